From an optimization exercise on the open Yosys and OpenROAD flow, aimed at small area, a short achievable clock period and few clock cycles; shortcuts taken in it are not production practice.
Only simulation tests tie the RTL to the original design; equivalence was not proved.
The runs stand in the order in which they began. Some may have run side by side, so a run need not build on the results above it, and the first need not be the original design.
Not every run is shown, and edits may drop behaviour that the tests do not exercise.

File: flow/design.v
`timescale 1ns / 1ps
module Viterbi(
		input wire clock,
		input wire reset,
		input wire enable,
		input wire [1:0] Vinput,
		output reg outputValid,
		output reg Voutput
    );
	parameter N = 96;
	reg [64*N-1:0] preState;      
	reg [8*64-1:0] stateMetric;   
	reg [7:0] inputCounter;
	reg [4*64-1:0] encOut;        
	reg [N - 1:0] decoded;
	reg [5:0] min;
	integer i, k;
	reg [7:0] bm0 [0:63];
	reg [7:0] bm1 [0:63];
	reg [7:0] pathA [0:63];   
	reg [7:0] pathB [0:63];   
	reg [63:0] sel;
	reg [7:0] best [0:63];
	reg [5:0] minNext;
	reg [7:0] minMetric;
	always @*
	begin
		for(i = 0; i < 64; i = i + 1)
		begin
			bm0[i] = (encOut[i*4+1] ^ Vinput[1]) + (encOut[i*4+0] ^ Vinput[0]);
			bm1[i] = (encOut[i*4+3] ^ Vinput[1]) + (encOut[i*4+2] ^ Vinput[0]);
			pathA[i] = bm1[i] + stateMetric[((i + 64)/2)*8 +: 8];
			pathB[i] = bm0[i] + stateMetric[(i/2)*8 +: 8];
			sel[i] = (pathA[i] <= pathB[i]);
			best[i] = sel[i] ? pathA[i] : pathB[i];
		end
		minNext = min;
		minMetric = stateMetric[min*8 +: 8];
		for(i = 0; i < 64; i = i + 1)
			if(best[i] < minMetric)
			begin
				minNext = i;
				minMetric = stateMetric[i*8 +: 8];
			end
	end
	reg [5:0] tbState [0:N];
	reg [N - 1:0] tbBits;
	always @*
	begin
		tbState[N] = min;
		for(k = N - 1; k >= 0; k = k - 1)
		begin
			tbBits[k] = tbState[k+1][0];
			tbState[k] = {preState[k*64 + tbState[k+1]], tbState[k+1][5:1]};
		end
	end
	always@(posedge clock)
	begin
		if(reset)
		begin
			inputCounter <= 'd0;
			outputValid <= 'd0;
			min <= 0;
			encOut <= {4'b1100, 4'b0011, 4'b1001, 4'b0110, 4'b0011, 4'b1100, 4'b0110, 4'b1001,
			           4'b0011, 4'b1100, 4'b0110, 4'b1001, 4'b1100, 4'b0011, 4'b1001, 4'b0110,
			           4'b1100, 4'b0011, 4'b1001, 4'b0110, 4'b0011, 4'b1100, 4'b0110, 4'b1001,
			           4'b0011, 4'b1100, 4'b0110, 4'b1001, 4'b1100, 4'b0011, 4'b1001, 4'b0110,
			           4'b0110, 4'b1001, 4'b0011, 4'b1100, 4'b1001, 4'b0110, 4'b1100, 4'b0011,
			           4'b1001, 4'b0110, 4'b1100, 4'b0011, 4'b0110, 4'b1001, 4'b0011, 4'b1100,
			           4'b0110, 4'b1001, 4'b0011, 4'b1100, 4'b1001, 4'b0110, 4'b1100, 4'b0011,
			           4'b1001, 4'b0110, 4'b1100, 4'b0011, 4'b0110, 4'b1001, 4'b0011, 4'b1100};   
		end
		else if(enable)
		begin
			if(inputCounter < 2 * N + 2)
				inputCounter <= inputCounter + 1;
			if(inputCounter < 6)
			begin
				for(k = 0; k < 6; k = k + 1)
					if(inputCounter == k)
						preState[k*64 +: 64] <= preState[k*64 +: 64] & ~((64'd2 << k) - 64'd1);
				for(i = 0; i < 64; i = i + 1)
				begin
					if(i < (2 << inputCounter))
					begin
						if(inputCounter == 0)
							stateMetric[i*8 +: 8] <= bm0[i];
						else
							stateMetric[i*8 +: 8] <= pathB[i];
					end
				end
			end
			else if(inputCounter < N)
			begin
				for(k = 6; k < N; k = k + 1)
					if(inputCounter == k)
						preState[k*64 +: 64] <= sel;
				for(i = 0; i < 64; i = i + 1)
					stateMetric[i*8 +: 8] <= best[i];
				min <= minNext;
			end
			else if(inputCounter == N)  
			begin
				decoded <= tbBits;
			end
			else if(inputCounter < 2 * N + 1)
			begin
				outputValid <= 1;
				Voutput <= decoded[inputCounter - N - 1];
			end
			else
				outputValid <= 0;
		end
	end
endmodule
File: flow/run.sh
#!/bin/bash
# synth_recipe.tcl (not shown) runs the flow's synth.tcl, then flattens the netlist and writes it again
# the make line also repeats each setting of config.mk as NAME=value (left out here)
make -C /OpenROAD-flow-scripts/flow DESIGN_CONFIG=/design/flow/config.mk WORK_HOME=/design/flow/orfs CLKGATE_MAP_FILE= SYNTH_SCRIPT=/design/flow/synth_recipe.tcl finish
File: flow/config.mk
export PLATFORM = sky130hd
export DESIGN_NAME = Viterbi
export DESIGN_NICKNAME = Viterbi
export VERILOG_FILES = /design/flow/design.v
export SDC_FILE = /design/flow/constraint.sdc
export NUM_CORES = 4
export LEC_CHECK = 0
export CAP_MARGIN = 20
export CORE_MARGIN = 2
export CORE_UTILIZATION = 30
export PLACE_DENSITY = 0.5
export SLEW_MARGIN = 20
File: flow/constraint.sdc
create_clock -name core_clock -period 500.0 [get_ports {clock}]
set_input_delay 100.0000 -clock core_clock [delete_from_list [all_inputs] [get_ports {clock}]]
set_output_delay 100.0000 -clock core_clock [all_outputs]
set_load 0.01 [all_outputs]
==> flow_summary_export.csv, run 1 <==
group,metric,value,unit
outcome,run_status,"complete, no violations",
clock_tree,cts_buffers,720,
floorplanning,row_count,379,
clock_tree,max-clock-path-buffers,5,
floorplanning,die_area,1080000,um2
clock_tree,cts_hold_repair.buffers,0,
clock_tree,clk_transition_reported_paths,0.05,ns
setup_path,longest_individual_stage_delay_on_the_worst_path,0.92,ns
hold_path,holdPathStages,1,
layout,ff_latch_area,192000,um2
floorplanning,initial_core_util,30.1,%
grt,grt_start_max_net_pins,129,
grt,grt_pass1_vias,202810,
yosys,mappedNetlistArea,320000,um2
yosys,synth_fp_nets,25166,
hold_path,hp-class,"reg2reg",
drt,drcViolationCount,0,
layout,most-common-layout-cells,"6369 x edfxtp_1, 2054 x mux2i_1, 2014 x nand2_1",
layout,layout.cells.most_common,"edfxtp_1",
layout,area_delta_synth_final,13.0,%
placement,placement.io_buffers,6,
layout,post_layout_net_count,25138,
placement,detailedPlacementHpwl,789000,um
sta,grt_setup_unrepaired,"no",
yosys,seq_area_frac_synth,59.8,%
drt,postRouteWirelength,1260000,um
setup_path,critical_path.n_buffers_inverters,45,
setup_path,r2r_setup_slack,360.56,ns
setup_path,rr_endpoint,"min[1]",
setup_path,timing.rr.start,"min[0]",
drt,first_pass_iters,6,
sta,relSlewSlack,12.9,%
floorplanning,boundaryPins,7,
clock_tree,worstSkewPairLatency,1.14,ns
yosys,number_of_cells_produced_by_synthesis,24120,
floorplanning,core,1060000,um2
sta,tightestPinTransition,1.30,ns
drt,drtAntennaViolNets,0,
layout,drive_gt1_share,15.3,%
sta,clock-skew-final,0.104,ns
drt,vias_per_instance,5.49,
sta,slew_violations,0,
grt,grt-ovfl-total,0,
run,maxCapViolCount,0,
floorplanning,die_x,1040,um
placement,placer_s_final_routability_congestion_estimate,0.941,
drt,detail_route.iter0.violations,27909,
yosys,async_flop_share,0,%
setup_path,critical_path.endpoint,"min[1]",
setup_path,crit_type,"in2reg",
grt,grt.total_usage,22.6,%
setup_path,cp_top_family,"compound AO/OA/AOI/OAI gates",
sta,finalSetupTns,0,ns
yosys,synth_area_per_cell,13.3,um2
clock_tree,clock_sinks,6384,
setup_path,crit_path_max_fanout,63,
yosys,synth_enable_flop_cells,6369,
floorplanning,die-height,1040,um
sta,final-setup-viol-count,0,
hold_path,min_delay_worst_endpoint,"outputValid",
hold_path,hold_path.startpoint,"outputValid",
sta,timing.final.crit_share,47.8,%
sta,maxClockFrequency,4.18,MHz
yosys,ys_types,124,
clock_tree,clockRootBuffer,"clkbuf_16",
setup_path,critical_path.startpoint,"Vinput[0]",
drt,post_drt_wl_per_cell,32.4,um
setup_path,r2r.worst_path.cells,568,
clock_tree,post_cts_resized,0,
yosys,postSynthRegisterBits,6384,
layout,multiInputGateArea,121000,um2
grt,first_pass_grt_wire_length,1710000,um
setup_path,worstPathRequired,501.00,ns
sta,final_period_minus_worst_setup_slack,238.98,ns
clock_tree,htreeDepth,6,
drt,total_number_of_vias,213152,
sta,hold_violations,0,
setup_path,worst_path_max_delay_cell,"o41ai_1",
setup_path,critPathMostFrequentCell,"ha_1",
setup_path,crit_arrival,239.98,ns
setup_path,worst-path-stages,577,
clock_tree,post_cts_setup_driven_buffer_insertion_count,0,
grt,antenna_violations_before_repair,234,
setup_path,worst_setup_path_end_kind,"register",
setup_path,timing.critical_path.from_type,"input pin",
yosys,yosysWarnings,7,
clock_tree,cts_tree,"yes",
yosys,yosys_most_used_dff,"edfxtp_1",
layout,fillCellCount,103706,
==> cells by family (layout without fill, tap and decap cells) <==
group / Yosys count / after routing / share of synthesized area, %
DFF: 6384 / 6384 / 59.8
AOI/OAI and AO/OA: 5046 / 5046 / 9.71
and+or+nand+nor: 4697 / 4697 / 6.50
muxes: 3898 / 3898 / 14.3
buffers and inverters: 2140 / 2683 / 2.90
adders and majority gates: 1069 / 1069 / 4.31
xor gates and xnor gates: 886 / 886 / 2.42
other: 0 / 79 / 0
==> sequential cells by signal (all words and copies together) (netlist names) <==
signal        cells
Voutput           1
decoded          96
inputCounter      8
min               6
outputValid       1
preState       5760
stateMetric     512
==> metrics by stage <==
| stage | std cells | area [um2] | hold WS (ns) | worst slack (ns) | utilization [%] |
|---|---|---|---|---|---|
| 2_1_floorplan | 24120 | 320000 | 0.403 | 279.19 | - |
| 6_report | 38839 | 362000 | 0.585 | 261.02 | 34.0 |
| 5_1_grt | 38770 | 361000 | 0.598 | 248.26 | 34.0 |
| 3_5_place_dp | 37464 | 339000 | 0.565 | 260.92 | 31.8 |
| 3_3_place_gp | 37462 | 339000 | 0.550 | 261.26 | 31.8 |
| 4_1_cts | 38757 | 361000 | 0.569 | 261.63 | 34.0 |
==> cell usage after synthesis, drive strengths merged, types with 467 or more instances <==
cell type  count  area (um2)
edfxtp      6369      191000
mux2i       2080       21000
nand2       2058        7720
o21ai       1691        8470
mux2        1446       16300
nor2        1327        4980
a21oi       1259        6310
ha           977       12200
clkbuf       892        3370
inv          663        2510
buf          581        3380
xnor2        467        4090
==> final cells by class <==
| cell class | count | area share, % |
|---|---|---|
| multi-input cells | 15596 | 33.5 |
| inverters | 665 | 0.712 |
| clock buffers | 890 | 5.19 |
| diodes | 79 | 0.0547 |
| repair buffers | 725 | 1.60 |
| flip-flops and latches | 6384 | 53.0 |
| well taps | 14097 | 4.88 |
| clock inverters | 403 | 1.08 |
==> layer usage <==
layer / vias up / track usage, % / share of wire (%)
met5: - / 0 / 0.012
met4: 18 / 6.81 / 3.2
met3: 1604 / 3.04 / 7.6
met2: 9613 / 36.7 / 46
met1: 109876 / 31.4 / 43
li1: 92041 / - / -
Testbench counts, summed over its fixed seeds: cycles 24,704.
Power of run 1 is not shown: the default activity estimate is doubtful for this run.
==> inputs of run 2 (changes only) <==
==> flow/design.v (replaced) <==
`timescale 1ns / 1ps
module Viterbi(
		input wire clock,
		input wire reset,
		input wire enable,
		input wire [1:0] Vinput,
		output reg outputValid,
		output reg Voutput
    );
	parameter N = 96;
	localparam NC = N - 6;        
	localparam [63:0] LAB = {2'd3,2'd2,2'd0,2'd1,2'd0,2'd1,2'd3,2'd2,
	                         2'd3,2'd2,2'd0,2'd1,2'd0,2'd1,2'd3,2'd2,
	                         2'd1,2'd0,2'd2,2'd3,2'd2,2'd3,2'd1,2'd0,
	                         2'd1,2'd0,2'd2,2'd3,2'd2,2'd3,2'd1,2'd0};  
	reg rst_q, en_q;
	reg [1:0] vin_q;
	always @(posedge clock)
	begin
		rst_q <= reset;
		en_q <= enable;
		vin_q <= Vinput;
	end
	reg [7:0] cnt;                
	reg [5*64-1:0] sm;            
	reg [5:0] min;
	reg [64*NC-1:0] surv;         
	wire step = en_q & (cnt < N);
	wire full = (cnt >= 6);       
	integer i, j, k;
	reg [1:0] bmL [0:3];
	reg [4:0] D, Do;
	reg [1:0] x, y;
	reg s0, s1;
	reg [63:0] sel;
	reg [4:0] best [0:63];
	reg [4:0] base0, base1;
	always @*
	begin
		for(i = 0; i < 4; i = i + 1)
			bmL[i] = (i[1] ^ vin_q[1]) + (i[0] ^ vin_q[0]);
		for(j = 0; j < 32; j = j + 1)
		begin
			x = bmL[LAB[2*j +: 2]];
			y = 2'd2 - x;
			D = sm[(j+32)*5 +: 5] - sm[j*5 +: 5];
			Do = D ^ 5'b10000;
			case(x)
				2'd0: begin s0 = (Do <= 5'd14); s1 = (Do <= 5'd18); end
				2'd1: begin s0 = (Do <= 5'd16); s1 = s0; end
				default: begin s0 = (Do <= 5'd18); s1 = (Do <= 5'd14); end
			endcase
			s0 = s0 & full;
			s1 = s1 & full;
			sel[2*j] = s0;
			sel[2*j+1] = s1;
			base0 = s0 ? sm[(j+32)*5 +: 5] : sm[j*5 +: 5];
			base1 = s1 ? sm[(j+32)*5 +: 5] : sm[j*5 +: 5];
			best[2*j] = base0 + (s0 ? y : x);
			best[2*j+1] = base1 + (s1 ? x : y);
		end
	end
	reg [4:0] M;
	reg [4:0] dM;
	reg [63:0] lt;
	reg [5:0] minNext;
	always @*
	begin
		M = sm[min*5 +: 5];
		for(i = 0; i < 64; i = i + 1)
		begin
			dM = best[i] - M;
			lt[i] = dM[4];
			if(lt[i])
				M = sm[i*5 +: 5];
		end
	end
	reg [63:0] any1;
	reg [5:0] idx1 [0:63];
	always @*
	begin
		for(i = 0; i < 64; i = i + 1)
		begin
			any1[i] = lt[i];
			idx1[i] = 6'd0;
		end
		for(k = 1; k < 64; k = k * 2)
			for(i = 0; i < 64; i = i + 2*k)
			begin
				idx1[i] = any1[i+k] ? (idx1[i+k] | k) : idx1[i];
				any1[i] = any1[i] | any1[i+k];
			end
		minNext = any1[0] ? idx1[0] : min;
	end
	reg [5:0] S;
	reg [N-1:0] tb;
	reg [63:0] col;
	reg [31:0] h5;
	reg [15:0] h4;
	reg [7:0] h3;
	reg [3:0] h2;
	reg [1:0] h1;
	always @*
	begin
		S = min;
		for(i = 0; i < 6; i = i + 1)
			tb[N-1-i] = min[i];
		for(k = N - 1; k >= 6; k = k - 1)
		begin
			col = surv[(k-6)*64 +: 64];
			for(i = 0; i < 32; i = i + 1) h5[i] = S[0] ? col[2*i+1] : col[2*i];
			for(i = 0; i < 16; i = i + 1) h4[i] = S[1] ? h5[2*i+1] : h5[2*i];
			for(i = 0; i < 8; i = i + 1) h3[i] = S[2] ? h4[2*i+1] : h4[2*i];
			for(i = 0; i < 4; i = i + 1) h2[i] = S[3] ? h3[2*i+1] : h3[2*i];
			for(i = 0; i < 2; i = i + 1) h1[i] = S[4] ? h2[2*i+1] : h2[2*i];
			tb[k-6] = S[5] ? h1[1] : h1[0];
			S = {tb[k-6], S[5:1]};
		end
	end
	always @(posedge clock)
	begin
		if(step)
		begin
			for(i = 0; i < 64; i = i + 1)
				sm[i*5 +: 5] <= best[i];
			if(full)
			begin
				surv <= {sel, surv[64*NC-1:64]};
				min <= minNext;
			end
		end
		if(rst_q)
		begin
			cnt <= 8'd0;
			min <= 6'd0;
			sm[4:0] <= 5'd0;      
		end
		else if(step || (cnt >= N && cnt < 2 * N + 1))
			cnt <= cnt + 8'd1;
	end
	wire [7:0] oidx = cnt - 8'd96;
	always @(posedge clock)
	begin
		if(reset || rst_q)
			outputValid <= 1'b0;
		else
			outputValid <= (cnt >= N) && (cnt < 2 * N);
		Voutput <= tb[oidx[6:0]];
	end
endmodule
==> flow_summary_export.csv, run 2 <==
group,metric,value,unit
grt,grt.total_usage,14.6,%
drt,drtAntennaViolNets,0,
outcome,run_status,"complete, no violations",
sta,clock-skew-final,0.104,ns
layout,post_layout_net_count,16146,
yosys,yosys_most_used_dff,"edfxtp_1",
sta,tightestPinTransition,1.19,ns
yosys,seq_area_frac_synth,66.0,%
clock_tree,clk_transition_reported_paths,0.06,ns
layout,largest_reg_flops,5760,
setup_path,longest_individual_stage_delay_on_the_worst_path,0.84,ns
clock_tree,htreeDepth,6,
sta,timing.final.crit_share,23.6,%
clock_tree,max-clock-path-buffers,5,
yosys,yosysTopAreaCell,"edfxtp_1",
yosys,mappedNetlistArea,277000,um2
clock_tree,cts_tree,"yes",
grt,antenna_violations_before_repair,36,
drt,drcViolationCount,0,
yosys,number_of_cells_produced_by_synthesis,15329,
setup_path,worstPathRequired,500.94,ns
drt,detail_route.iter0.violations,12945,
floorplanning,row_count,352,
setup_path,r2r.worst_path.cells,474,
floorplanning,die-height,965,um
sta,finalSetupTns,0,ns
yosys,postSynthRegisterBits,6100,
yosys,synth_fp_nets,15768,
clock_tree,clock_sinks,6100,
setup_path,worst_setup_path_end_kind,"register",
setup_path,timing.critical_path.from_type,"register",
setup_path,r2r_setup_slack,381.78,ns
floorplanning,initial_core_util,30.1,%
yosys,share_of_yosys_cell_area_claimed_by_the_top_area_cell_type,65.9,%
setup_path,crit_arrival,119.15,ns
sta,final-setup-viol-count,0,
run,maxCapViolCount,0,
yosys,synth_area_per_cell,18.1,um2
drt,postRouteWirelength,698000,um
layout,multiInputGateArea,86500,um2
sta,grt_setup_unrepaired,"no",
drt,vias_per_instance,5.00,
setup_path,crit_path_max_fanout,17,
drt,first_pass_iters,6,
layout,drive_gt1_share,23.2,%
layout,biggestRegsByFlops,"surv (5760), sm (320), cnt (8)",
yosys,synth.most_common_cell,"edfxtp_1",
clock_tree,worstSkewPairLatency,1.09,ns
setup_path,cp_top_family,"compound AO/OA/AOI/OAI gates",
drt,total_number_of_vias,142252,
yosys,synth_top_cells_by_area,"edfxtp_1 66%, mux4_2 12%, mux2i_1 2.7%",
yosys,yosysWarnings,4,
placement,placement.io_buffers,6,
sta,slew_violations,0,
setup_path,rr_endpoint,"min[2]",
clock_tree,post_cts_resized,0,
layout,final_core_util,33.8,%
setup_path,timing.rr.start,"sm[2]",
sta,final_period_minus_worst_setup_slack,118.22,ns
setup_path,critical_path.n_buffers_inverters,28,
clock_tree,cts_hold_repair.buffers,0,
hold_path,hp-class,"reg2reg",
layout,most-common-layout-cells,"6075 x edfxtp_1, 1519 x mux4_2, 930 x nand2_1",
floorplanning,boundaryPins,7,
layout,layout.cells.most_common,"edfxtp_1",
setup_path,critPathMostFrequentCell,"ha_1",
yosys,ys_types,196,
clock_tree,post_cts_setup_driven_buffer_insertion_count,0,
grt,first_pass_grt_wire_length,1020000,um
clock_tree,clockRootBuffer,"clkbuf_16",
floorplanning,core,920000,um2
clock_tree,cts_buffers,696,
setup_path,worst_path_max_delay_cell,"xnor2_1",
layout,largest-register,"surv",
hold_path,min_delay_worst_endpoint,"surv[2638]",
sta,hold_violations,0,
placement,placer_s_final_routability_congestion_estimate,0.892,
yosys,yosys-top-cells-count,"6075 x edfxtp_1, 1518 x mux4_2, 930 x nand2_1",
hold_path,holdPathStages,0,
layout,fillCellCount,87176,
layout,area_delta_synth_final,12.1,%
sta,relSlewSlack,20.6,%
floorplanning,die_x,965,um
placement,detailedPlacementHpwl,478000,um
grt,grt-ovfl-total,0,
sta,maxClockFrequency,8.46,MHz
grt,grt_start_max_net_pins,204,
floorplanning,die_area,931000,um2
layout,ff_latch_area,183000,um2
yosys,synth_enable_flop_cells,6075,
hold_path,hold_path.startpoint,"surv[2702]",
drt,post_drt_wl_per_cell,24.5,um
setup_path,crit_type,"reg2reg",
yosys,async_flop_share,0,%
grt,grt_pass1_vias,146672,
[run 2: area by class of cell]
class	instances	area share, %
Antenna cell	29	0.0234
Clock buffer	837	5.85
Clock inverter	366	0.948
Inverter	505	0.613
Multi-Input combinational cell	8083	27.9
Sequential cell	6100	58.9
Tap cell	12213	4.92
Timing Repair Buffer	321	0.847
[run 2: cell families (layout without fill, tap and decap cells)]
| family | Yosys count | in the layout | share of synthesized area [%] |
|---|---|---|---|
| buf+inv | 1146 | 2029 | 2.88 |
| xor+xnor | 444 | 444 | 1.53 |
| compound gates | 2103 | 2103 | 5.14 |
| mux | 2833 | 2833 | 17.9 |
| simple gates | 2161 | 2161 | 3.88 |
| fa+ha+maj | 542 | 542 | 2.62 |
| other cells | 0 | 29 | 0 |
| flops | 6100 | 6100 | 66.0 |
[run 2: how the worst max path moves through the flow]
stage | endpoint | slack (ns) | start | depth (start not counted)
floorplan | min[0] | 230.59 | cnt[0] | 15
global placement | min[0] | 384.00 | sm[2] | 478
global route | min[3] | 372.78 | cnt[0] | 481
finish | min[2] | 381.78 | sm[2] | 474
CTS | min[2] | 383.05 | sm[2] | 475
detailed placement | min[2] | 383.58 | sm[2] | 475
[run 2: layer usage]
metal,GRT usage (%),vias to the layer above,share of wire (%)
met5,0,-,0.0064
met2,23.1,3421,46
met4,4.74,6,3.3
li1,-,62981,-
met1,20.4,74805,45
met3,2.68,1039,5.2
[run 2: metrics by stage]
| stage | std cells | hold slack, ns | setup WS [ns] | cell area [um2] |
|---|---|---|---|---|
| floorplan | 15329 | 0.417 | 230.59 | 277000 |
| global placement | 27220 | 0.422 | 384.00 | 289000 |
| detailed placement | 27221 | 0.426 | 383.58 | 289000 |
| CTS | 28424 | 0.373 | 383.05 | 310000 |
| global route | 28439 | 0.381 | 372.78 | 310000 |
| finish | 28454 | 0.359 | 381.78 | 310000 |
[run 2: worst register-to-register path: cells and delay by family (launching register included)]
kind / cells / cell delay [ns]
flip-flops: 1 / 0.58
AO/OA/AOI/OAI: 182 / 42.61
adder cells (fa/ha/maj): 65 / 21.40
XOR/XNOR: 30 / 13.14
multiplexers: 33 / 9.19
AND/OR/NAND/NOR: 136 / 28.56
buffers and inverters: 28 / 2.78
Testbench counts for the RTL of run 2, summed over its fixed seeds: cycles 24,704.
Power of run 2 is not shown: default switching activity piles up to over one toggle a cycle in this logic, so the estimate is an artifact.
==> inputs of run 3 (changes only) <==
--- a/flow/design.v
+++ b/flow/design.v
@@ -24,8 +24,10 @@
 	reg [7:0] cnt;                
 	reg [5*64-1:0] sm;            
 	reg [5:0] min;
-	reg [64*NC-1:0] surv;         
+	localparam CW = 49;
+	reg [CW*NC-1:0] surv;
 	wire step = en_q & (cnt < N);
+	wire pv = vin_q[1] ^ vin_q[0];
 	wire full = (cnt >= 6);       
 	integer i, j, k;
 	reg [1:0] bmL [0:3];
@@ -60,19 +62,42 @@
 			best[2*j+1] = base1 + (s1 ? x : y);
 		end
 	end
+	reg [CW-1:0] newcol;
+	reg dmq;
+	always @*
+	begin
+		for(i = 0; i < 16; i = i + 1)
+		begin
+			dmq = i[0] ^ pv;        
+			newcol[3*i+0] = dmq ? sel[2*(i+16)] : sel[2*i];
+			newcol[3*i+1] = dmq ? sel[2*(i+16)+1] : sel[2*i+1];
+			newcol[3*i+2] = dmq ? sel[2*i] : sel[2*(i+16)];
+		end
+		newcol[48] = pv;
+	end
 	reg [4:0] M;
-	reg [4:0] dM;
 	reg [63:0] lt;
 	reg [5:0] minNext;
+	reg c0, c1, cc, l0;
+	integer n;
 	always @*
 	begin
 		M = sm[min*5 +: 5];
-		for(i = 0; i < 64; i = i + 1)
+		for(i = 0; i < 64; i = i + 2)
 		begin
-			dM = best[i] - M;
-			lt[i] = dM[4];
-			if(lt[i])
-				M = sm[i*5 +: 5];
+			c0 = 1'b0;
+			c1 = 1'b0;
+			cc = 1'b0;
+			for(n = 0; n < 4; n = n + 1)
+			begin
+				c0 = (~best[i][n] & M[n]) | ((~best[i][n] | M[n]) & c0);
+				c1 = (~best[i+1][n] & M[n]) | ((~best[i+1][n] | M[n]) & c1);
+				cc = (~best[i+1][n] & sm[i*5+n]) | ((~best[i+1][n] | sm[i*5+n]) & cc);
+			end
+			l0 = best[i][4] ^ M[4] ^ c0;
+			lt[i] = l0;
+			lt[i+1] = l0 ? (best[i+1][4] ^ sm[i*5+4] ^ cc) : (best[i+1][4] ^ M[4] ^ c1);
+			M = lt[i+1] ? sm[(i+1)*5 +: 5] : (lt[i] ? sm[i*5 +: 5] : M);
 		end
 	end
 	reg [63:0] any1;
@@ -92,31 +117,42 @@
 			end
 		minNext = any1[0] ? idx1[0] : min;
 	end
-	reg [5:0] S;
+	localparam KS = 51;
+	reg [5:0] S, Smid;
 	reg [N-1:0] tb;
-	reg [63:0] col;
-	reg [31:0] h5;
-	reg [15:0] h4;
-	reg [7:0] h3;
-	reg [3:0] h2;
-	reg [1:0] h1;
+	reg [CW-1:0] col;
+	reg [2:0] h4 [0:7];
+	reg [2:0] h3 [0:3];
+	reg [2:0] h2 [0:1];
+	reg [2:0] w;
+	reg x0, x1;
+	reg [5:0] Sup;
 	always @*
 	begin
 		S = min;
+		Sup = 6'd0;
 		for(i = 0; i < 6; i = i + 1)
 			tb[N-1-i] = min[i];
 		for(k = N - 1; k >= 6; k = k - 1)
 		begin
-			col = surv[(k-6)*64 +: 64];
-			for(i = 0; i < 32; i = i + 1) h5[i] = S[0] ? col[2*i+1] : col[2*i];
-			for(i = 0; i < 16; i = i + 1) h4[i] = S[1] ? h5[2*i+1] : h5[2*i];
-			for(i = 0; i < 8; i = i + 1) h3[i] = S[2] ? h4[2*i+1] : h4[2*i];
-			for(i = 0; i < 4; i = i + 1) h2[i] = S[3] ? h3[2*i+1] : h3[2*i];
-			for(i = 0; i < 2; i = i + 1) h1[i] = S[4] ? h2[2*i+1] : h2[2*i];
-			tb[k-6] = S[5] ? h1[1] : h1[0];
+			if(k == KS - 1)
+			begin
+				Sup = S;
+				S = Smid;
+			end
+			col = surv[(k-6)*CW +: CW];
+			for(i = 0; i < 8; i = i + 1) h4[i] = S[1] ? col[3*(2*i+1) +: 3] : col[3*(2*i) +: 3];
+			for(i = 0; i < 4; i = i + 1) h3[i] = S[2] ? h4[2*i+1] : h4[2*i];
+			for(i = 0; i < 2; i = i + 1) h2[i] = S[3] ? h3[2*i+1] : h3[2*i];
+			w = S[4] ? h2[1] : h2[0];
+			x0 = (S[1] ^ col[48]) ? w[2] : (S[0] ? w[1] : w[0]);
+			x1 = (S[1] ^ col[48]) ? (S[0] ? w[1] : w[0]) : w[2];
+			tb[k-6] = S[5] ? x1 : x0;
 			S = {tb[k-6], S[5:1]};
 		end
 	end
+	always @(posedge clock)
+		Smid <= Sup;
 	always @(posedge clock)
 	begin
 		if(step)
@@ -125,7 +161,7 @@
 				sm[i*5 +: 5] <= best[i];
 			if(full)
 			begin
-				surv <= {sel, surv[64*NC-1:64]};
+				surv <= {newcol, surv[CW*NC-1:CW]};
 				min <= minNext;
 			end
 		end
@@ -135,16 +171,16 @@
 			min <= 6'd0;
 			sm[4:0] <= 5'd0;      
 		end
-		else if(step || (cnt >= N && cnt < 2 * N + 1))
+		else if(step || (cnt >= N && cnt < 2 * N + 2))
 			cnt <= cnt + 8'd1;
 	end
-	wire [7:0] oidx = cnt - 8'd96;
+	wire [7:0] oidx = cnt - 8'd97;
 	always @(posedge clock)
 	begin
 		if(reset || rst_q)
 			outputValid <= 1'b0;
 		else
-			outputValid <= (cnt >= N) && (cnt < 2 * N);
+			outputValid <= (cnt >= N + 1) && (cnt < 2 * N + 1);
 		Voutput <= tb[oidx[6:0]];
 	end
 endmodule
--- a/flow/config.mk
+++ b/flow/config.mk
@@ -7,6 +7,9 @@
 export LEC_CHECK = 0
 export CAP_MARGIN = 20
 export CORE_MARGIN = 2
-export CORE_UTILIZATION = 30
-export PLACE_DENSITY = 0.5
+export CORE_UTILIZATION = 50
+export CTS_BUF_LIST = sky130_fd_sc_hd__clkbuf_8
+export CTS_CLUSTER_DIAMETER = 45
+export CTS_CLUSTER_SIZE = 18
+export PLACE_DENSITY = 0.6
 export SLEW_MARGIN = 20
==> flow_summary_export.csv, run 3 <==
group,metric,value,unit
floorplanning,die_x,671,um
floorplanning,boundaryPins,7,
clock_tree,max-clock-path-buffers,4,
setup_path,critical_path.endpoint,"outputValid",
drt,drcViolationCount,0,
sta,timing.final.crit_share,20.4,%
setup_path,timing.critical_path.from_type,"register",
yosys,mappedNetlistArea,222000,um2
grt,grt_pass1_vias,123728,
yosys,seq_area_frac_synth,64.1,%
setup_path,crit_arrival,2.05,ns
clock_tree,clockRootBuffer,"clkbuf_8",
yosys,synth.most_common_cell,"edfxtp_1",
setup_path,crit_type,"reg2out",
layout,most-common-layout-cells,"4725 x edfxtp_1, 1161 x mux4_2, 730 x nand2_1",
sta,maxClockFrequency,9.80,MHz
floorplanning,initial_core_util,50.3,%
sta,clock-skew-final,0.119,ns
yosys,synth_top_family_by_area,"multiplexers",
floorplanning,row_count,244,
yosys,yosysTopAreaCell,"edfxtp_1",
grt,grt-ovfl-total,0,
layout,post_layout_net_count,13739,
yosys,synth.mux.area_fraction,16.5,%
clock_tree,htreeDepth,6,
sta,relSlewSlack,17.9,%
drt,drtAntennaViolNets,0,
sta,final-setup-viol-count,0,
yosys,number_of_cells_produced_by_synthesis,13127,
setup_path,crit_path_max_fanout,1,
grt,first_pass_grt_wire_length,832000,um
clock_tree,cts_buffers,556,
sta,hold_violations,0,
clock_tree,post_cts_setup_driven_buffer_insertion_count,0,
yosys,yosys-top-cells-count,"4725 x edfxtp_1, 1161 x mux4_2, 730 x nand2_1",
setup_path,worst_setup_path_end_kind,"primary output",
yosys,synth_enable_flop_cells,4725,
clock_tree,cts_tree,"yes",
sta,slew_violations,0,
grt,antenna_violations_before_repair,45,
clock_tree,post_cts_resized,0,
run,maxCapViolCount,0,
grt,grt_start_max_net_pins,221,
setup_path,worst-path-stages,1,
sta,grt_setup_unrepaired,"no",
yosys,post_synthesis_share_of_cell_area_spent_on_full_adders_half_adders_and_majority_gates,2.94,%
placement,placer_s_final_routability_congestion_estimate,0.986,
yosys,yosys_most_used_dff,"edfxtp_1",
setup_path,path_cells,"clkdlybuf4s50_1",
drt,vias_per_instance,6.24,
hold_path,hold_path.startpoint,"surv[4305]",
outcome,run_status,"complete, no violations",
setup_path,timing.rr.start,"sm[2]",
layout,layout.cells.most_common,"edfxtp_1",
drt,met1Wirelength,238000,um
clock_tree,cts_hold_repair.buffers,0,
yosys,simple_gate_share_of_the_synthesized_area,4.29,%
setup_path,critical_path.startpoint,"outputValid",
setup_path,longest_individual_stage_delay_on_the_worst_path,0.53,ns
hold_path,hp-class,"reg2reg",
floorplanning,die-height,671,um
drt,detail_route.iter0.violations,13116,
drt,met2_wirelength,263000,um
yosys,ys_types,203,
yosys,yosysWarnings,7,
layout,area_delta_synth_final,9.07,%
placement,detailedPlacementHpwl,389000,um
layout,drive_gt1_share,23.4,%
sta,final_period_minus_worst_setup_slack,102.05,ns
clock_tree,clock_sinks,4756,
placement,placement.io_buffers,6,
yosys,synth_compound_area_share,7.20,%
yosys,share_of_yosys_cell_area_claimed_by_the_top_area_cell_type,63.8,%
yosys,synthXorXnorAreaFrac,2.87,%
drt,first_pass_iters,7,
yosys,async_flop_share,0,%
setup_path,cp_top_family,"buffers and inverters",
clock_tree,worstSkewPairLatency,1.26,ns
layout,largest_reg_flops,4410,
floorplanning,die_area,450000,um2
yosys,postSynthRegisterBits,4756,
sta,tightestPinTransition,1.23,ns
floorplanning,core,442000,um2
drt,postRouteWirelength,562000,um
drt,post_drt_wl_per_cell,28.4,um
grt,grt.total_usage,24.6,%
yosys,synth_top_cells_by_area,"edfxtp_1 64%, mux4_2 12%, mux2i_1 2.7%",
setup_path,worst_path_max_delay_cell,"clkdlybuf4s50_1",
setup_path,rr_endpoint,"min[0]",
yosys,synth_area_per_cell,16.9,um2
yosys,synth_fp_nets,13496,
setup_path,critical_path.n_buffers_inverters,1,
setup_path,r2r_setup_slack,430.90,ns
hold_path,holdPathStages,0,
drt,total_number_of_vias,123288,
setup_path,r2r.worst_path.cells,190,
drt,highest_layer,"met5",
layout,biggestRegsByFlops,"surv (4410), sm (320), cnt (8)",
sta,finalSetupTns,0,ns
clock_tree,clk_transition_reported_paths,0.09,ns
layout,largest-register,"surv",
drt,met3WireLength,40100,um
setup_path,worstPathRequired,400.00,ns
[run 3: changes by cell type in the layout (fill, tap and decap cells not counted), moves of 149 or more]
| cell | change |
|---|---|
| mux2i_1 | -153 |
| nand2_1 | -200 |
| clkbuf_16 | -706 |
| mux2_2 | -149 |
| o21ai_0 | -218 |
| edfxtp_1 | -1350 |
| xor2_1 | +150 |
| clkbuf_8 | +576 |
| mux4_2 | -358 |
[run 3: per-stage QoR]
stage	setup WS [ns]	instances	cell area, um2	hold slack (ns)	util, %
after global placement	398.70	18714	230000	0.422	52.0
after global routing	397.79	19744	242000	0.416	54.8
after floorplan	359.80	13127	222000	0.421	-
final	397.95	19758	242000	0.386	54.8
after CTS	397.79	19736	242000	0.387	54.8
after detailed placement	398.74	18714	230000	0.427	52.0
[run 3: worst min-delay path by stage]
stage,endpoint,slack [ns]
after global placement,surv[2563],0.42
after floorplan,surv[1007],0.42
after global routing,surv[4273],0.42
final,surv[4256],0.39
after detailed placement,surv[76],0.43
after CTS,surv[4273],0.39
[run 3: layer usage]
metal  vias to the layer above  global-route usage, %
met3                      1010                   4.45
met2                      4526                   38.8
met5                         -                      0
met4                        26                   8.32
met1                     64108                   34.7
li1                      53618                      -
[run 3: logic make-up (layout without fill, tap and decap cells)]
| logic type | count (synthesis) | after routing |
|---|---|---|
| xor gates and xnor gates | 690 | 690 |
| adders and majority gates | 485 | 485 |
| DFF | 4756 | 4756 |
| muxes | 2083 | 2083 |
| and+or+nand+nor | 1948 | 1948 |
| buffers and inverters | 983 | 1690 |
| AOI/OAI and AO/OA | 2182 | 2182 |
| other | 0 | 20 |
[run 3: final cells by class]
type                       instances  area [um2]
antenna                           20        50.0
clock buffer                     576        7930
clock inverter                   446        4680
fill                           34626      200000
inverter                         433        1640
multi-input combinational       7388       76300
sequential                      4756      143000
tap                             5904        7390
timing repair buffer             235        1950
Testbench counts for the RTL of run 3, summed over its fixed seeds: cycles 24,832.
Power of run 3 is left out for the same reason.
==> inputs of run 4 (changes only) <==
--- a/flow/design.v
+++ b/flow/design.v
@@ -117,42 +117,51 @@
 			end
 		minNext = any1[0] ? idx1[0] : min;
 	end
-	localparam KS = 51;
+	localparam K = 10;
 	reg [5:0] S, Smid;
-	reg [N-1:0] tb;
+	reg [N-7-K:0] tb;
+	reg [K+5:0] ub, ubits;
 	reg [CW-1:0] col;
 	reg [2:0] h4 [0:7];
 	reg [2:0] h3 [0:3];
 	reg [2:0] h2 [0:1];
 	reg [2:0] w;
-	reg x0, x1;
+	reg x0, x1, p;
 	reg [5:0] Sup;
 	always @*
 	begin
-		S = min;
+		S = minNext;
 		Sup = 6'd0;
 		for(i = 0; i < 6; i = i + 1)
-			tb[N-1-i] = min[i];
+			ub[K+5-i] = minNext[i];
 		for(k = N - 1; k >= 6; k = k - 1)
 		begin
-			if(k == KS - 1)
+			if(k == N - K - 1)
 			begin
 				Sup = S;
 				S = Smid;
 			end
-			col = surv[(k-6)*CW +: CW];
+			col = (k == N - 1) ? newcol : (k >= N - K) ? surv[(k-5)*CW +: CW] : surv[(k-6)*CW +: CW];
 			for(i = 0; i < 8; i = i + 1) h4[i] = S[1] ? col[3*(2*i+1) +: 3] : col[3*(2*i) +: 3];
 			for(i = 0; i < 4; i = i + 1) h3[i] = S[2] ? h4[2*i+1] : h4[2*i];
 			for(i = 0; i < 2; i = i + 1) h2[i] = S[3] ? h3[2*i+1] : h3[2*i];
 			w = S[4] ? h2[1] : h2[0];
 			x0 = (S[1] ^ col[48]) ? w[2] : (S[0] ? w[1] : w[0]);
 			x1 = (S[1] ^ col[48]) ? (S[0] ? w[1] : w[0]) : w[2];
-			tb[k-6] = S[5] ? x1 : x0;
-			S = {tb[k-6], S[5:1]};
+			p = S[5] ? x1 : x0;
+			if(k >= N - K)
+				ub[k-(N-K)] = p;
+			else
+				tb[k-6] = p;
+			S = {p, S[5:1]};
 		end
 	end
 	always @(posedge clock)
-		Smid <= Sup;
+		if(step && cnt == N - 1)
+		begin
+			Smid <= Sup;
+			ubits <= ub;
+		end
 	always @(posedge clock)
 	begin
 		if(step)
@@ -171,16 +180,17 @@
 			min <= 6'd0;
 			sm[4:0] <= 5'd0;      
 		end
-		else if(step || (cnt >= N && cnt < 2 * N + 2))
+		else if(step || (cnt >= N && cnt < 2 * N + 1))
 			cnt <= cnt + 8'd1;
 	end
-	wire [7:0] oidx = cnt - 8'd97;
+	wire [7:0] oidx = cnt - 8'd96;
+	wire [N-1:0] bits = {ubits, tb};
 	always @(posedge clock)
 	begin
 		if(reset || rst_q)
 			outputValid <= 1'b0;
 		else
-			outputValid <= (cnt >= N + 1) && (cnt < 2 * N + 1);
-		Voutput <= tb[oidx[6:0]];
+			outputValid <= (cnt >= N) && (cnt < 2 * N);
+		Voutput <= bits[oidx[6:0]];
 	end
 endmodule
==> flow_summary_export.csv, run 4 <==
group,metric,value,unit
outcome,run_status,"complete, no violations",
sta,clock-skew-final,0.0840,ns
setup_path,r2r_setup_slack,413.21,ns
drt,drtAntennaViolNets,0,
sta,hold_violations,0,
layout,drive_gt1_share,22.0,%
layout,post_layout_net_count,14037,
clock_tree,clockRootBuffer,"clkbuf_8",
drt,drcViolationCount,0,
clock_tree,post_cts_setup_driven_buffer_insertion_count,0,
placement,detailedPlacementHpwl,396000,um
drt,detail_route.iter0.violations,12353,
grt,grt_start_max_net_pins,209,
yosys,ys_types,203,
clock_tree,cts_buffers,543,
setup_path,crit_path_max_fanout,1,
placement,placement.io_buffers,6,
setup_path,timing.critical_path.from_type,"register",
clock_tree,cts_tree,"yes",
run,maxCapViolCount,0,
setup_path,crit_arrival,2.06,ns
grt,grt-ovfl-total,0,
yosys,yosys-top-cells-count,"4741 x edfxtp_1, 1068 x mux4_2, 848 x mux2i_1",
clock_tree,cts_hold_repair.buffers,0,
floorplanning,die-height,672,um
setup_path,worstPathRequired,400.00,ns
hold_path,hp-class,"reg2reg",
yosys,synth_enable_flop_cells,4741,
clock_tree,clk_transition_reported_paths,0.10,ns
hold_path,holdPathStages,0,
hold_path,min_delay_worst_endpoint,"surv[3885]",
yosys,synth_area_per_cell,16.6,um2
floorplanning,die_x,672,um
sta,final_period_minus_worst_setup_slack,102.06,ns
grt,grt.total_usage,24.8,%
layout,most-common-layout-cells,"4741 x edfxtp_1, 1068 x mux4_2, 815 x mux2i_1",
sta,tightestPinTransition,1.19,ns
drt,first_pass_iters,6,
yosys,mappedNetlistArea,223000,um2
setup_path,timing.rr.start,"ubits[3]",
yosys,synth.most_common_cell,"edfxtp_1",
grt,first_pass_grt_wire_length,843000,um
clock_tree,clock_sinks,4766,
sta,grt_setup_unrepaired,"no",
sta,timing.final.crit_share,20.4,%
yosys,share_of_yosys_cell_area_claimed_by_the_top_area_cell_type,63.8,%
layout,biggestRegsByFlops,"surv (4410), sm (320), ubits (16)",
layout,final_core_util,54.5,%
placement,placedInstanceArea,230000,um2
drt,vias_per_instance,6.21,
yosys,yosysWarnings,7,
drt,postRouteWirelength,569000,um
grt,antenna_violations_before_repair,24,
layout,layout.cells.most_common,"edfxtp_1",
sta,final-setup-viol-count,0,
hold_path,hold_path.startpoint,"surv[3934]",
setup_path,worst_setup_path_end_kind,"primary output",
yosys,yosysTopAreaCell,"edfxtp_1",
placement,placer_s_final_routability_congestion_estimate,0.977,
yosys,seq_area_frac_synth,64.0,%
drt,total_number_of_vias,124457,
setup_path,path_cells,"clkdlybuf4s50_1",
floorplanning,row_count,245,
floorplanning,initial_core_util,50.2,%
setup_path,longest_individual_stage_delay_on_the_worst_path,0.54,ns
yosys,async_flop_share,0,%
clock_tree,post_cts_resized,0,
floorplanning,core,445000,um2
layout,largest_reg_flops,4410,
sta,slew_violations,0,
yosys,synth_fp_nets,13826,
setup_path,critical_path.n_buffers_inverters,1,
setup_path,rr_endpoint,"Voutput",
placement,placedCellCount,19050,
clock_tree,max-clock-path-buffers,4,
layout,post_layout_nonfiller_instances,20054,
floorplanning,boundaryPins,7,
yosys,synth_top_cells_by_area,"edfxtp_1 64%, mux4_2 11%, mux2i_1 3.8%",
setup_path,r2r.worst_path.cells,264,
setup_path,cp_top_family,"buffers and inverters",
sta,finalSetupTns,0,ns
clock_tree,worstSkewPairLatency,1.20,ns
layout,largest-register,"surv",
sta,relSlewSlack,19.5,%
setup_path,worst_path_max_delay_cell,"clkdlybuf4s50_1",
yosys,postSynthRegisterBits,4766,
yosys,number_of_cells_produced_by_synthesis,13457,
drt,post_drt_wl_per_cell,28.4,um
clock_tree,htreeDepth,6,
floorplanning,die_area,452000,um2
grt,grt_pass1_vias,125978,
setup_path,crit_type,"reg2out",
yosys,yosys_most_used_dff,"edfxtp_1",
layout,design_area,242000,um2
layout,area_delta_synth_final,8.57,%
sta,maxClockFrequency,9.80,MHz
[run 4: how the worst max path moves through the flow]
stage                     start     endpoint  slack, ns  depth (start not counted)
floorplan                cnt[0]       min[1]     372.07                         12
global placement          reset  outputValid     399.12                          2
detailed placement        reset  outputValid     399.09                          2
CTS                 outputValid  outputValid     397.78                          1
global route        outputValid  outputValid     397.83                          1
finish              outputValid  outputValid     397.95                          1
[run 4: metrics by stage]
step	setup WS (ns)	hold slack, ns
after global routing	397.83	0.386
after global placement	399.12	0.403
final	397.95	0.423
after floorplan	372.07	0.400
after detailed placement	399.09	0.405
after CTS	397.78	0.386
[run 4: cell type report]
cell class	instances	area [um2]
Antenna cell	8	20.0
Clock buffer	563	7750
Clock inverter	432	4390
Fill cell	35096	203000
Inverter	486	1850
Multi-Input combinational cell	7635	76200
Sequential cell	4766	143000
Tap cell	5928	7420
Timing Repair Buffer	236	1940
[run 4: cell families after synthesis]
family	count (synthesis)	share of synthesized area [%]
AO/OA/AOI/OAI	2162	7.14
XOR/XNOR	656	2.67
adder cells (fa/ha/maj)	480	2.89
buffers and inverters	1056	2.24
flip-flops	4766	64.0
multiplexers	2206	16.3
AND/OR/NAND/NOR	2131	4.81
[run 4: per-layer routing]
metal,global-route usage [%],vias to the layer above,share of wire (%)
met4,9.59,22,4.2
met3,3.83,1098,6.0
met2,41.1,4209,49
met5,0,-,0.026
li1,-,54527,-
met1,33.2,64601,41
Testbench counts for the RTL of run 4, summed over its fixed seeds: cycles 24,704.
Power of run 4 is left out for the same reason.
==> inputs of run 5 (changes only) <==
--- a/flow/design.v
+++ b/flow/design.v
@@ -78,26 +78,43 @@
 	reg [4:0] M;
 	reg [63:0] lt;
 	reg [5:0] minNext;
-	reg c0, c1, cc, l0;
-	integer n;
+	reg [3:0] ca;           
+	reg [3:0] cm [0:2];     
+	reg c, t;
+	reg [4:0] ua, ub;
+	integer n, l, g;
 	always @*
 	begin
 		M = sm[min*5 +: 5];
-		for(i = 0; i < 64; i = i + 2)
-		begin
-			c0 = 1'b0;
-			c1 = 1'b0;
-			cc = 1'b0;
-			for(n = 0; n < 4; n = n + 1)
-			begin
-				c0 = (~best[i][n] & M[n]) | ((~best[i][n] | M[n]) & c0);
-				c1 = (~best[i+1][n] & M[n]) | ((~best[i+1][n] | M[n]) & c1);
-				cc = (~best[i+1][n] & sm[i*5+n]) | ((~best[i+1][n] | sm[i*5+n]) & cc);
-			end
-			l0 = best[i][4] ^ M[4] ^ c0;
-			lt[i] = l0;
-			lt[i+1] = l0 ? (best[i+1][4] ^ sm[i*5+4] ^ cc) : (best[i+1][4] ^ M[4] ^ c1);
-			M = lt[i+1] ? sm[(i+1)*5 +: 5] : (lt[i] ? sm[i*5 +: 5] : M);
+		for(g = 0; g < 64; g = g + 4)
+		begin
+			for(l = 0; l < 4; l = l + 1)
+			begin
+				ua = best[g+l];
+				c = 1'b0;
+				for(n = 0; n < 4; n = n + 1)
+					c = (~ua[n] & M[n]) | ((~ua[n] | M[n]) & c);
+				ca[l] = ua[4] ^ M[4] ^ c;
+			end
+			for(k = 0; k < 3; k = k + 1)
+			begin
+				cm[k] = 4'd0;
+				for(l = k + 1; l < 4; l = l + 1)
+				begin
+					ua = best[g+l];
+					ub = sm[(g+k)*5 +: 5];
+					c = 1'b0;
+					for(n = 0; n < 4; n = n + 1)
+						c = (~ua[n] & ub[n]) | ((~ua[n] | ub[n]) & c);
+					cm[k][l] = ua[4] ^ ub[4] ^ c;
+				end
+			end
+			lt[g] = ca[0];
+			lt[g+1] = lt[g] ? cm[0][1] : ca[1];
+			lt[g+2] = lt[g+1] ? cm[1][2] : (lt[g] ? cm[0][2] : ca[2]);
+			lt[g+3] = lt[g+2] ? cm[2][3] : (lt[g+1] ? cm[1][3] : (lt[g] ? cm[0][3] : ca[3]));
+			M = lt[g+3] ? sm[(g+3)*5 +: 5] : lt[g+2] ? sm[(g+2)*5 +: 5] :
+			    lt[g+1] ? sm[(g+1)*5 +: 5] : lt[g] ? sm[g*5 +: 5] : M;
 		end
 	end
 	reg [63:0] any1;
@@ -117,51 +134,42 @@
 			end
 		minNext = any1[0] ? idx1[0] : min;
 	end
-	localparam K = 10;
+	localparam KS = 51;
 	reg [5:0] S, Smid;
-	reg [N-7-K:0] tb;
-	reg [K+5:0] ub, ubits;
+	reg [N-1:0] tb;
 	reg [CW-1:0] col;
 	reg [2:0] h4 [0:7];
 	reg [2:0] h3 [0:3];
 	reg [2:0] h2 [0:1];
 	reg [2:0] w;
-	reg x0, x1, p;
+	reg x0, x1;
 	reg [5:0] Sup;
 	always @*
 	begin
-		S = minNext;
+		S = min;
 		Sup = 6'd0;
 		for(i = 0; i < 6; i = i + 1)
-			ub[K+5-i] = minNext[i];
+			tb[N-1-i] = min[i];
 		for(k = N - 1; k >= 6; k = k - 1)
 		begin
-			if(k == N - K - 1)
+			if(k == KS - 1)
 			begin
 				Sup = S;
 				S = Smid;
 			end
-			col = (k == N - 1) ? newcol : (k >= N - K) ? surv[(k-5)*CW +: CW] : surv[(k-6)*CW +: CW];
+			col = surv[(k-6)*CW +: CW];
 			for(i = 0; i < 8; i = i + 1) h4[i] = S[1] ? col[3*(2*i+1) +: 3] : col[3*(2*i) +: 3];
 			for(i = 0; i < 4; i = i + 1) h3[i] = S[2] ? h4[2*i+1] : h4[2*i];
 			for(i = 0; i < 2; i = i + 1) h2[i] = S[3] ? h3[2*i+1] : h3[2*i];
 			w = S[4] ? h2[1] : h2[0];
 			x0 = (S[1] ^ col[48]) ? w[2] : (S[0] ? w[1] : w[0]);
 			x1 = (S[1] ^ col[48]) ? (S[0] ? w[1] : w[0]) : w[2];
-			p = S[5] ? x1 : x0;
-			if(k >= N - K)
-				ub[k-(N-K)] = p;
-			else
-				tb[k-6] = p;
-			S = {p, S[5:1]};
-		end
-	end
-	always @(posedge clock)
-		if(step && cnt == N - 1)
-		begin
-			Smid <= Sup;
-			ubits <= ub;
-		end
+			tb[k-6] = S[5] ? x1 : x0;
+			S = {tb[k-6], S[5:1]};
+		end
+	end
+	always @(posedge clock)
+		Smid <= Sup;
 	always @(posedge clock)
 	begin
 		if(step)
@@ -180,17 +188,16 @@
 			min <= 6'd0;
 			sm[4:0] <= 5'd0;      
 		end
-		else if(step || (cnt >= N && cnt < 2 * N + 1))
+		else if(step || (cnt >= N && cnt < 2 * N + 2))
 			cnt <= cnt + 8'd1;
 	end
-	wire [7:0] oidx = cnt - 8'd96;
-	wire [N-1:0] bits = {ubits, tb};
+	wire [7:0] oidx = cnt - 8'd97;
 	always @(posedge clock)
 	begin
 		if(reset || rst_q)
 			outputValid <= 1'b0;
 		else
-			outputValid <= (cnt >= N) && (cnt < 2 * N);
-		Voutput <= bits[oidx[6:0]];
+			outputValid <= (cnt >= N + 1) && (cnt < 2 * N + 1);
+		Voutput <= tb[oidx[6:0]];
 	end
 endmodule
==> flow/flow/run.sh (new file) <==
#!/bin/bash
# Own layout flow: the standard ORFS flow (standard.sh), with one change:
# the ABC script that maps the combinational logic in synthesis is replaced by
# an area-oriented one (flow/abc_area_map.script: structural choices + amap).
# Registers, their names and cell types come out of synthesis unchanged.
set -euo pipefail
work=$(pwd)
rm -rf "$work/orfs_scripts"
cp -r "$FLOW_HOME/scripts" "$work/orfs_scripts"
cp "$work/flow/abc_area_map.script" "$work/orfs_scripts/abc_speed.script"
bash "$work/standard.sh" SCRIPTS_DIR="$work/orfs_scripts" finish > "$work/flow_make.log" 2>&1
==> flow/flow/abc_area_map.script (new file) <==
strash
dch -f
amap
strash
dch -f
amap
topo
stime -c
buffer -c
dnsize -c
==> flow/standard.sh (new file) <==
#!/bin/bash
# synth_recipe.tcl (not shown) runs the flow's synth.tcl, then flattens the netlist and writes it again
# the make line also repeats each setting of config.mk as NAME=value (left out here)
make -C /OpenROAD-flow-scripts/flow DESIGN_CONFIG=/design/flow/config.mk WORK_HOME=/design/flow/orfs CLKGATE_MAP_FILE= SYNTH_SCRIPT=/design/flow/synth_recipe.tcl "${@:-finish}"
removed: flow/run.sh
==> flow_summary_export.csv, run 5 <==
group,metric,value,unit
drt,first_pass_iters,9,
drt,post_drt_wl_per_cell,28.4,um
yosys,synth_area_per_cell,13.2,um2
yosys,synth_enable_flop_cells,4725,
yosys,synth_fp_nets,16236,
sta,relSlewSlack,14.8,%
placement,detailedPlacementHpwl,401000,um
layout,post_layout_net_count,16090,
clock_tree,cts_hold_repair.buffers,0,
placement,placer_s_final_routability_congestion_estimate,0.984,
drt,total_number_of_vias,146460,
yosys,async_flop_share,0,%
sta,grt_setup_unrepaired,"no",
yosys,yosysTopAreaCell,"edfxtp_1",
floorplanning,die_area,424000,um2
clock_tree,clk_transition_reported_paths,0.10,ns
clock_tree,clockRootBuffer,"clkbuf_8",
layout,layout.cells.most_common,"edfxtp_1",
clock_tree,max-clock-path-buffers,4,
grt,first_pass_grt_wire_length,906000,um
yosys,synth.most_common_cell,"edfxtp_1",
yosys,postSynthRegisterBits,4756,
clock_tree,worstSkewPairLatency,1.28,ns
drt,drcViolationCount,0,
layout,area_delta_synth_final,9.11,%
grt,grt_pass1_vias,138082,
yosys,yosys_most_used_dff,"edfxtp_1",
layout,drive_gt1_share,8.86,%
layout,largest_reg_flops,4410,
layout,biggestRegsByFlops,"surv (4410), sm (320), cnt (8)",
sta,finalSetupTns,0,ns
yosys,yosysWarnings,8,
setup_path,path_cells,"clkdlybuf4s50_1",
drt,postRouteWirelength,616000,um
setup_path,cp_top_family,"buffers and inverters",
layout,most-common-layout-cells,"4725 x edfxtp_1, 2841 x o22ai_1, 1344 x a21oi_1",
clock_tree,post_cts_setup_driven_buffer_insertion_count,0,
setup_path,longest_individual_stage_delay_on_the_worst_path,0.52,ns
grt,grt-ovfl-total,0,
setup_path,worstPathRequired,400.00,ns
clock_tree,cts_buffers,536,
clock_tree,cts_tree,"yes",
setup_path,critical_path.n_buffers_inverters,1,
sta,slew_violations,0,
sta,clock-skew-final,0.120,ns
setup_path,worst_setup_path_end_kind,"primary output",
sta,timing.final.crit_share,20.4,%
layout,largest-register,"surv",
run,maxCapViolCount,0,
layout,fillCellCount,34114,
sta,final_period_minus_worst_setup_slack,102.05,ns
sta,tightestPinTransition,1.27,ns
yosys,share_of_yosys_cell_area_claimed_by_the_top_area_cell_type,67.7,%
layout,final_core_util,54.8,%
setup_path,crit_arrival,2.05,ns
floorplanning,core,417000,um2
drt,vias_per_instance,6.76,
floorplanning,die-height,651,um
floorplanning,row_count,237,
grt,grt_start_max_net_pins,191,
hold_path,hp-class,"reg2reg",
setup_path,crit_type,"reg2out",
floorplanning,initial_core_util,50.3,%
outcome,run_status,"complete, no violations",
setup_path,timing.critical_path.from_type,"register",
yosys,seq_area_frac_synth,68.0,%
floorplanning,die_x,651,um
clock_tree,post_cts_resized,0,
sta,maxClockFrequency,9.80,MHz
clock_tree,clock_sinks,4756,
floorplanning,boundaryPins,7,
placement,placement.io_buffers,6,
grt,antenna_violations_before_repair,13,
grt,grt.total_usage,27.9,%
clock_tree,htreeDepth,6,
setup_path,worst_path_max_delay_cell,"clkdlybuf4s50_1",
yosys,mappedNetlistArea,210000,um2
yosys,synth_top_cells_by_area,"edfxtp_1 68%, o22ai_1 8.6%, a221oi_1 3.4%",
drt,detail_route.iter0.violations,18790,
sta,final-setup-viol-count,0,
drt,drtAntennaViolNets,0,
yosys,yosys-top-cells-count,"4725 x edfxtp_1, 2884 x o22ai_1, 1354 x a21oi_1",
setup_path,crit_path_max_fanout,1,
yosys,number_of_cells_produced_by_synthesis,15867,
yosys,ys_types,56,
sta,hold_violations,0,
## run 5: worst register-to-register path, delay by kind of cell (launching register included)
kind	cells	cell delay, ns
DFF	1	0.52
buffers and inverters	79	21.41
and+or+nand+nor	26	5.02
AOI/OAI and AO/OA	136	55.49
## run 5: logic make-up (layout without fill, tap and decap cells)
kind of cell,count (synthesis),after routing,synth area share (%)
flops,4756,4756,68.0
fa+ha+maj,364,364,2.52
other cells,0,8,0
simple gates,1708,1708,3.32
xor+xnor,2,2,0.00836
buf+inv,2073,2368,3.72
compound gates,6964,6964,22.4
## run 5: final cells by class
class	count	area, um2	area share (%)
Clock buffer	543	7470	3.27
Multi-Input combinational cell	9038	60400	26.4
Timing Repair Buffer	352	2820	1.23
Inverter	1037	3910	1.71
Sequential cell	4756	143000	62.3
Tap cell	5497	6880	3.01
Antenna cell	8	20.0	0.00876
Clock inverter	436	4580	2.00
## run 5: layer usage
layer  vias to the layer above  GRT usage, %  share of wire, %
met5                         -             0             0.013
met4                        10          9.80               3.7
met3                      1202          5.15               8.5
met2                      6664          43.0                46
met1                     73480          39.8                42
li1                      65104             -                 -
## run 5: path summary, 6_finish.rpt
kind                    start           to  slack (ns)  cells after the start
hold reg to reg    surv[2349]   surv[2300]        0.37                      0
hold / removal     surv[2349]   surv[2300]        0.37                      0
setup / recovery  outputValid  outputValid      397.95                      1
setup reg to reg       min[0]       min[4]      417.38                    241
## run 5: per-stage QoR
stage	setup slack, ns	cell area (um2)	cells	hold slack, ns
3_3_place_gp	399.05	216000	20678	0.427
2_1_floorplan	269.18	210000	15867	0.417
5_1_grt	397.85	229000	21661	0.410
6_report	397.95	229000	21667	0.375
3_5_place_dp	399.04	216000	20678	0.432
4_1_cts	397.80	229000	21657	0.402
Testbench counts for the RTL of run 5, summed over its fixed seeds: cycles 24,832.
Power of run 5 is left out for the same reason.
==> inputs of run 6 (changes only) <==
--- a/flow/design.v
+++ b/flow/design.v
@@ -81,7 +81,7 @@
 	reg [3:0] ca;           
 	reg [3:0] cm [0:2];     
 	reg c, t;
-	reg [4:0] ua, ub;
+	reg [4:0] ca_a, ca_b;
 	integer n, l, g;
 	always @*
 	begin
@@ -90,23 +90,23 @@
 		begin
 			for(l = 0; l < 4; l = l + 1)
 			begin
-				ua = best[g+l];
+				ca_a = best[g+l];
 				c = 1'b0;
 				for(n = 0; n < 4; n = n + 1)
-					c = (~ua[n] & M[n]) | ((~ua[n] | M[n]) & c);
-				ca[l] = ua[4] ^ M[4] ^ c;
+					c = (~ca_a[n] & M[n]) | ((~ca_a[n] | M[n]) & c);
+				ca[l] = ca_a[4] ^ M[4] ^ c;
 			end
 			for(k = 0; k < 3; k = k + 1)
 			begin
 				cm[k] = 4'd0;
 				for(l = k + 1; l < 4; l = l + 1)
 				begin
-					ua = best[g+l];
-					ub = sm[(g+k)*5 +: 5];
+					ca_a = best[g+l];
+					ca_b = sm[(g+k)*5 +: 5];
 					c = 1'b0;
 					for(n = 0; n < 4; n = n + 1)
-						c = (~ua[n] & ub[n]) | ((~ua[n] | ub[n]) & c);
-					cm[k][l] = ua[4] ^ ub[4] ^ c;
+						c = (~ca_a[n] & ca_b[n]) | ((~ca_a[n] | ca_b[n]) & c);
+					cm[k][l] = ca_a[4] ^ ca_b[4] ^ c;
 				end
 			end
 			lt[g] = ca[0];
@@ -134,42 +134,51 @@
 			end
 		minNext = any1[0] ? idx1[0] : min;
 	end
-	localparam KS = 51;
+	localparam K = 20;
 	reg [5:0] S, Smid;
-	reg [N-1:0] tb;
+	reg [N-7-K:0] tb;
+	reg [K+5:0] ub, ubits;
 	reg [CW-1:0] col;
 	reg [2:0] h4 [0:7];
 	reg [2:0] h3 [0:3];
 	reg [2:0] h2 [0:1];
 	reg [2:0] w;
-	reg x0, x1;
+	reg x0, x1, p;
 	reg [5:0] Sup;
 	always @*
 	begin
-		S = min;
+		S = minNext;
 		Sup = 6'd0;
 		for(i = 0; i < 6; i = i + 1)
-			tb[N-1-i] = min[i];
+			ub[K+5-i] = minNext[i];
 		for(k = N - 1; k >= 6; k = k - 1)
 		begin
-			if(k == KS - 1)
+			if(k == N - K - 1)
 			begin
 				Sup = S;
 				S = Smid;
 			end
-			col = surv[(k-6)*CW +: CW];
+			col = (k == N - 1) ? newcol : (k >= N - K) ? surv[(k-5)*CW +: CW] : surv[(k-6)*CW +: CW];
 			for(i = 0; i < 8; i = i + 1) h4[i] = S[1] ? col[3*(2*i+1) +: 3] : col[3*(2*i) +: 3];
 			for(i = 0; i < 4; i = i + 1) h3[i] = S[2] ? h4[2*i+1] : h4[2*i];
 			for(i = 0; i < 2; i = i + 1) h2[i] = S[3] ? h3[2*i+1] : h3[2*i];
 			w = S[4] ? h2[1] : h2[0];
 			x0 = (S[1] ^ col[48]) ? w[2] : (S[0] ? w[1] : w[0]);
 			x1 = (S[1] ^ col[48]) ? (S[0] ? w[1] : w[0]) : w[2];
-			tb[k-6] = S[5] ? x1 : x0;
-			S = {tb[k-6], S[5:1]};
-		end
-	end
-	always @(posedge clock)
-		Smid <= Sup;
+			p = S[5] ? x1 : x0;
+			if(k >= N - K)
+				ub[k-(N-K)] = p;
+			else
+				tb[k-6] = p;
+			S = {p, S[5:1]};
+		end
+	end
+	always @(posedge clock)
+		if(step && cnt == N - 1)
+		begin
+			Smid <= Sup;
+			ubits <= ub;
+		end
 	always @(posedge clock)
 	begin
 		if(step)
@@ -188,16 +197,17 @@
 			min <= 6'd0;
 			sm[4:0] <= 5'd0;      
 		end
-		else if(step || (cnt >= N && cnt < 2 * N + 2))
+		else if(step || (cnt >= N && cnt < 2 * N + 1))
 			cnt <= cnt + 8'd1;
 	end
-	wire [7:0] oidx = cnt - 8'd97;
+	wire [7:0] oidx = cnt - 8'd96;
+	wire [N-1:0] bits = {ubits, tb};
 	always @(posedge clock)
 	begin
 		if(reset || rst_q)
 			outputValid <= 1'b0;
 		else
-			outputValid <= (cnt >= N + 1) && (cnt < 2 * N + 1);
-		Voutput <= tb[oidx[6:0]];
+			outputValid <= (cnt >= N) && (cnt < 2 * N);
+		Voutput <= bits[oidx[6:0]];
 	end
 endmodule
==> flow/flow/run.sh (replaced) <==
#!/bin/bash
# Own layout flow: the standard ORFS flow (standard.sh) with two changes:
#  * the ABC script that maps the combinational logic in synthesis is an
#    area-oriented one (flow/abc_area_map.script: structural choices + amap);
#    registers, their names and cell types come out of synthesis unchanged;
#  * clock tree synthesis inserts no dummy load cells.
# Each make/tool step writes its own log under orfs/logs; make's output goes
# to flow_make.log.
set -euo pipefail
work=$(pwd)
rm -rf "$work/orfs_scripts"
cp -r "$FLOW_HOME/scripts" "$work/orfs_scripts"
cp "$work/flow/abc_area_map.script" "$work/orfs_scripts/abc_speed.script"
export CTS_ARGS="-sink_clustering_enable -repair_clock_nets -sink_clustering_size 18 -sink_clustering_max_diameter 45 -buf_list sky130_fd_sc_hd__clkbuf_8 -dont_use_dummy_load"
bash "$work/standard.sh" SCRIPTS_DIR="$work/orfs_scripts" finish > "$work/flow_make.log" 2>&1
==> flow_summary_export.csv, run 6 <==
group,metric,value,unit
yosys,yosys-top-cells-count,"4751 x edfxtp_1, 2823 x o22ai_1, 1334 x a21oi_1",
yosys,yosysWarnings,8,
yosys,share_of_yosys_cell_area_claimed_by_the_top_area_cell_type,67.5,%
setup_path,crit_arrival,103.31,ns
yosys,ys_types,77,
yosys,number_of_cells_produced_by_synthesis,15937,
setup_path,worst_path_max_delay_cell,"o32ai_1",
yosys,synth_area_per_cell,13.3,um2
hold_path,holdPathStages,0,
setup_path,longest_individual_stage_delay_on_the_worst_path,1.00,ns
yosys,postSynthRegisterBits,4776,
sta,grt_setup_unrepaired,"no",
sta,timing.final.crit_share,20.5,%
sta,final-setup-viol-count,0,
setup_path,worstPathRequired,500.94,ns
grt,first_pass_grt_wire_length,929000,um
drt,first_pass_iters,6,
setup_path,cp_top_family,"compound AO/OA/AOI/OAI gates",
layout,drive_gt1_share,7.12,%
hold_path,hp-class,"reg2reg",
layout,post_layout_net_count,16147,
drt,vias_per_instance,6.86,
yosys,synth_top_cells_by_area,"edfxtp_1 68%, o22ai_1 8.4%, a221oi_1 3.2%",
setup_path,timing.rr.start,"min[0]",
drt,postRouteWirelength,637000,um
clock_tree,clock_sinks,4776,
yosys,seq_area_frac_synth,67.8,%
floorplanning,die-height,654,um
clock_tree,post_cts_resized,0,
grt,grt_start_max_net_pins,188,
yosys,synth_enable_flop_cells,4751,
outcome,run_status,"complete, no violations",
layout,biggestRegsByFlops,"surv (4410), sm (320), ubits (26)",
floorplanning,core,420000,um2
drt,drtAntennaViolNets,0,
sta,slew_violations,0,
sta,final_period_minus_worst_setup_slack,102.37,ns
hold_path,hold_path.startpoint,"surv[3447]",
setup_path,crit_type,"reg2reg",
placement,detailedPlacementHpwl,423000,um
setup_path,critical_path.startpoint,"min[0]",
drt,drcViolationCount,0,
yosys,yosysTopAreaCell,"edfxtp_1",
placement,placer_s_final_routability_congestion_estimate,1.03,
layout,largest_reg_flops,4410,
setup_path,critical_path.n_buffers_inverters,108,
grt,grt-ovfl-total,0,
setup_path,crit_path_max_fanout,54,
run,maxCapViolCount,0,
yosys,yosys_most_used_dff,"edfxtp_1",
yosys,mappedNetlistArea,211000,um2
clock_tree,worstSkewPairLatency,1.30,ns
clock_tree,cts_hold_repair.buffers,0,
clock_tree,cts_buffers,535,
clock_tree,htreeDepth,6,
sta,relSlewSlack,18.4,%
grt,grt.total_usage,28.8,%
layout,fillCellCount,35028,
clock_tree,clockRootBuffer,"clkbuf_8",
floorplanning,boundaryPins,7,
layout,largest-register,"surv",
sta,tightestPinTransition,1.22,ns
sta,finalSetupTns,0,ns
setup_path,critPathMostFrequentCell,"inv_1",
floorplanning,die_x,654,um
floorplanning,die_area,428000,um2
layout,most-common-layout-cells,"4751 x edfxtp_1, 2770 x o22ai_1, 1329 x a21oi_1",
clock_tree,max-clock-path-buffers,4,
floorplanning,row_count,238,
drt,post_drt_wl_per_cell,29.7,um
yosys,synth_fp_nets,16306,
setup_path,timing.critical_path.from_type,"register",
placement,placement.io_buffers,6,
setup_path,r2r.worst_path.cells,362,
clock_tree,clk_transition_reported_paths,0.09,ns
yosys,async_flop_share,0,%
clock_tree,cts_tree,"yes",
sta,clock-skew-final,0.165,ns
grt,grt_pass1_vias,137965,
clock_tree,post_cts_setup_driven_buffer_insertion_count,0,
layout,layout.cells.most_common,"edfxtp_1",
drt,total_number_of_vias,146945,
floorplanning,initial_core_util,50.2,%
sta,hold_violations,0,
layout,area_delta_synth_final,6.54,%
setup_path,worst-path-stages,362,
sta,maxClockFrequency,9.77,MHz
setup_path,worst_setup_path_end_kind,"register",
yosys,synth.most_common_cell,"edfxtp_1",
grt,antenna_violations_before_repair,20,
drt,detail_route.iter0.violations,18634,
run 6: cell types whose count changed after synthesis, moves of 34 or more:
cell,delta
a221oi_1,-40
o22ai_1,-61
buf_1,-43
nand2_1,+52
clkbuf_1,-61
inv_1,-41
a31oi_1,-34
clkbuf_8,+51
run 6: final timing paths:
check          endpoint  slack (ns)
max            ubits[0]      397.63
min          surv[3398]        0.36
max reg2reg    ubits[0]      397.63
min reg2reg  surv[3398]        0.36
run 6: through the flow:
stage               setup slack [ns]  hold slack, ns  utilization (%)  area [um2]  instances
floorplan                     285.08           0.400                -      211000      15937
global placement              396.77           0.401             51.7      218000      20875
detailed placement            398.62           0.405             51.8      218000      20880
CTS                           397.79           0.363             53.5      225000      21415
global route                  389.08           0.368             53.5      225000      21420
finish                        397.63           0.365             53.5      225000      21425
run 6: layout make-up:
cell class / instances / area (um2) / area share (%)
tap: 5640 / 7060 / 3.14
clock buffer: 535 / 7360 / 3.27
multi-input combinational: 9122 / 60900 / 27.1
antenna: 9 / 22.5 / 0.0100
sequential: 4776 / 143000 / 63.6
inverter: 1004 / 3780 / 1.68
timing repair buffer: 339 / 2750 / 1.22
run 6: cell families after synthesis:
group           count (synthesis)  synth area share (%)
xor+xnor                        3                0.0124
simple gates                 1810                  3.49
flops                        4776                  67.8
buf+inv                      2039                  3.98
compound gates               6945                  22.3
fa+ha+maj                     364                  2.50
run 6: routing by layer:
metal	vias to the layer above	GRT usage, %	share of wire, %
met5	-	0	0.0091
met4	10	11.1	4.4
met3	1304	5.49	8.6
met2	6938	44.8	46
met1	73919	40.1	41
li1	64774	-	-
Testbench counts for the RTL of run 6, summed over its fixed seeds: cycles 24,704.
Power of run 6 is left out for the same reason.
==> inputs of run 7 (changes only) <==
--- a/flow/design.v
+++ b/flow/design.v
@@ -8,7 +8,7 @@
 		output reg Voutput
     );
 	parameter N = 96;
-	localparam NC = N - 6;        
+	localparam NC = N - 7;        
 	localparam [63:0] LAB = {2'd3,2'd2,2'd0,2'd1,2'd0,2'd1,2'd3,2'd2,
 	                         2'd3,2'd2,2'd0,2'd1,2'd0,2'd1,2'd3,2'd2,
 	                         2'd1,2'd0,2'd2,2'd3,2'd2,2'd3,2'd1,2'd0,
@@ -158,7 +158,7 @@
 				Sup = S;
 				S = Smid;
 			end
-			col = (k == N - 1) ? newcol : (k >= N - K) ? surv[(k-5)*CW +: CW] : surv[(k-6)*CW +: CW];
+			col = (k == N - 1) ? newcol : surv[(k-6)*CW +: CW];
 			for(i = 0; i < 8; i = i + 1) h4[i] = S[1] ? col[3*(2*i+1) +: 3] : col[3*(2*i) +: 3];
 			for(i = 0; i < 4; i = i + 1) h3[i] = S[2] ? h4[2*i+1] : h4[2*i];
 			for(i = 0; i < 2; i = i + 1) h2[i] = S[3] ? h3[2*i+1] : h3[2*i];
@@ -187,7 +187,8 @@
 				sm[i*5 +: 5] <= best[i];
 			if(full)
 			begin
-				surv <= {newcol, surv[CW*NC-1:CW]};
+				if(cnt != N - 1)
+					surv <= {newcol, surv[CW*NC-1:CW]};
 				min <= minNext;
 			end
 		end
--- a/flow/config.mk
+++ b/flow/config.mk
@@ -7,9 +7,9 @@
 export LEC_CHECK = 0
 export CAP_MARGIN = 20
 export CORE_MARGIN = 2
-export CORE_UTILIZATION = 50
+export CORE_UTILIZATION = 60
 export CTS_BUF_LIST = sky130_fd_sc_hd__clkbuf_8
 export CTS_CLUSTER_DIAMETER = 45
 export CTS_CLUSTER_SIZE = 18
-export PLACE_DENSITY = 0.6
+export PLACE_DENSITY = 0.7
 export SLEW_MARGIN = 20
==> flow_summary_export.csv, run 7 <==
group,metric,value,unit
outcome,run_status,"complete, no violations",
yosys,synth_top_cells_by_area,"edfxtp_1 67%, o22ai_1 8.3%, a221oi_1 3.3%",
drt,total_number_of_vias,146561,
grt,grt.total_usage,32.0,%
clock_tree,clockRootBuffer,"clkbuf_8",
clock_tree,clock_sinks,4727,
yosys,synth_enable_flop_cells,4702,
setup_path,longest_individual_stage_delay_on_the_worst_path,0.91,ns
hold_path,hp-class,"reg2reg",
clock_tree,cts_hold_repair.buffers,0,
setup_path,crit_type,"reg2reg",
grt,grt_start_max_net_pins,216,
setup_path,cp_top_family,"compound AO/OA/AOI/OAI gates",
yosys,yosysWarnings,8,
clock_tree,clk_transition_reported_paths,0.09,ns
clock_tree,cts_tree,"yes",
clock_tree,post_cts_resized,0,
grt,grt_pass1_vias,137152,
yosys,yosys-top-cells-count,"4702 x edfxtp_1, 2801 x o22ai_1, 1390 x a21oi_1",
layout,most-common-layout-cells,"4702 x edfxtp_1, 2749 x o22ai_1, 1387 x a21oi_1",
layout,drive_gt1_share,6.68,%
clock_tree,post_cts_setup_driven_buffer_insertion_count,0,
yosys,synth_area_per_cell,13.2,um2
drt,post_drt_wl_per_cell,28.9,um
yosys,mappedNetlistArea,210000,um2
sta,slew_violations,0,
run,maxCapViolCount,0,
sta,clock-skew-final,0.150,ns
yosys,number_of_cells_produced_by_synthesis,15924,
floorplanning,die_x,596,um
floorplanning,initial_core_util,60.2,%
layout,multiInputGateArea,61100,um2
grt,first_pass_grt_wire_length,869000,um
layout,ff_latch_area,142000,um2
layout,area_delta_synth_final,5.33,%
setup_path,critical_path.n_buffers_inverters,102,
placement,detailedPlacementHpwl,388000,um
setup_path,r2r_setup_slack,391.57,ns
yosys,yosys_most_used_dff,"edfxtp_1",
placement,placer_s_final_routability_congestion_estimate,1.06,
yosys,ys_types,81,
placement,placedInstanceArea,215000,um2
hold_path,min_delay_worst_endpoint,"surv[1918]",
drt,detail_route.iter0.violations,20362,
drt,vias_per_instance,7.23,
clock_tree,max-clock-path-buffers,4,
sta,grt_setup_unrepaired,"no",
layout,fillCellCount,25679,
clock_tree,worstSkewPairLatency,1.23,ns
floorplanning,core,349000,um2
hold_path,hold_path.startpoint,"surv[1967]",
sta,tightestPinTransition,1.34,ns
yosys,postSynthRegisterBits,4727,
hold_path,holdPathStages,0,
yosys,share_of_yosys_cell_area_claimed_by_the_top_area_cell_type,67.2,%
sta,finalSetupTns,0,ns
floorplanning,row_count,217,
yosys,async_flop_share,0,%
drt,first_pass_iters,9,
floorplanning,boundaryPins,7,
yosys,seq_area_frac_synth,67.4,%
setup_path,timing.rr.start,"sm[2]",
clock_tree,htreeDepth,5,
grt,antenna_violations_before_repair,14,
layout,biggestRegsByFlops,"surv (4361), sm (320), ubits (26)",
floorplanning,die-height,596,um
sta,timing.final.crit_share,21.7,%
layout,largest-register,"surv",
setup_path,timing.critical_path.from_type,"register",
sta,final_period_minus_worst_setup_slack,108.43,ns
sta,maxClockFrequency,9.22,MHz
setup_path,worst_path_max_delay_cell,"o21ai_0",
layout,layout.cells.most_common,"edfxtp_1",
setup_path,crit_arrival,109.41,ns
setup_path,crit_path_max_fanout,53,
setup_path,rr_endpoint,"ubits[0]",
yosys,yosysTopAreaCell,"edfxtp_1",
clock_tree,cts_buffers,470,
setup_path,worstPathRequired,500.98,ns
placement,placement.io_buffers,6,
sta,hold_violations,0,
floorplanning,die_area,355000,um2
drt,drtAntennaViolNets,0,
setup_path,r2r.worst_path.cells,353,
layout,post_layout_net_count,16041,
grt,grt-ovfl-total,0,
drt,drcViolationCount,0,
layout,design_area,221000,um2
layout,largest_reg_flops,4361,
setup_path,critPathMostFrequentCell,"inv_1",
yosys,synth.most_common_cell,"edfxtp_1",
sta,final-setup-viol-count,0,
setup_path,worst_setup_path_end_kind,"register",
yosys,synth_fp_nets,16293,
drt,postRouteWirelength,587000,um
sta,relSlewSlack,10.3,%
==> run 7: layer usage <==
layer  wire (um)  GRT usage [%]
met3       63200           6.37
met5          83              0
met2      266000           49.1
met1      225000           44.1
met4       32300           15.3
==> run 7: area by class of cell <==
type,count,share of cell area (%)
inverter,1001,1.70
antenna,4,0.00452
sequential,4727,64.0
timing repair buffer,314,1.14
multi-input combinational,9158,27.6
clock buffer,470,2.92
tap,4599,2.60
==> run 7: worst max path at each step <==
| stage | from | end | depth (start not counted) | slack [ns] |
|---|---|---|---|---|
| after floorplan | cnt[5] | surv[0] | 5 | 387.61 |
| after global placement | sm[2] | ubits[0] | 352 | 395.31 |
| after detailed placement | sm[2] | ubits[0] | 349 | 395.22 |
| after CTS | sm[1] | ubits[0] | 352 | 395.01 |
| after global routing | sm[1] | ubits[0] | 350 | 384.56 |
| final | sm[2] | ubits[0] | 353 | 391.57 |
==> run 7: cell families after synthesis <==
group           Yosys count  share of synthesized area [%]
compound gates         6964                           22.4
flops                  4727                           67.4
buf+inv                2039                           4.05
simple gates           1825                           3.53
fa+ha+maj               364                           2.51
xor+xnor                  5                         0.0208
==> run 7: per-stage QoR <==
step | util (%) | hold WS, ns | instances | worst slack (ns)
4_1_cts | 63.4 | 0.359 | 20266 | 395.01
3_5_place_dp | 61.5 | 0.432 | 19796 | 395.22
5_1_grt | 63.4 | 0.385 | 20270 | 384.56
3_3_place_gp | 61.5 | 0.424 | 19795 | 395.31
2_1_floorplan | - | 0.417 | 15924 | 387.61
6_report | 63.4 | 0.368 | 20273 | 391.57
Testbench counts for the RTL of run 7, summed over its fixed seeds: cycles 24,704.
Power of run 7 is left out for the same reason.
==> inputs of run 8 (changes only) <==
--- a/flow/design.v
+++ b/flow/design.v
@@ -81,7 +81,7 @@
 	reg [3:0] ca;           
 	reg [3:0] cm [0:2];     
 	reg c, t;
-	reg [4:0] ca_a, ca_b;
+	reg [4:0] ua, ub;
 	integer n, l, g;
 	always @*
 	begin
@@ -90,23 +90,23 @@
 		begin
 			for(l = 0; l < 4; l = l + 1)
 			begin
-				ca_a = best[g+l];
+				ua = best[g+l];
 				c = 1'b0;
 				for(n = 0; n < 4; n = n + 1)
-					c = (~ca_a[n] & M[n]) | ((~ca_a[n] | M[n]) & c);
-				ca[l] = ca_a[4] ^ M[4] ^ c;
+					c = (~ua[n] & M[n]) | ((~ua[n] | M[n]) & c);
+				ca[l] = ua[4] ^ M[4] ^ c;
 			end
 			for(k = 0; k < 3; k = k + 1)
 			begin
 				cm[k] = 4'd0;
 				for(l = k + 1; l < 4; l = l + 1)
 				begin
-					ca_a = best[g+l];
-					ca_b = sm[(g+k)*5 +: 5];
+					ua = best[g+l];
+					ub = sm[(g+k)*5 +: 5];
 					c = 1'b0;
 					for(n = 0; n < 4; n = n + 1)
-						c = (~ca_a[n] & ca_b[n]) | ((~ca_a[n] | ca_b[n]) & c);
-					cm[k][l] = ca_a[4] ^ ca_b[4] ^ c;
+						c = (~ua[n] & ub[n]) | ((~ua[n] | ub[n]) & c);
+					cm[k][l] = ua[4] ^ ub[4] ^ c;
 				end
 			end
 			lt[g] = ca[0];
@@ -134,31 +134,40 @@
 			end
 		minNext = any1[0] ? idx1[0] : min;
 	end
-	localparam K = 20;
+	localparam KS = 51;
 	reg [5:0] S, Smid;
-	reg [N-7-K:0] tb;
-	reg [K+5:0] ub, ubits;
+	reg [N-1:0] tb;
 	reg [CW-1:0] col;
 	reg [2:0] h4 [0:7];
 	reg [2:0] h3 [0:3];
 	reg [2:0] h2 [0:1];
 	reg [2:0] w;
-	reg x0, x1, p;
+	reg x0, x1, p, p95, p95r;
 	reg [5:0] Sup;
 	always @*
 	begin
 		S = minNext;
+		col = newcol;
+		for(i = 0; i < 8; i = i + 1) h4[i] = S[1] ? col[3*(2*i+1) +: 3] : col[3*(2*i) +: 3];
+		for(i = 0; i < 4; i = i + 1) h3[i] = S[2] ? h4[2*i+1] : h4[2*i];
+		for(i = 0; i < 2; i = i + 1) h2[i] = S[3] ? h3[2*i+1] : h3[2*i];
+		w = S[4] ? h2[1] : h2[0];
+		x0 = (S[1] ^ col[48]) ? w[2] : (S[0] ? w[1] : w[0]);
+		x1 = (S[1] ^ col[48]) ? (S[0] ? w[1] : w[0]) : w[2];
+		p95 = S[5] ? x1 : x0;
+		for(i = 0; i < 6; i = i + 1)
+			tb[N-1-i] = min[i];
+		tb[N-7] = p95r;
+		S = {p95r, min[5:1]};
 		Sup = 6'd0;
-		for(i = 0; i < 6; i = i + 1)
-			ub[K+5-i] = minNext[i];
-		for(k = N - 1; k >= 6; k = k - 1)
-		begin
-			if(k == N - K - 1)
+		for(k = N - 2; k >= 6; k = k - 1)
+		begin
+			if(k == KS - 1)
 			begin
 				Sup = S;
 				S = Smid;
 			end
-			col = (k == N - 1) ? newcol : surv[(k-6)*CW +: CW];
+			col = surv[(k-6)*CW +: CW];
 			for(i = 0; i < 8; i = i + 1) h4[i] = S[1] ? col[3*(2*i+1) +: 3] : col[3*(2*i) +: 3];
 			for(i = 0; i < 4; i = i + 1) h3[i] = S[2] ? h4[2*i+1] : h4[2*i];
 			for(i = 0; i < 2; i = i + 1) h2[i] = S[3] ? h3[2*i+1] : h3[2*i];
@@ -166,19 +175,16 @@
 			x0 = (S[1] ^ col[48]) ? w[2] : (S[0] ? w[1] : w[0]);
 			x1 = (S[1] ^ col[48]) ? (S[0] ? w[1] : w[0]) : w[2];
 			p = S[5] ? x1 : x0;
-			if(k >= N - K)
-				ub[k-(N-K)] = p;
-			else
-				tb[k-6] = p;
+			tb[k-6] = p;
 			S = {p, S[5:1]};
 		end
 	end
 	always @(posedge clock)
+	begin
+		Smid <= Sup;
 		if(step && cnt == N - 1)
-		begin
-			Smid <= Sup;
-			ubits <= ub;
-		end
+			p95r <= p95;
+	end
 	always @(posedge clock)
 	begin
 		if(step)
@@ -198,17 +204,16 @@
 			min <= 6'd0;
 			sm[4:0] <= 5'd0;      
 		end
-		else if(step || (cnt >= N && cnt < 2 * N + 1))
+		else if(step || (cnt >= N && cnt < 2 * N + 2))
 			cnt <= cnt + 8'd1;
 	end
-	wire [7:0] oidx = cnt - 8'd96;
-	wire [N-1:0] bits = {ubits, tb};
+	wire [7:0] oidx = cnt - 8'd97;
 	always @(posedge clock)
 	begin
 		if(reset || rst_q)
 			outputValid <= 1'b0;
 		else
-			outputValid <= (cnt >= N) && (cnt < 2 * N);
-		Voutput <= bits[oidx[6:0]];
+			outputValid <= (cnt >= N + 1) && (cnt < 2 * N + 1);
+		Voutput <= tb[oidx[6:0]];
 	end
 endmodule
==> flow/flow/run.sh (replaced) <==
#!/bin/bash
# Own layout flow: the standard ORFS flow (standard.sh) with three changes:
#  * the ABC script that maps the combinational logic in synthesis is an
#    area-oriented one (flow/abc_area_map.script: structural choices + amap);
#    registers, their names and cell types come out of synthesis unchanged;
#  * clock tree synthesis inserts no dummy load cells;
#  * the port buffers are buf_2 cells (by default a delay buffer is picked).
# Each make/tool step writes its own log under orfs/logs; make's output goes
# to flow_make.log.
set -euo pipefail
work=$(pwd)
rm -rf "$work/orfs_scripts"
cp -r "$FLOW_HOME/scripts" "$work/orfs_scripts"
cp "$work/flow/abc_area_map.script" "$work/orfs_scripts/abc_speed.script"
export CTS_ARGS="-sink_clustering_enable -repair_clock_nets -sink_clustering_size 18 -sink_clustering_max_diameter 45 -buf_list sky130_fd_sc_hd__clkbuf_8 -dont_use_dummy_load"
export BUFFER_PORTS_ARGS="-buffer_cell sky130_fd_sc_hd__buf_2"
bash "$work/standard.sh" SCRIPTS_DIR="$work/orfs_scripts" finish > "$work/flow_make.log" 2>&1
--- a/flow/config.mk
+++ b/flow/config.mk
@@ -7,9 +7,9 @@
 export LEC_CHECK = 0
 export CAP_MARGIN = 20
 export CORE_MARGIN = 2
-export CORE_UTILIZATION = 60
+export CORE_UTILIZATION = 50
 export CTS_BUF_LIST = sky130_fd_sc_hd__clkbuf_8
 export CTS_CLUSTER_DIAMETER = 45
 export CTS_CLUSTER_SIZE = 18
-export PLACE_DENSITY = 0.7
+export PLACE_DENSITY = 0.6
 export SLEW_MARGIN = 20
==> flow_summary_export.csv, run 8 <==
group,metric,value,unit
sta,clock-skew-final,0.111,ns
clock_tree,clock_sinks,4708,
yosys,synth.mux.area_fraction,0,%
setup_path,crit_arrival,1.65,ns
setup_path,worstPathRequired,400.00,ns
layout,final_core_util,53.5,%
drt,drcViolationCount,0,
placement,placer_s_final_routability_congestion_estimate,0.982,
drt,postRouteWirelength,635000,um
clock_tree,cts_buffers,540,
yosys,post_synthesis_share_of_cell_area_spent_on_full_adders_half_adders_and_majority_gates,2.53,%
placement,placement.io_buffers,6,
clock_tree,clockRootBuffer,"clkbuf_8",
setup_path,worst_path_max_delay_cell,"dfxtp_1",
sta,layout_setup_ws,398.35,ns
setup_path,worst_setup_path_end_kind,"primary output",
yosys,synth_top_family_by_area,"compound AO/OA/AOI/OAI gates",
clock_tree,cts_hold_repair.buffers,0,
yosys,postSynthRegisterBits,4708,
yosys,yosys-top-cells-count,"4677 x edfxtp_1, 2943 x o22ai_1, 1417 x a21oi_1",
sta,hold_violations,0,
sta,final-setup-viol-count,0,
clock_tree,cts_tree,"yes",
run,maxCapViolCount,0,
yosys,yosysTopAreaCell,"edfxtp_1",
yosys,simple_gate_share_of_the_synthesized_area,3.29,%
drt,total_number_of_vias,146127,
floorplanning,initial_core_util,50.1,%
yosys,mappedNetlistArea,208000,um2
floorplanning,boundaryPins,7,
sta,final_period_minus_worst_setup_slack,101.65,ns
yosys,ys_types,62,
yosys,share_of_yosys_cell_area_claimed_by_the_top_area_cell_type,67.4,%
sta,finalSetupTns,0,ns
floorplanning,die-height,649,um
grt,grt_pass1_vias,135682,
grt,grt-ovfl-total,0,
setup_path,crit_path_max_fanout,1,
yosys,synth_fp_nets,16207,
drt,drtAntennaViolNets,0,
layout,drive_gt1_share,7.01,%
clock_tree,max-clock-path-buffers,4,
layout,biggestRegsByFlops,"surv (4361), sm (320), cnt (8)",
drt,vias_per_instance,6.89,
layout,post_layout_net_count,16069,
sta,grt_setup_unrepaired,"no",
setup_path,critical_path.n_buffers_inverters,1,
hold_path,hp-class,"reg2reg",
clock_tree,post_cts_setup_driven_buffer_insertion_count,0,
setup_path,timing.critical_path.from_type,"register",
layout,largest-register,"surv",
sta,timing.final.crit_share,20.3,%
layout,largest_reg_flops,4361,
yosys,synth_top_cells_by_area,"edfxtp_1 67%, o22ai_1 8.8%, a21oi_1 3.4%",
outcome,run_status,"complete, no violations",
sta,tightestPinTransition,1.32,ns
sta,relSlewSlack,11.9,%
yosys,yosys_most_used_dff,"edfxtp_1",
yosys,seq_area_frac_synth,67.7,%
yosys,yosysWarnings,8,
grt,grt.total_usage,28.9,%
clock_tree,worstSkewPairLatency,1.24,ns
clock_tree,clk_transition_reported_paths,0.11,ns
yosys,synth_enable_flop_cells,4677,
yosys,async_flop_share,0,%
drt,post_drt_wl_per_cell,30.0,um
yosys,synth_area_per_cell,13.1,um2
setup_path,cp_top_family,"flip-flops",
placement,dp_slack,399.15,ns
layout,layout.cells.most_common,"edfxtp_1",
layout,area_delta_synth_final,6.87,%
setup_path,crit_type,"reg2out",
clock_tree,post_cts_resized,0,
placement,detailedPlacementHpwl,416000,um
drt,detail_route.iter0.violations,19450,
layout,most-common-layout-cells,"4677 x edfxtp_1, 2898 x o22ai_1, 1412 x a21oi_1",
yosys,synthXorXnorAreaFrac,0.0126,%
sta,maxClockFrequency,9.84,MHz
setup_path,longest_individual_stage_delay_on_the_worst_path,0.31,ns
yosys,synth.most_common_cell,"edfxtp_1",
drt,first_pass_iters,7,
yosys,number_of_cells_produced_by_synthesis,15838,
grt,grt_start_max_net_pins,199,
sta,slew_violations,0,
setup_path,path_cells,"buf_2",
floorplanning,die_area,422000,um2
floorplanning,row_count,237,
grt,first_pass_grt_wire_length,922000,um
floorplanning,die_x,649,um
grt,antenna_violations_before_repair,20,
yosys,synth_compound_area_share,22.7,%
clock_tree,htreeDepth,6,
floorplanning,core,416000,um2
run 8: cell types whose count changed in the layout (fill, tap and decap cells not counted), sizes merged, moves of 38 or more:
cell	before	now
o22ai	2804	2944
a22o	198	151
inv	927	965
buf	308	349
nor2	1131	1047
clkbuf	470	540
nand2	359	305
run 8: final cells by class:
type                    instances  area [um2]
clock buffers                 540        7430
repair buffers                349        2710
diodes                          9        22.5
fillers                     34431      193000
multi-input cells            9083       60600
well taps                    5497        6880
flip-flops and latches       4708      141000
inverters                    1018        3840
run 8: routing by layer:
layer | global-route usage [%] | wire [um]
met4 | 9.64 | 23500
met1 | 42.6 | 273000
met3 | 6.71 | 64900
met2 | 42.2 | 274000
met5 | 0 | 64
run 8: per-stage QoR:
step                cells  hold WS, ns  instance area [um2]
floorplan           15838        0.417               208000
global placement    20653        0.425               215000
detailed placement  20654        0.429               215000
CTS                 21194        0.351               222000
global route        21199        0.332               223000
finish              21204        0.393               223000
run 8: worst paths after layout:
| check | start | to | slack [ns] | cells past startpoint |
|---|---|---|---|---|
| worst max-delay path | outputValid | outputValid | 398.35 | 1 |
| worst min-delay path | surv[159] | surv[110] | 0.39 | 0 |
| worst max register to register | sm[1] | p95r | 418.83 | 261 |
| worst min register to register | surv[159] | surv[110] | 0.39 | 0 |
run 8: kinds of logic (layout without fill, tap and decap cells):
logic type,Yosys count,count (layout)
AOI/OAI and AO/OA,7039,7039
DFF,4708,4708
buffers and inverters,2047,1907
and+or+nand+nor,1677,1677
adders and majority gates,364,364
xor gates and xnor gates,3,3
other,0,9
Testbench counts for the RTL of run 8, summed over its fixed seeds: cycles 24,832.
Power of run 8 is left out for the same reason.
==> inputs of run 9 (changes only) <==
--- a/flow/design.v
+++ b/flow/design.v
@@ -78,28 +78,33 @@
 	reg [4:0] M;
 	reg [63:0] lt;
 	reg [5:0] minNext;
-	reg [3:0] ca;           
-	reg [3:0] cm [0:2];     
-	reg c, t;
+	reg [2:0] ca;           
+	reg [2:0] cm [0:1];     
+	reg c, cur;
 	reg [4:0] ua, ub;
 	integer n, l, g;
 	always @*
 	begin
 		M = sm[min*5 +: 5];
-		for(g = 0; g < 64; g = g + 4)
-		begin
-			for(l = 0; l < 4; l = l + 1)
-			begin
-				ua = best[g+l];
-				c = 1'b0;
-				for(n = 0; n < 4; n = n + 1)
-					c = (~ua[n] & M[n]) | ((~ua[n] | M[n]) & c);
-				ca[l] = ua[4] ^ M[4] ^ c;
-			end
-			for(k = 0; k < 3; k = k + 1)
-			begin
-				cm[k] = 4'd0;
-				for(l = k + 1; l < 4; l = l + 1)
+		for(g = 0; g < 64; g = g + 3)
+		begin
+			for(l = 0; l < 3; l = l + 1)
+			begin
+				ca[l] = 1'b0;
+				if(g + l < 64)
+				begin
+					ua = best[g+l];
+					c = 1'b0;
+					for(n = 0; n < 4; n = n + 1)
+						c = (~ua[n] & M[n]) | ((~ua[n] | M[n]) & c);
+					ca[l] = ua[4] ^ M[4] ^ c;
+				end
+			end
+			for(k = 0; k < 2; k = k + 1)
+			begin
+				cm[k] = 3'd0;
+				for(l = k + 1; l < 3; l = l + 1)
+				if(g + l < 64)
 				begin
 					ua = best[g+l];
 					ub = sm[(g+k)*5 +: 5];
@@ -109,12 +114,18 @@
 					cm[k][l] = ua[4] ^ ub[4] ^ c;
 				end
 			end
-			lt[g] = ca[0];
-			lt[g+1] = lt[g] ? cm[0][1] : ca[1];
-			lt[g+2] = lt[g+1] ? cm[1][2] : (lt[g] ? cm[0][2] : ca[2]);
-			lt[g+3] = lt[g+2] ? cm[2][3] : (lt[g+1] ? cm[1][3] : (lt[g] ? cm[0][3] : ca[3]));
-			M = lt[g+3] ? sm[(g+3)*5 +: 5] : lt[g+2] ? sm[(g+2)*5 +: 5] :
-			    lt[g+1] ? sm[(g+1)*5 +: 5] : lt[g] ? sm[g*5 +: 5] : M;
+			for(l = 0; l < 3; l = l + 1)
+			if(g + l < 64)
+			begin
+				cur = ca[l];
+				for(k = 0; k < l; k = k + 1)
+					if(lt[g+k])
+						cur = cm[k][l];
+				lt[g+l] = cur;
+			end
+			for(l = 0; l < 3; l = l + 1)
+				if(g + l < 64 && lt[g+l])
+					M = sm[(g+l)*5 +: 5];
 		end
 	end
 	reg [63:0] any1;
==> flow/flow/abc_area_map.script (replaced) <==
strash
dch -f
amap
strash
dch -f
amap
strash
dch -f
amap
topo
stime -c
buffer -c
dnsize -c
--- a/flow/config.mk
+++ b/flow/config.mk
@@ -7,9 +7,9 @@
 export LEC_CHECK = 0
 export CAP_MARGIN = 20
 export CORE_MARGIN = 2
-export CORE_UTILIZATION = 50
+export CORE_UTILIZATION = 60
 export CTS_BUF_LIST = sky130_fd_sc_hd__clkbuf_8
 export CTS_CLUSTER_DIAMETER = 45
 export CTS_CLUSTER_SIZE = 18
-export PLACE_DENSITY = 0.6
+export PLACE_DENSITY = 0.7
 export SLEW_MARGIN = 20
==> flow_summary_export.csv, run 9 <==
group,metric,value,unit
floorplanning,initial_core_util,60.2,%
floorplanning,core,343000,um2
run,maxCapViolCount,0,
setup_path,worst_path_max_delay_cell,"dfxtp_1",
drt,post_drt_wl_per_cell,30.4,um
clock_tree,post_cts_setup_driven_buffer_insertion_count,0,
yosys,seq_area_frac_synth,68.3,%
setup_path,timing.critical_path.from_type,"register",
layout,drive_gt1_share,6.60,%
grt,first_pass_grt_wire_length,887000,um
setup_path,longest_individual_stage_delay_on_the_worst_path,0.31,ns
yosys,synth_fp_nets,15942,
setup_path,r2r.worst_path.cells,282,
setup_path,crit_type,"reg2out",
yosys,yosys-top-cells-count,"4677 x edfxtp_1, 3063 x o22ai_1, 1025 x inv_1",
sta,finalSetupTns,0,ns
sta,relSlewSlack,13.3,%
layout,biggestRegsByFlops,"surv (4361), sm (320), cnt (8)",
setup_path,cp_top_family,"flip-flops",
floorplanning,boundaryPins,7,
drt,first_pass_iters,7,
layout,area_delta_synth_final,6.01,%
setup_path,r2r_setup_slack,414.62,ns
setup_path,critical_path.endpoint,"outputValid",
setup_path,crit_arrival,1.60,ns
yosys,synth_area_per_cell,13.3,um2
grt,grt_start_max_net_pins,202,
sta,final_period_minus_worst_setup_slack,101.60,ns
layout,layout.cells.most_common,"edfxtp_1",
outcome,run_status,"complete, no violations",
layout,most-common-layout-cells,"4677 x edfxtp_1, 3026 x o22ai_1, 1003 x a21oi_1",
drt,total_number_of_vias,145297,
sta,hold_violations,0,
setup_path,worstPathRequired,400.00,ns
placement,detailedPlacementHpwl,402000,um
setup_path,timing.rr.start,"min[1]",
clock_tree,clock_sinks,4708,
layout,fillCellCount,25242,
yosys,mappedNetlistArea,206000,um2
yosys,synth_top_cells_by_area,"edfxtp_1 68%, o22ai_1 9.3%, a21oi_1 2.5%",
grt,grt_pass1_vias,134370,
sta,final-setup-viol-count,0,
yosys,yosysTopAreaCell,"edfxtp_1",
drt,postRouteWirelength,608000,um
yosys,postSynthRegisterBits,4708,
clock_tree,worstSkewPairLatency,1.20,ns
drt,drtAntennaViolNets,0,
floorplanning,die-height,591,um
setup_path,critical_path.n_buffers_inverters,1,
clock_tree,max-clock-path-buffers,4,
hold_path,hp-class,"reg2reg",
yosys,async_flop_share,0,%
layout,largest_reg_flops,4361,
setup_path,crit_path_max_fanout,1,
clock_tree,cts_buffers,483,
clock_tree,cts_tree,"yes",
grt,grt-ovfl-total,0,
sta,clock-skew-final,0.142,ns
setup_path,critical_path.startpoint,"outputValid",
sta,maxClockFrequency,9.84,MHz
clock_tree,post_cts_resized,0,
grt,antenna_violations_before_repair,16,
sta,timing.final.crit_share,20.3,%
sta,timing.hold.ws,0.392,ns
floorplanning,die_area,349000,um2
clock_tree,clk_transition_reported_paths,0.09,ns
yosys,yosys_most_used_dff,"edfxtp_1",
drt,detail_route.iter0.violations,21177,
drt,drcViolationCount,0,
yosys,synth.most_common_cell,"edfxtp_1",
drt,vias_per_instance,7.27,
setup_path,path_cells,"buf_2",
grt,grt.total_usage,33.8,%
yosys,yosysWarnings,12,
placement,placement.io_buffers,6,
floorplanning,die_x,591,um
layout,largest-register,"surv",
sta,grt_setup_unrepaired,"no",
clock_tree,htreeDepth,5,
clock_tree,cts_hold_repair.buffers,0,
yosys,ys_types,71,
sta,tightestPinTransition,1.29,ns
clock_tree,clockRootBuffer,"clkbuf_8",
setup_path,worst_setup_path_end_kind,"primary output",
sta,slew_violations,0,
setup_path,worst-path-stages,1,
yosys,synth_enable_flop_cells,4677,
placement,placer_s_final_routability_congestion_estimate,1.02,
yosys,number_of_cells_produced_by_synthesis,15573,
yosys,share_of_yosys_cell_area_claimed_by_the_top_area_cell_type,68.0,%
layout,post_layout_net_count,15769,
setup_path,rr_endpoint,"p95r",
floorplanning,row_count,215,
run 9: changes by cell type after synthesis, moves of 39 or more:
cell,previous run,this run
nand2_1,305,379
a211oi_1,104,37
o22ai_1,2943,3063
a221oi_1,765,543
nor2_1,1047,1000
inv_1,969,1025
o22a_1,454,252
o21ai_0,237,387
o221ai_1,247,400
a21oi_1,1417,1012
a22oi_1,197,275
a22o_1,151,112
run 9: metal layers:
layer,up-vias,GRT usage (%),part of all wire (%)
met5,-,0,0.015
met4,12,12.9,4.2
met3,1237,6.87,11
met2,8557,51.2,45
met1,72282,48.5,40
li1,63209,-,-
run 9: area by class of cell:
class                      instances  area [um2]  share of cell area [%]
antenna                           20        50.0                  0.0229
clock buffer                     483        6650                    3.04
inverter                        1065        4020                    1.83
multi-input combinational       8807       58700                    26.8
sequential                      4708      141000                    64.5
tap                             4557        5700                    2.61
timing repair buffer             335        2660                    1.22
run 9: worst min-delay path by stage:
stage	slack (ns)	cells past startpoint	from	end
3_5_place_dp	0.43	0	surv[2089]	surv[2040]
3_3_place_gp	0.43	0	surv[2011]	surv[1962]
5_1_grt	0.37	0	surv[4189]	surv[4140]
6_report	0.39	0	surv[1510]	surv[1461]
4_1_cts	0.36	0	surv[4189]	surv[4140]
2_1_floorplan	0.42	0	surv[2089]	surv[2040]
run 9: kinds of logic (layout without fill, tap and decap cells):
family                   after synthesis  count (layout)  synth area share (%)
flip-flops                          4708            4708                  68.3
adder cells (fa/ha/maj)              364             364                  2.56
XOR/XNOR                               1               1               0.00424
other                                  0              20                     0
AO/OA/AOI/OAI                       6719            6719                  21.9
AND/OR/NAND/NOR                     1723            1723                  3.42
buffers and inverters               2058            1883                  3.81
run 9: through the flow:
step	worst slack, ns	cells	cell area (um2)	util [%]
after floorplan	307.90	15573	206000	-
after global placement	399.59	19470	212000	61.9
after detailed placement	399.59	19470	212000	61.9
after CTS	398.30	19953	219000	63.8
after global routing	398.34	19966	219000	63.9
final	398.40	19975	219000	63.9
Testbench counts for the RTL of run 9, summed over its fixed seeds: cycles 24,832.
Power of run 9 is left out for the same reason.
==> inputs of run 10 (changes only) <==
==> flow/flow/run.sh (replaced) <==
#!/bin/bash
# Own layout flow: the standard ORFS flow (standard.sh) with these changes:
#  * the ABC script that maps the combinational logic in synthesis is an
#    area-oriented one (flow/abc_area_map.script: structural choices + amap);
#    registers, their names and cell types come out of synthesis unchanged;
#  * clock tree synthesis clusters up to 16 sinks within 70 um per leaf
#    buffer, uses a clkbuf_16 at the root and inserts no dummy load cells;
#  * the port buffers are buf_2 cells (by default a delay buffer is picked).
# Each make/tool step writes its own log under orfs/logs; make's output goes
# to flow_make.log.
set -euo pipefail
work=$(pwd)
rm -rf "$work/orfs_scripts"
cp -r "$FLOW_HOME/scripts" "$work/orfs_scripts"
cp "$work/flow/abc_area_map.script" "$work/orfs_scripts/abc_speed.script"
export CTS_ARGS="-sink_clustering_enable -repair_clock_nets -sink_clustering_size 16 -sink_clustering_max_diameter 70 -buf_list sky130_fd_sc_hd__clkbuf_8 -root_buf sky130_fd_sc_hd__clkbuf_16 -dont_use_dummy_load"
export BUFFER_PORTS_ARGS="-buffer_cell sky130_fd_sc_hd__buf_2"
bash "$work/standard.sh" SCRIPTS_DIR="$work/orfs_scripts" finish > "$work/flow_make.log" 2>&1
==> flow_summary_export.csv, run 10 <==
group,metric,value,unit
grt,globalRoute.busiestLayer,"met2",
clock_tree,clock_sinks,4708,
placement,placedCellCount,19470,
yosys,synth_top_family_by_area,"compound AO/OA/AOI/OAI gates",
yosys,async_flop_share,0,%
yosys,synth_compound_area_share,21.9,%
placement,placement.io_buffers,6,
yosys,mappedNetlistArea,206000,um2
layout,post_layout_net_count,15644,
layout,largest_reg_flops,4361,
setup_path,crit_arrival,1.46,ns
yosys,yosys_most_used_dff,"edfxtp_1",
layout,biggestRegsByFlops,"surv (4361), sm (320), cnt (8)",
placement,detailedPlacementHpwl,402000,um
layout,most-common-layout-cells,"4677 x edfxtp_1, 3026 x o22ai_1, 1003 x a21oi_1",
layout,layout.cells.most_common,"edfxtp_1",
drt,postRouteWirelength,607000,um
setup_path,worst_setup_path_end_kind,"primary output",
sta,maxClockFrequency,9.86,MHz
clock_tree,clk_transition_reported_paths,0.11,ns
setup_path,critical_path.n_buffers_inverters,1,
clock_tree,cts_buffers,358,
sta,slew_violations,0,
layout,fillCellCount,25348,
drt,first_pass_iters,7,
yosys,yosys-top-cells-count,"4677 x edfxtp_1, 3063 x o22ai_1, 1025 x inv_1",
setup_path,rr_endpoint,"p95r",
floorplanning,die-height,591,um
yosys,yosysWarnings,12,
setup_path,r2r.worst_path.cells,283,
setup_path,timing.rr.start,"min[1]",
layout,largest-register,"surv",
sta,hold_violations,0,
setup_path,longest_individual_stage_delay_on_the_worst_path,0.32,ns
layout,final_core_util,63.5,%
sta,clock-skew-final,0.0852,ns
setup_path,r2r_setup_slack,414.28,ns
grt,grt.total_usage,33.7,%
sta,tightestPinTransition,1.32,ns
yosys,share_of_yosys_cell_area_claimed_by_the_top_area_cell_type,68.0,%
floorplanning,core,343000,um2
setup_path,worstPathRequired,400.00,ns
clock_tree,cts_tree,"yes",
setup_path,critical_path.endpoint,"outputValid",
yosys,yosysTopAreaCell,"edfxtp_1",
yosys,synth_fp_nets,15942,
floorplanning,row_count,215,
yosys,synth_top_cells_by_area,"edfxtp_1 68%, o22ai_1 9.3%, a21oi_1 2.5%",
grt,grt.met2_usage,51.3,%
yosys,synth_enable_flop_cells,4677,
hold_path,hp-class,"reg2reg",
clock_tree,post_cts_setup_driven_buffer_insertion_count,0,
sta,layout_setup_ws,398.54,ns
clock_tree,cts_hold_repair.buffers,0,
grt,grt_pass1_vias,133671,
floorplanning,initial_core_util,60.2,%
outcome,run_status,"complete, no violations",
clock_tree,post_cts_resized,0,
grt,globalRouteMet3Util,6.76,%
grt,grt_start_max_net_pins,202,
grt,groute.layer.met1.usage,48.5,%
yosys,post_synthesis_share_of_cell_area_spent_on_full_adders_half_adders_and_majority_gates,2.56,%
grt,antenna_violations_before_repair,20,
floorplanning,die_x,591,um
drt,post_drt_wl_per_cell,30.6,um
yosys,simple_gate_share_of_the_synthesized_area,3.42,%
run,maxCapViolCount,0,
sta,final-setup-viol-count,0,
grt,grt-ovfl-total,0,
sta,grt_setup_unrepaired,"no",
yosys,synth_area_per_cell,13.3,um2
setup_path,crit_path_max_fanout,1,
sta,relSlewSlack,11.7,%
setup_path,cp_top_family,"flip-flops",
yosys,synth.mux.area_fraction,0,%
floorplanning,boundaryPins,7,
layout,post_layout_nonfiller_instances,19851,
setup_path,worst_path_max_delay_cell,"dfxtp_1",
setup_path,crit_type,"reg2out",
clock_tree,worstSkewPairLatency,1.05,ns
yosys,synthXorXnorAreaFrac,0.00424,%
drt,vias_per_instance,7.30,
setup_path,critical_path.startpoint,"outputValid",
drt,total_number_of_vias,144853,
sta,timing.final.crit_share,20.3,%
setup_path,path_cells,"buf_2",
yosys,ys_types,71,
layout,drive_gt1_share,5.84,%
setup_path,worst-path-stages,1,
sta,finalSetupTns,0,ns
yosys,seq_area_frac_synth,68.3,%
clock_tree,max-clock-path-buffers,4,
floorplanning,die_area,349000,um2
yosys,number_of_cells_produced_by_synthesis,15573,
yosys,synth.most_common_cell,"edfxtp_1",
sta,final_period_minus_worst_setup_slack,101.46,ns
grt,first_pass_grt_wire_length,885000,um
placement,placer_s_final_routability_congestion_estimate,1.02,
clock_tree,clockRootBuffer,"clkbuf_16",
yosys,postSynthRegisterBits,4708,
drt,drtAntennaViolNets,0,
drt,detail_route.iter0.violations,20319,
setup_path,timing.critical_path.from_type,"register",
layout,area_delta_synth_final,5.36,%
drt,drcViolationCount,0,
clock_tree,htreeDepth,5,
placement,dp_slack,399.59,ns
[run 10: cell counts after synthesis]
No cell type changed its count.
[run 10: cell type report]
cell class / count / area, um2 / area share (%)
flip-flops and latches: 4708 / 141000 / 64.9
well taps: 4557 / 5700 / 2.62
multi-input cells: 8807 / 58700 / 27.0
diodes: 21 / 52.6 / 0.0242
inverters: 1065 / 4020 / 1.85
clock buffers: 358 / 5300 / 2.44
repair buffers: 335 / 2660 / 1.22
[run 10: logic make-up after synthesis]
logic type	after synthesis
xor+xnor	1
fa+ha+maj	364
compound gates	6719
flops	4708
simple gates	1723
buf+inv	2058
[run 10: through the flow]
step                      instance area, um2  hold slack [ns]
after global routing                  217000            0.424
after CTS                             217000            0.401
after global placement                212000            0.428
after detailed placement              212000            0.431
after floorplan                       206000            0.417
final                                 218000            0.402
[run 10: metal layers]
| metal | vias to the layer above | routed length [um] |
|---|---|---|
| met4 | 12 | 24700 |
| met2 | 8456 | 275000 |
| met5 | - | 115 |
| met3 | 1194 | 64700 |
| met1 | 72221 | 242000 |
| li1 | 62970 | - |
[run 10: worst min path at each step]
stage	start	endpoint	slack [ns]	depth (start not counted)
2_1_floorplan	surv[2089]	surv[2040]	0.42	0
3_3_place_gp	surv[2011]	surv[1962]	0.43	0
3_5_place_dp	surv[2089]	surv[2040]	0.43	0
4_1_cts	surv[2880]	surv[2831]	0.40	0
5_1_grt	surv[2886]	surv[2837]	0.42	0
6_report	surv[2880]	surv[2831]	0.40	0
Power of run 10 is left out for the same reason.
==> inputs of run 11 (changes only) <==
--- a/flow/config.mk
+++ b/flow/config.mk
@@ -7,9 +7,9 @@
 export LEC_CHECK = 0
 export CAP_MARGIN = 20
 export CORE_MARGIN = 2
-export CORE_UTILIZATION = 60
+export CORE_UTILIZATION = 68
 export CTS_BUF_LIST = sky130_fd_sc_hd__clkbuf_8
-export CTS_CLUSTER_DIAMETER = 45
-export CTS_CLUSTER_SIZE = 18
-export PLACE_DENSITY = 0.7
+export CTS_CLUSTER_DIAMETER = 70
+export CTS_CLUSTER_SIZE = 16
+export PLACE_DENSITY = 0.78
 export SLEW_MARGIN = 20
==> flow_summary_export.csv, run 11 <==
group,metric,value,unit
yosys,synth_fp_nets,15942,
placement,placement.io_buffers,6,
setup_path,crit_path_max_fanout,1,
yosys,yosysTopAreaCell,"edfxtp_1",
sta,slew_violations,0,
clock_tree,post_cts_setup_driven_buffer_insertion_count,0,
run,maxCapViolCount,0,
yosys,synth_enable_flop_cells,4677,
setup_path,timing.critical_path.from_type,"register",
yosys,number_of_cells_produced_by_synthesis,15573,
sta,finalSetupTns,0,ns
setup_path,longest_individual_stage_delay_on_the_worst_path,0.36,ns
setup_path,critical_path.n_buffers_inverters,1,
layout,most-common-layout-cells,"4677 x edfxtp_1, 3025 x o22ai_1, 1004 x inv_1",
sta,clock-skew-final,0.0921,ns
grt,grt.total_usage,39.7,%
setup_path,path_cells,"buf_2",
sta,grt_setup_unrepaired,"no",
floorplanning,core,303000,um2
clock_tree,max-clock-path-buffers,4,
yosys,postSynthRegisterBits,4708,
drt,post_drt_wl_per_cell,32.9,um
yosys,yosysWarnings,12,
setup_path,worst_path_max_delay_cell,"dfxtp_1",
sta,final-setup-viol-count,0,
placement,placer_s_final_routability_congestion_estimate,1.04,
grt,first_pass_grt_wire_length,914000,um
layout,fillCellCount,17788,
yosys,yosys-top-cells-count,"4677 x edfxtp_1, 3063 x o22ai_1, 1025 x inv_1",
sta,final_period_minus_worst_setup_slack,101.50,ns
yosys,synth_top_cells_by_area,"edfxtp_1 68%, o22ai_1 9.3%, a21oi_1 2.5%",
placement,detailedPlacementHpwl,428000,um
yosys,mappedNetlistArea,206000,um2
grt,antenna_violations_before_repair,23,
layout,ff_latch_area,141000,um2
drt,postRouteWirelength,635000,um
clock_tree,worstSkewPairLatency,1.00,ns
setup_path,worstPathRequired,400.00,ns
layout,biggestRegsByFlops,"surv (4361), sm (320), cnt (8)",
layout,largest-register,"surv",
yosys,seq_area_frac_synth,68.3,%
clock_tree,clock_sinks,4708,
floorplanning,initial_core_util,68.2,%
clock_tree,cts_buffers,354,
yosys,share_of_yosys_cell_area_claimed_by_the_top_area_cell_type,68.0,%
floorplanning,row_count,202,
drt,vias_per_instance,7.89,
yosys,async_flop_share,0,%
layout,post_layout_net_count,15651,
sta,hold_violations,0,
setup_path,worst-path-stages,1,
sta,relSlewSlack,13.1,%
clock_tree,htreeDepth,5,
drt,drtAntennaViolNets,0,
hold_path,hold_path.startpoint,"surv[272]",
drt,total_number_of_vias,152048,
drt,first_pass_iters,13,
layout,multiInputGateArea,58700,um2
yosys,synth.most_common_cell,"edfxtp_1",
setup_path,crit_type,"reg2out",
setup_path,timing.rr.start,"sm[160]",
sta,maxClockFrequency,9.85,MHz
outcome,run_status,"complete, no violations",
yosys,ys_types,71,
sta,tightestPinTransition,1.30,ns
clock_tree,cts_tree,"yes",
clock_tree,clockRootBuffer,"clkbuf_16",
floorplanning,die-height,555,um
floorplanning,die_area,308000,um2
sta,timing.final.crit_share,20.3,%
grt,grt_start_max_net_pins,227,
yosys,yosys_most_used_dff,"edfxtp_1",
hold_path,holdPathStages,0,
hold_path,hp-class,"reg2reg",
clock_tree,cts_hold_repair.buffers,0,
setup_path,worst_setup_path_end_kind,"primary output",
clock_tree,post_cts_resized,0,
yosys,synth_area_per_cell,13.3,um2
setup_path,cp_top_family,"flip-flops",
layout,largest_reg_flops,4361,
layout,drive_gt1_share,5.90,%
layout,layout.cells.most_common,"edfxtp_1",
floorplanning,boundaryPins,7,
layout,area_delta_synth_final,5.07,%
floorplanning,die_x,555,um
grt,grt-ovfl-total,0,
grt,grt_pass1_vias,141207,
setup_path,r2r.worst_path.cells,298,
clock_tree,clk_transition_reported_paths,0.09,ns
setup_path,crit_arrival,1.50,ns
setup_path,critical_path.startpoint,"outputValid",
drt,drcViolationCount,0,
drt,detail_route.iter0.violations,28014,
-- run 11: cell count changes in the layout (fill, tap and decap cells not counted), sizes merged --
cell    before  now
buf        335  346
clkbuf     358  354
diode       21   19
-- run 11: area by class of cell --
type	count	area share (%)
Sequential cell	4708	65.0
Multi-Input combinational cell	8807	27.1
Clock buffer	354	2.42
Tap cell	3978	2.29
Inverter	1065	1.85
Timing Repair Buffer	346	1.29
Antenna cell	19	0.0219
-- run 11: final timing paths --
check | slack, ns | to
max | 398.50 | outputValid
min | 0.39 | surv[223]
max reg2reg | 413.24 | p95r
min reg2reg | 0.39 | surv[223]
-- run 11: layer usage --
layer | GRT usage (%) | wire length (um)
met5 | 0 | 201
met4 | 17.5 | 34200
met3 | 8.88 | 82500
met2 | 62.4 | 293000
met1 | 53.8 | 225000
-- run 11: through the flow --
step	cell area [um2]	setup WS [ns]	hold WS (ns)	instances	util, %
2_1_floorplan	206000	307.90	0.417	15573	-
3_3_place_gp	211000	399.54	0.426	18899	69.9
3_5_place_dp	211000	399.50	0.432	18900	69.9
4_1_cts	217000	398.43	0.399	19254	71.6
5_1_grt	217000	398.47	0.410	19265	71.7
6_report	217000	398.50	0.388	19277	71.7
-- run 11: cell families after synthesis --
| logic type | share of synthesized area (%) |
|---|---|
| AO/OA/AOI/OAI | 21.9 |
| XOR/XNOR | 0.00424 |
| adder cells (fa/ha/maj) | 2.56 |
| buffers and inverters | 3.81 |
| flip-flops | 68.3 |
| AND/OR/NAND/NOR | 3.42 |
Power of run 11 is left out for the same reason.
==> inputs of run 12 (changes only) <==
--- a/flow/config.mk
+++ b/flow/config.mk
@@ -7,9 +7,9 @@
 export LEC_CHECK = 0
 export CAP_MARGIN = 20
 export CORE_MARGIN = 2
-export CORE_UTILIZATION = 68
+export CORE_UTILIZATION = 75
 export CTS_BUF_LIST = sky130_fd_sc_hd__clkbuf_8
 export CTS_CLUSTER_DIAMETER = 70
 export CTS_CLUSTER_SIZE = 16
-export PLACE_DENSITY = 0.78
+export PLACE_DENSITY = 0.85
 export SLEW_MARGIN = 20
==> flow_summary_export.csv, run 12 <==
group,metric,value,unit
yosys,yosys_most_used_dff,"edfxtp_1",
yosys,number_of_cells_produced_by_synthesis,15573,
placement,detailedPlacementHpwl,437000,um
yosys,synth.most_common_cell,"edfxtp_1",
clock_tree,clockRootBuffer,"clkbuf_16",
yosys,synth.mux.area_fraction,0,%
floorplanning,row_count,192,
floorplanning,die_x,529,um
clock_tree,cts_buffers,354,
floorplanning,die-height,529,um
yosys,synth_top_cells_by_area,"edfxtp_1 68%, o22ai_1 9.3%, a21oi_1 2.5%",
yosys,yosysWarnings,12,
yosys,yosys-top-cells-count,"4677 x edfxtp_1, 3063 x o22ai_1, 1025 x inv_1",
clock_tree,post_cts_setup_driven_buffer_insertion_count,0,
yosys,simple_gate_share_of_the_synthesized_area,3.42,%
yosys,synth_enable_flop_cells,4677,
clock_tree,max-clock-path-buffers,4,
outcome,run_status,"did not finish",
outcome,firstError,"[ERROR GRT-0232] Routing congestion too high. Check the congestion heatmap in the GUI.",
yosys,synth_fp_nets,15942,
yosys,postSynthRegisterBits,4708,
grt,antenna_violations_before_repair,100,
yosys,ys_types,71,
grt,grt_start_max_net_pins,221,
yosys,post_synthesis_share_of_cell_area_spent_on_full_adders_half_adders_and_majority_gates,2.56,%
yosys,yosysTopAreaCell,"edfxtp_1",
yosys,seq_area_frac_synth,68.3,%
yosys,share_of_yosys_cell_area_claimed_by_the_top_area_cell_type,68.0,%
yosys,synth_compound_area_share,21.9,%
clock_tree,cts_hold_repair.buffers,0,
yosys,synth_top_family_by_area,"compound AO/OA/AOI/OAI gates",
yosys,async_flop_share,0,%
outcome,flow.stopped_at,"5_1_grt",
floorplanning,initial_core_util,75.4,%
grt,grt-ovfl-total,95,
clock_tree,clock_sinks,4708,
floorplanning,boundaryPins,7,
grt,grt.total_usage,68.6,%
clock_tree,post_cts_resized,0,
yosys,mappedNetlistArea,206000,um2
yosys,synth_area_per_cell,13.3,um2
clock_tree,htreeDepth,5,
yosys,synthXorXnorAreaFrac,0.00424,%
placement,placement.io_buffers,6,
placement,placer_s_final_routability_congestion_estimate,1.06,
[run 12: how the worst min path moves through the flow]
stage	from	endpoint	cells past startpoint
2_1_floorplan	surv[2089]	surv[2040]	0
3_3_place_gp	surv[3061]	surv[3012]	0
3_5_place_dp	surv[1298]	surv[1249]	0
4_1_cts	surv[2724]	surv[2675]	0
[run 12: per-layer routing]
metal  GRT overflow  global-route usage (%)
met1              3                    71.2
met2              6                    84.2
met3             54                    52.7
met4             30                    61.6
met5              2                    40.1
[run 12: kinds of logic after synthesis]
logic type / after synthesis
simple gates: 1723
buf+inv: 2058
xor+xnor: 1
compound gates: 6719
flops: 4708
fa+ha+maj: 364
[run 12: metrics by stage]
step	std cells	instance area (um2)	worst slack (ns)	utilization [%]	hold WS, ns
global placement	18496	211000	399.56	77.0	0.428
detailed placement	18498	211000	399.58	77.0	0.433
floorplan	15573	206000	307.90	-	0.417
CTS	18852	216000	398.49	78.9	0.389
==> inputs of run 13 (changes only) <==
==> flow/flow/run.sh (replaced) <==
#!/bin/bash
# Own layout flow: the standard ORFS flow (standard.sh) with these changes:
#  * the ABC script that maps the combinational logic in synthesis is an
#    area-oriented one (flow/abc_area_map.script: structural choices + amap);
#    registers, their names and cell types come out of synthesis unchanged;
#  * clock tree synthesis clusters up to 16 sinks within 85 um per leaf
#    buffer, uses a clkbuf_16 at the root and inserts no dummy load cells;
#  * the port buffers are buf_2 cells (by default a delay buffer is picked).
# Each make/tool step writes its own log under orfs/logs; make's output goes
# to flow_make.log.
set -euo pipefail
work=$(pwd)
rm -rf "$work/orfs_scripts"
cp -r "$FLOW_HOME/scripts" "$work/orfs_scripts"
cp "$work/flow/abc_area_map.script" "$work/orfs_scripts/abc_speed.script"
export CTS_ARGS="-sink_clustering_enable -repair_clock_nets -sink_clustering_size 16 -sink_clustering_max_diameter 85 -buf_list sky130_fd_sc_hd__clkbuf_8 -root_buf sky130_fd_sc_hd__clkbuf_16 -dont_use_dummy_load"
export BUFFER_PORTS_ARGS="-buffer_cell sky130_fd_sc_hd__buf_2"
bash "$work/standard.sh" SCRIPTS_DIR="$work/orfs_scripts" finish > "$work/flow_make.log" 2>&1
--- a/flow/config.mk
+++ b/flow/config.mk
@@ -7,9 +7,9 @@
 export LEC_CHECK = 0
 export CAP_MARGIN = 20
 export CORE_MARGIN = 2
-export CORE_UTILIZATION = 75
+export CORE_UTILIZATION = 60
 export CTS_BUF_LIST = sky130_fd_sc_hd__clkbuf_8
-export CTS_CLUSTER_DIAMETER = 70
+export CTS_CLUSTER_DIAMETER = 85
 export CTS_CLUSTER_SIZE = 16
-export PLACE_DENSITY = 0.85
+export PLACE_DENSITY = 0.7
 export SLEW_MARGIN = 20
==> flow_summary_export.csv, run 13 <==
group,metric,value,unit
layout,fillCellCount,25315,
layout,biggestRegsByFlops,"surv (4361), sm (320), cnt (8)",
drt,detail_route.iter0.violations,20763,
setup_path,crit_path_max_fanout,1,
grt,globalRoute.busiestLayer,"met2",
grt,grt-ovfl-total,0,
grt,globalRouteMet3Util,6.71,%
setup_path,worstPathRequired,400.00,ns
sta,final-setup-viol-count,0,
sta,tightestPinTransition,1.27,ns
sta,final_period_minus_worst_setup_slack,101.45,ns
run,maxCapViolCount,0,
sta,slew_violations,0,
layout,ff_latch_area,141000,um2
yosys,yosysTopAreaCell,"edfxtp_1",
yosys,postSynthRegisterBits,4708,
setup_path,path_cells,"buf_2",
floorplanning,die_area,349000,um2
layout,post_layout_net_count,15632,
yosys,yosys-top-cells-count,"4677 x edfxtp_1, 3063 x o22ai_1, 1025 x inv_1",
layout,design_area,217000,um2
setup_path,cp_top_family,"flip-flops",
layout,area_delta_synth_final,5.28,%
drt,postRouteWirelength,606000,um
yosys,synth_top_cells_by_area,"edfxtp_1 68%, o22ai_1 9.3%, a21oi_1 2.5%",
sta,grt_setup_unrepaired,"no",
placement,placedInstanceArea,212000,um2
sta,timing.final.crit_share,20.3,%
outcome,run_status,"complete, no violations",
grt,grt_start_max_net_pins,202,
drt,total_number_of_vias,144778,
clock_tree,cts_tree,"yes",
setup_path,longest_individual_stage_delay_on_the_worst_path,0.32,ns
grt,first_pass_grt_wire_length,885000,um
layout,multiInputGateArea,58700,um2
layout,post_layout_nonfiller_instances,19837,
clock_tree,htreeDepth,5,
grt,antenna_violations_before_repair,21,
yosys,synth.most_common_cell,"edfxtp_1",
setup_path,crit_type,"reg2out",
sta,clock-skew-final,0.105,ns
sta,hold_violations,0,
yosys,mappedNetlistArea,206000,um2
floorplanning,initial_core_util,60.2,%
yosys,ys_types,71,
drt,drcViolationCount,0,
sta,relSlewSlack,14.5,%
layout,largest-register,"surv",
clock_tree,clock_sinks,4708,
grt,grt.met2_usage,51.2,%
setup_path,worst_path_max_delay_cell,"dfxtp_1",
placement,placedCellCount,19470,
yosys,yosys_most_used_dff,"edfxtp_1",
yosys,async_flop_share,0,%
yosys,number_of_cells_produced_by_synthesis,15573,
yosys,seq_area_frac_synth,68.3,%
yosys,share_of_yosys_cell_area_claimed_by_the_top_area_cell_type,68.0,%
sta,maxClockFrequency,9.86,MHz
clock_tree,clk_transition_reported_paths,0.10,ns
layout,largest_reg_flops,4361,
clock_tree,post_cts_resized,0,
setup_path,r2r_setup_slack,414.72,ns
hold_path,hp-class,"reg2reg",
yosys,yosysWarnings,12,
layout,layout.cells.most_common,"edfxtp_1",
setup_path,crit_arrival,1.45,ns
floorplanning,core,343000,um2
setup_path,timing.critical_path.from_type,"register",
drt,post_drt_wl_per_cell,30.5,um
clock_tree,post_cts_setup_driven_buffer_insertion_count,0,
placement,placement.io_buffers,6,
floorplanning,boundaryPins,7,
setup_path,worst_setup_path_end_kind,"primary output",
floorplanning,row_count,215,
clock_tree,cts_hold_repair.buffers,0,
placement,detailedPlacementHpwl,402000,um
drt,vias_per_instance,7.30,
yosys,synth_enable_flop_cells,4677,
layout,drive_gt1_share,5.77,%
clock_tree,cts_buffers,346,
clock_tree,max-clock-path-buffers,4,
placement,placer_s_final_routability_congestion_estimate,1.02,
clock_tree,worstSkewPairLatency,1.04,ns
setup_path,critical_path.n_buffers_inverters,1,
layout,most-common-layout-cells,"4677 x edfxtp_1, 3026 x o22ai_1, 1003 x a21oi_1",
grt,grt_pass1_vias,133348,
drt,drtAntennaViolNets,0,
drt,first_pass_iters,9,
clock_tree,clockRootBuffer,"clkbuf_16",
yosys,synth_fp_nets,15942,
grt,groute.layer.met1.usage,48.6,%
floorplanning,die-height,591,um
yosys,synth_area_per_cell,13.3,um2
grt,grt.total_usage,33.7,%
sta,finalSetupTns,0,ns
floorplanning,die_x,591,um
run 13: cell counts after synthesis:
No cell type changed its count.
run 13: worst paths after layout:
kind	from	endpoint	cells after the start
worst min-delay path	surv[186]	surv[137]	0
worst max-delay path	outputValid	outputValid	1
worst max register to register	min[1]	p95r	287
worst min register to register	surv[186]	surv[137]	0
run 13: cells by family after synthesis:
group	after synthesis	synth area share (%)
and+or+nand+nor	1723	3.42
xor gates and xnor gates	1	0.00424
AOI/OAI and AO/OA	6719	21.9
adders and majority gates	364	2.56
DFF	4708	68.3
buffers and inverters	2058	3.81
run 13: layer usage:
metal,vias up,share of wire [%]
met3,1262,11
met2,8559,45
li1,62919,-
met1,72026,40
met5,-,0.013
met4,12,4.2
run 13: final cells by class:
cell class / instances / share of cell area, %
Antenna cell: 19 / 0.0219
Clock buffer: 346 / 2.36
Multi-Input combinational cell: 8807 / 27.0
Inverter: 1065 / 1.85
Timing Repair Buffer: 335 / 1.22
Sequential cell: 4708 / 64.9
Tap cell: 4557 / 2.62
run 13: through the flow:
step | hold WS (ns) | util, % | setup slack [ns]
after detailed placement | 0.431 | 61.9 | 399.59
after global placement | 0.428 | 61.9 | 399.59
after CTS | 0.418 | 63.4 | 398.48
after global routing | 0.421 | 63.4 | 398.49
final | 0.417 | 63.4 | 398.55
after floorplan | 0.417 | - | 307.90
Power of run 13 is left out for the same reason.

static timing again, ports no longer ideal:
In the flow no input, the clock included, has a driving cell. The finished layouts below were timed again as built, in two steps.
Step 1 sets driving cells, clkbuf_16 on the clock port and buf_2 on the other inputs (assumed; they add their load-dependent delay and slew).
Step 2 adds t to the input delays and takes it off the output delays; t is the mean of the earliest and latest rising clock arrival at the registers after step 1. Input paths then give back, and output paths get back, about the clock's delay inside the block.
a / b / c = no drivers / after step 1 / after step 2; a / b = the first two.
run | t, ns | setup slack, ns | pins driven straight from the clock port
run 1 | 1.241 | 261.018 / 260.809 / 259.568 | 1
run 2 | 1.170 | 381.784 / 381.784 / 381.784 | 1
run 3 | 1.310 | 397.952 / 397.842 / 398.702 | 1
run 4 | 1.273 | 397.945 / 397.835 / 399.109 | 1
run 5 | 1.343 | 397.953 / 397.839 / 398.988 | 1
run 6 | 1.318 | 397.630 / 397.630 / 397.630 | 1
run 7 | 1.256 | 391.571 / 391.571 / 391.571 | 1
run 8 | 1.321 | 398.350 / 398.229 / 399.157 | 1
run 9 | 1.234 | 398.402 / 398.296 / 399.529 | 1
run 10 | 1.107 | 398.544 / 398.436 / 399.543 | 1
run 11 | 1.077 | 398.499 / 398.383 / 399.460 | 1
run 13 | 1.093 | 398.554 / 398.445 / 399.538 | 1
After both steps every run listed still meets setup and hold. For run 1, which loses most, drivers alone change the setup slack by -0.209 ns; drivers and shift together by -1.450 ns.
